From an optimization exercise on the open Yosys and OpenROAD flow, aimed at small area, a short achievable clock period and few clock cycles; shortcuts taken in it are not production practice.
At most, simulation tests tie the RTL to the original design; equivalence was not proved.
Order is by start time. A run may have started before the one above it ended, and the first run may already hold edits.
The series may have gaps, and a smaller design here may also do less where the tests do not look.
For runs 2 to 4, only the layout was checked, not whether the RTL still works.
Power and IR drop assume default switching activity.

==> flow/run.sh <==
#!/bin/bash
# synth_recipe.tcl (not shown) runs the flow's synth.tcl, then flattens the netlist and writes it again
# the make line also repeats each setting of config.mk as NAME=value (left out here)
make -C /OpenROAD-flow-scripts/flow DESIGN_CONFIG=/design/flow/config.mk WORK_HOME=/design/flow/orfs CLKGATE_MAP_FILE= SYNTH_SCRIPT=/design/flow/synth_recipe.tcl finish
==> flow/config.mk <==
export PLATFORM = sky130hd
export DESIGN_NAME = CHIP
export DESIGN_NICKNAME = CHIP
export VERILOG_FILES = /design/flow/design.v
export SDC_FILE = /design/flow/constraint.sdc
export NUM_CORES = 4
export LEC_CHECK = 0
export CAP_MARGIN = 20
export CORE_MARGIN = 2
export CORE_UTILIZATION = 40
export SLEW_MARGIN = 20
==> flow/constraint.sdc <==
create_clock -name core_clock -period 10.5 [get_ports {clk}]
set_input_delay 2.1000 -clock core_clock [delete_from_list [all_inputs] [get_ports {clk}]]
set_output_delay 2.1000 -clock core_clock [all_outputs]
set_load 0.01 [all_outputs]
==> flow/design.v <==
module CHIP(
    input         clk, rst_n ,
    output       mem_wen_D  ,   
    output [31:0] mem_addr_D ,   
    output [31:0] mem_wdata_D,   
    input  [31:0] mem_rdata_D,   
    output [31:0] mem_addr_I ,   
    input  [31:0] mem_rdata_I   
);
    wire jalr, jal, branch, mem2reg, mem_write, alu_src, reg_write;
    wire [31:0] inst;
    wire [31:0] m2r_mux_out;  
    reg [31:0] registers [0:31];
    wire [31:0] read_data_2, write_data;
    wire signed [31:0] read_data_1;
    wire [3:0] alu_ctrl;
    wire signed [31:0] alu_input_2;
    reg [31:0] pc, alu_out;
    wire [31:0] pc_next, pc_a4;
    wire signed [31:0] imm_gen_out;
    assign inst = {mem_rdata_I[7:0], mem_rdata_I[15:8], mem_rdata_I[23:16], mem_rdata_I[31:24]};
    assign mem_wen_D = mem_write;
    assign mem_addr_D = alu_out;
    assign mem_wdata_D = {read_data_2[7:0], read_data_2[15:8], read_data_2[23:16], read_data_2[31:24]};
    assign mem_addr_I = pc;
    assign jal  = inst[2] & inst[3];
    assign jalr = inst[2] & (!inst[3]);
    assign branch = inst[6] & (!inst[2]);
    assign mem2reg = !inst[5];
    assign mem_write = (!inst[6]) & inst[5] & (!inst[4]);
    assign alu_src = inst[4] | (inst[6] & (!inst[2]));
    assign reg_write = inst[4] | inst[2] | (!inst[5]);
    assign m2r_mux_out = mem2reg? {mem_rdata_D[7:0], mem_rdata_D[15:8], mem_rdata_D[23:16], mem_rdata_D[31:24]} : alu_out;
    assign imm_gen_out[12:0] = inst[5]?
                                inst[3]?
                                    {inst[12], inst[20], inst[30:21], 1'b0}
                                : inst[6]?
                                    inst[2]?
                                        {inst[31], inst[31:20]}
                                    : {inst[31], inst[7], inst[30:25], inst[11:8], 1'b0}
                                : {inst[31], inst[31:25], inst[11:7]}
                            : {inst[31], inst[31:20]};
    assign imm_gen_out[20:13] = inst[3]? {inst[31], inst[19:13]} : {8{imm_gen_out[12]}};
    assign imm_gen_out[31:21] = {11{imm_gen_out[20]}};
    assign alu_ctrl[0] = inst[4] & inst[14] & inst[13] & (!inst[12]);
    assign alu_ctrl[1] = !(inst[4] & (!inst[3]) & inst[13]);
    assign alu_ctrl[2] = ( (!inst[4]) & (!inst[13]) ) | ( inst[30] & inst[4] );
    assign alu_ctrl[3] = inst[4] & (!inst[14]) & inst[13];
    assign write_data = (jal | jalr)? pc_a4 : m2r_mux_out;
    assign read_data_1 = registers[inst[19:15]];
    assign read_data_2 = registers[inst[24:20]];
    assign alu_input_2 = alu_src? read_data_2 : imm_gen_out;  
    always @(*) begin
        case (alu_ctrl)
            4'b0000: alu_out = read_data_1 & alu_input_2;
            4'b0001: alu_out = read_data_1 | alu_input_2;
            4'b0010: alu_out = read_data_1 + alu_input_2;
            4'b0110: alu_out = read_data_1 - alu_input_2;
            4'b1000: alu_out = (read_data_1 < alu_input_2)? 1 : 0;
            default: alu_out = 0;
        endcase
    end 
    assign pc_a4 = pc + 4;
    assign pc_next = jalr? (imm_gen_out + (read_data_1))
                        : ( (branch & (alu_out == 0)) | jal )? (imm_gen_out + pc) : pc_a4;
    integer i;
    always @(posedge clk) begin
        if (rst_n == 0) begin
            pc <= 0;
            for (i=1; i<32; i=i+1) begin
                registers[i] <= 0;
            end
        end else begin
            pc <= pc_next;
            if (reg_write) begin
                registers[inst[11:7]] <= write_data;
            end
        end
        registers[0] <= 0;
    end
endmodule
==> summary.txt, run 1 <==
Drt
  – Drc violations: 0
  – Vias/cell: between 6 and 7
  – Vias: 46,200
  – DR iter-0 viols: approximately 6,400
  – Final ANT Viol Nets: 0
  – Drt total wl: ~240,000 um
  – Routed len/inst: around 33 um
  – Drt pass-1 iters: 6

Timing
  – Fin. Hold Viols: 0
  – Fin crit share: slightly below 100%
  – Final Max Tran Viols: 0
  – Least-Margin Pin Slew: 0.994 ns
  – Fmax: about 0.098 GHz
  – TNS Setup: 0 ns
  – Slew HR: about a third
  – Setup violators final: 0
  – RSZ-0062 raised after global routing: false
  – Post-layout min period: roughly 10 ns
  – Layout Skew: just over 0.05 ns

Hold path
  – HP Class: reg2reg
  – Hold path start: pc[0]$_SDFFE_PN0P_

Clock network
  – Clock sink count: ~1,100
  – CTS Buf Count: between 100 and 150
  – Root buffer selected by CTS: clkbuf_16
  – Clock transition at path regs: 0.07 ns
  – Latest clock arrival within the worst-skew pair: between 0.7 and 0.8 ns
  – # Post-CTS Setup Buffers: 0
  – # hold bufs at CTS: 0
  – H-tree depth: 3
  – CTS tree: yes
  – CTS max path bufs: 3

Logic synthesis
  – Ys flop type: edfxtp_1
  – Synth Warn #: 1
  – Post-Syn Area per Cell: between 10 and 15 sq um
  – Mapped Area: just over 60,000 sq um
  – Seq cells post-synth: 1,056
  – Post-synth EDFFs: 992
  – Async SR Flop Fraction: 0%
  – Distinct cell type count after synthesis: approximately 90
  – Seq/Total Area, Yosys: roughly half
  – Cells after Synth: roughly 4,900

Place
  – DP Wirelength: between 150,000 and 200,000 um
  – Placed insts: roughly 7,000
  – Port Buf Inserts: 160
  – Gpl congestion: 1.00

Power
  – Max VDD drop: approximately 150 uV
  – PD cells: roughly 170 nW/um^2
  – P_leak: around 26 nW

Floorplanning
  – Core ar.: approximately 150,000 sq um
  – Starting Density: around 40%
  – Die height: around 400 um
  – Io pins: between 150 and 200
  – Die area: roughly 160,000 sq um
  – Die W: around 400 um
  – Std-Cell Rows: between 100 and 150

Setup path
  – Slowest stage delay, CP: a little over 0.5 ns
  – Slowest-stage cell, CP: mux4_2
  – CP Capture Type: output port
  – Critical Path AT: 8.14 ns
  – CP required: about 8.4 ns
  – Critical path's most frequent cell: o21ai_0
  – CP top delay family: compound AO/OA/AOI/OAI gates
  – Critical-path cell list: buf_8, buf_12, buf_4, mux4_2, mux4_2, mux2_2, o21ai_0, ha_1, nor2_1, o21ai_0, and3_1, o21ai_0, o21ai_1, a21oi_1, a41oi_1, or3_1, a32oi_1, buf_4, inv_1, clkdlybuf4s50_1
  – CP Max Fanout: 26
  – Reg2Reg Launch Point: registers[19][4]$_SDFFCE_PN0P_
  – Crit. Startpoint: mem_rdata_I[12]
  – Bufs and invs on worst path: 6
  – Worst setup SP type: primary input
  – CP Class: in2out

Final layout
  – Layout fillers: around 14,000
  – Post-Route Utilization: 46.7%
  – Layout Cells excl Fill: just over 7,000
  – P&R area growth vs syn: 15.6%
  – NumNets Final: 5,278
  – Proportion of layout cells with a drive suffix above 1: approximately a quarter

Global route
  – First-pass GRT wire length: around 340,000 um
  – Vias in the first global route: around 46,000
  – Overall global routing resource usage: between 20% and 30%
  – Largest net degree at the start of global routing: 67
  – Grt ovf: 0
  – Antenna violations before repair: 16

Flow run
  – Maxcap violations: 0

Run status
  – Outcome: no timing/DRC/antenna violations
## placed cells by master (no fill, tap or decap), types with 38 or more instances in the layout
cell / Yosys / routed
nand2_2: 0 / 41
edfxtp_1: 992 / 992
xnor2_1: 53 / 53
xor2_1: 38 / 38
buf_4: 1 / 285
a21o_1: 41 / 41
inv_1: 148 / 148
nand2_1: 199 / 137
clkdlybuf4s50_1: 0 / 146
o21ai_0: 108 / 107
mux2i_1: 61 / 61
nor2_1: 1166 / 1164
clkbuf_16: 0 / 114
nand3_1: 50 / 50
ha_1: 160 / 160
a21oi_1: 194 / 167
nor3_1: 50 / 50
mux4_2: 640 / 640
dfxtp_1: 64 / 64
## stage by stage
| stage | hold WS [ns] | worst slack, ns | power (mW) | instance area (sq um) |
|---|---|---|---|---|
| detailed placement | 0.608 | 0.296 | 8.20 | 68000 |
| global placement | 0.602 | 0.331 | 8.18 | 68000 |
| CTS | 0.619 | 0.256 | 12.4 | 72000 |
| global route | 0.650 | 0.0645 | 12.8 | 72000 |
| floorplan | 0.509 | 0.559 | 6.80 | 62400 |
| finish | 0.608 | 0.263 | 12.5 | 72100 |
## power breakdown
part           total [mW]  internal [mW]  switching, mW
registers            4.88           4.78          0.107
logic                3.30           1.27           2.03
clock network        4.29           2.48           1.81
## path summary, 6_finish.rpt
path,cells after the start,slack [ns],end
max,20,0.26,mem_addr_D[26]
min,2,0.61,pc[0]$_SDFFE_PN0P_
max reg2reg,22,3.22,pc[21]$_SDFF_PN0_
min reg2reg,2,0.61,pc[0]$_SDFFE_PN0P_
## worst register-to-register path: cells and delay by family, from the launching register on
family | cells | cell delay [ns]
muxes | 3 | 1.43
and+or+nand+nor | 6 | 1.54
AOI/OAI and AO/OA | 8 | 2.56
adders and majority gates | 1 | 0.40
DFF | 1 | 0.39
buffers and inverters | 4 | 0.87
## registers in the layout, indices dropped and copies added, names as in the netlist
name and count:
registers 1024, pc 32
## repair_timing
action,in CTS,in global routing
endpoints found under the setup margin,0,1
resized for setup,0,1
hold endpoints to repair,0,0
## layer usage
layer / wire length [um] / GRT usage [%] / vias up
met5: 85 / 0 / -
met4: 14300 / 15.7 / 14
met3: 28000 / 7.52 / 704
met2: 113000 / 48.5 / 3119
met1: 83600 / 37.0 / 23500
li1: - / - / 18900
## cell type report
class | instances | area (sq um) | area share [%]
Sequential cell | 1056 | 31100 | 43.1
Multi-Input combinational cell | 3253 | 29500 | 41.0
Timing Repair Buffer | 472 | 4310 | 5.98
Clock buffer | 145 | 3030 | 4.20
Tap cell | 2044 | 2560 | 3.55
Clock inverter | 67 | 953 | 1.32
Inverter | 151 | 567 | 0.787
Antenna cell | 9 | 22.5 | 0.0313
## synthesized netlist by cell type, types with 21 or more instances
cell | number | area [sq um]
a211oi_1 | 34 | 255
a21o_1 | 41 | 308
a21oi_1 | 194 | 971
a31oi_1 | 23 | 144
and3_1 | 25 | 156
buf_1 | 74 | 278
clkbuf_1 | 343 | 1290
dfxtp_1 | 64 | 1280
edfxtp_1 | 992 | 29800
ha_1 | 160 | 2000
inv_1 | 148 | 556
mux2_2 | 30 | 338
mux2i_1 | 61 | 611
mux4_2 | 640 | 14400
nand2_1 | 199 | 747
nand2b_1 | 21 | 131
nand3_1 | 50 | 250
nor2_1 | 1166 | 4380
nor2b_1 | 27 | 169
nor3_1 | 50 | 250
o21ai_0 | 108 | 541
xnor2_1 | 53 | 464
xor2_1 | 38 | 333
## cell families (layout without fill, tap and decap cells)
| logic type | count (synthesis) | count (layout) | share of synthesized area (%) |
|---|---|---|---|
| xor+xnor | 91 | 91 | 1.28 |
| fa+ha+maj | 164 | 164 | 3.34 |
| buf+inv | 578 | 835 | 3.52 |
| mux | 731 | 731 | 24.7 |
| compound gates | 620 | 620 | 6.65 |
| flops | 1056 | 1056 | 49.9 |
| other cells | 1 | 41 | 0.00602 |
| simple gates | 1615 | 1615 | 10.7 |
Testbench counts, summed over its fixed seeds: cycles 16,554.
==> run 2, diff against run 1 <==
==> flow/design.v (replaced) <==
module CHIP(
    input         clk, rst_n ,
    output        mem_wen_D  ,
    output [31:0] mem_addr_D ,
    output [31:0] mem_wdata_D,
    input  [31:0] mem_rdata_D,
    output [31:0] mem_addr_I ,
    input  [31:0] mem_rdata_I
);
    integer i;
    reg [31:1] pc;
    reg [31:0] rf [1:31];
    reg [31:1] valid;
    reg        v2, we2, ld2, st2, beq2, jalr2, link2, sub2, and2, or2, slt2, imm2_sel;
    reg [4:0]  rd2;
    reg [31:0] a2, b2, i2;
    reg        we3, ld3, wen3;
    reg [4:0]  rd3;
    reg [31:0] r3, sd3;
    wire [31:0] inst = {mem_rdata_I[7:0], mem_rdata_I[15:8], mem_rdata_I[23:16], mem_rdata_I[31:24]};
    wire [31:0] pc32 = {pc, 1'b0};
    assign mem_addr_I = pc32;
    wire is_r    = inst[4];
    wire is_lw   = !inst[5];
    wire is_sw   = !inst[6] & inst[5] & !inst[4];
    wire is_beq  = inst[6] & !inst[2];
    wire is_jal  = inst[3];
    wire is_jalr = inst[2] & !inst[3];
    wire is_link = inst[2];
    wire wr1     = inst[4] | !inst[5] | inst[2];
    wire [4:0] rs1 = inst[19:15];
    wire [4:0] rs2 = inst[24:20];
    wire [4:0] rd1 = inst[11:7];
    wire [31:0] imm_i = {{20{inst[31]}}, inst[31:20]};
    wire [31:0] imm_s = {{20{inst[31]}}, inst[31:25], inst[11:7]};
    wire [31:0] imm_b = {{20{inst[31]}}, inst[7], inst[30:25], inst[11:8], 1'b0};
    wire [31:0] imm_j = {{12{inst[31]}}, inst[19:12], inst[20], inst[30:21], 1'b0};
    wire [31:0] br_tgt = pc32 + (inst[3] ? imm_j : imm_b);
    wire [31:1] pc4    = pc + 31'd2;
    reg [31:0] rf1, rf2;
    always @(*) begin
        rf1 = 32'd0;
        rf2 = 32'd0;
        for (i = 1; i < 32; i = i + 1) begin
            rf1 = rf1 | ({32{rs1 == i && valid[i]}} & rf[i]);
            rf2 = rf2 | ({32{rs2 == i && valid[i]}} & rf[i]);
        end
    end
    wire [31:0] r2;
    wire [31:0] wb3 = ld3 ? {mem_rdata_D[7:0], mem_rdata_D[15:8], mem_rdata_D[23:16], mem_rdata_D[31:24]} : r3;
    wire f2_1 = v2 & we2 & (rd2 == rs1);
    wire f2_2 = v2 & we2 & (rd2 == rs2);
    wire f3_1 = we3 & (rd3 == rs1);
    wire f3_2 = we3 & (rd3 == rs2);
    wire [31:0] a1 = f2_1 ? r2 : f3_1 ? wb3 : rf1;
    wire [31:0] b1 = is_link ? {pc4, 1'b0} : f2_2 ? r2 : f3_2 ? wb3 : rf2;
    wire stall = v2 & ld2 & we2 & ((rd2 == rs1) | (rd2 == rs2));
    wire [31:0] yv  = imm2_sel ? i2 : b2;
    wire [31:0] sum = a2 + (yv ^ {32{sub2}}) + {31'd0, sub2};
    wire        lt  = (a2[31] ^ b2[31]) ? a2[31] : sum[31];
    assign r2 = and2  ? (a2 & b2) :
                or2   ? (a2 | b2) :
                slt2  ? {31'd0, lt} :
                link2 ? b2 : sum;
    wire        eq       = (a2 == b2);
    wire        redirect = v2 & ((beq2 & eq) | jalr2);
    wire [31:1] target   = jalr2 ? sum[31:1] : i2[31:1];
    assign mem_addr_D  = r3;
    assign mem_wdata_D = {sd3[7:0], sd3[15:8], sd3[23:16], sd3[31:24]};
    assign mem_wen_D   = wen3;
    always @(posedge clk) begin
        if (!rst_n) begin
            pc   <= 31'd0;
            v2   <= 1'b0;
            we3  <= 1'b0;
            wen3 <= 1'b0;
        end else begin
            if (redirect)     pc <= target;
            else if (stall)   pc <= pc;
            else if (is_jal)  pc <= br_tgt[31:1];
            else              pc <= pc4;
            v2   <= !redirect & !stall;
            we3  <= v2 & we2;
            wen3 <= v2 & st2;
        end
        we2      <= wr1 & (rd1 != 5'd0);
        ld2      <= is_lw;
        st2      <= is_sw;
        beq2     <= is_beq;
        jalr2    <= is_jalr;
        link2    <= is_link;
        sub2     <= (is_r & inst[30]) | (is_r & !inst[14] & inst[13]);
        and2     <= is_r & inst[14] & inst[13] & inst[12];
        or2      <= is_r & inst[14] & inst[13] & !inst[12];
        slt2     <= is_r & !inst[14] & inst[13];
        imm2_sel <= !is_r & !is_beq;
        rd2      <= rd1;
        a2       <= a1;
        b2       <= b1;
        i2       <= is_beq ? br_tgt : is_sw ? imm_s : imm_i;
        ld3 <= ld2;
        rd3 <= rd2;
        r3  <= r2;
        sd3 <= b2;
        if (we3) rf[rd3] <= wb3;
    end
    always @(posedge clk) begin
        if (!rst_n) valid <= 31'd0;
        else if (we3) valid[rd3] <= 1'b1;
    end
endmodule
==> run 2 against run 1 <==
Still clean on timing, DRC and antenna. Non-clock buffer count shrank 172. Register-to-register slack gained 1.9 ns. Clock power grew 11%. Cell count shrank 6.8%. Sequential power grew 16%. Via count grew 7.4%. Critical path type is now in2reg. Critical endpoint is now b2[13]$_DFF_P_. Largest power group unchanged. Highest routed layer unchanged.
==> summary.txt, run 2 <==
Timing
  – Fin. Hold Viols: 0 (unchanged)
  – Setup violators final: 0 (unchanged)
  – Fin crit share: 57.0% (-41 points)
  – Fmax: 0.167 GHz (+71%)
  – Least-Margin Pin Slew: 1.29 ns (+0.299 ns)
  – TNS Setup: 0 ns (unchanged)
  – RSZ-0062 raised after global routing: false
  – Final Max Tran Viols: 0 (unchanged)
  – Post-layout min period: 5.98 ns (-4.25 ns)
  – Slew HR: 13.8% (-18 points)
  – Layout Skew: 0.0370 ns (-0.0138 ns)

Final layout
  – Most frequent cells in the layout: edfxtp_1 (992), a22oi_1 (519), dfxtp_1 (244), nor2_1 (218), a221oi_1 (210)
  – Reg area: 34,700 sq um (+12%)
  – Layout Cells excl Fill: 6,705 (-6.8%)
  – Largest Register: rf
  – P&R area growth vs syn: 14.5%
  – Commonest non-fill, non-tap cell in the layout: edfxtp_1
  – Area occupied by multi-input gates: 21,200 sq um (-28%)
  – NumNets Final: 4,907 (-7.0%)
  – Layout fillers: 12,700 (-6.7%)
  – Proportion of layout cells with a drive suffix above 1: 10.6% (-15 points)
  – Max reg flops: 992 (-3.1%)

Logic synthesis
  – Async SR Flop Fraction: 0% (unchanged)
  – Distinct cell type count after synthesis: 81 (-9.0%)
  – Ys flop type: edfxtp_1
  – Post-synth EDFFs: 992 (unchanged)
  – Most common cell in the netlist: edfxtp_1
  – Synth Warn #: 1 (unchanged)
  – Main area contributors after synthesis: edfxtp_1 (52%), dfxtp_1 (8.6%), a22oi_1 (6.8%)
  – Synth cell count leaders: edfxtp_1 (992), a22oi_1 (519), clkbuf_1 (306)
  – Top cell type's share of synthesized area: 51.9% (+4.1 points)
  – Cells after Synth: 4,631 (-4.6%)
  – Post-synth top area cell: edfxtp_1
  – Post-Syn Area per Cell: 12.4 sq um (-3.4%)
  – Seq cells post-synth: 1,239 (+17%)
  – Seq/Total Area, Yosys: 60.5% (+11 points)
  – Mapped Area: 57,400 sq um (-7.9%)

Setup path
  – Bufs and invs on worst path: 2 (-4)
  – Slowest stage delay, CP: 0.82 ns (+0.31 ns)
  – CP required: 11.14 ns (+2.74 ns)
  – Critical-path cell list: clkdlybuf4s50_1, nor3b_1, and3_2, buf_4, a22o_1, a221oi_1, nand3_1, or4_1, mux2i_1, mux2_2, o21ai_0
  – Slowest-stage cell, CP: clkdlybuf4s50_1
  – CP Capture Type: register
  – CP top delay family: simple AND/OR/NAND/NOR gates
  – Critical Path AT: 6.62 ns (-1.52 ns)
  – CP Class: in2reg
  – CP Max Fanout: 20 (-23%)
  – Worst setup SP type: primary input

Power
  – P_leak: 22.3 nW (-15%)
  – Max VDD drop: 173 uV (+18%)
  – PD cells: 178 nW/um^2 (+2.6%)

Clock network
  – CTS tree: yes
  – Root buffer selected by CTS: clkbuf_16
  – Post-CTS sizing: 0 (unchanged)
  – CTS Buf Count: 133 (+17%)
  – CTS max path bufs: 3 (unchanged)
  – # hold bufs at CTS: 0 (unchanged)
  – Clock sink count: 1,239 (+17%)
  – H-tree depth: 4 (+1)
  – # Post-CTS Setup Buffers: 0 (unchanged)
  – Latest clock arrival within the worst-skew pair: 0.79 ns (about the same)
  – Clock transition at path regs: 0.06 ns (about the same)

Place
  – Placed insts: 6,455 (-7.5%)
  – Gpl congestion: 0.978 (-2.1%)
  – Port Buf Inserts: 159 (-0.63%)
  – DP Wirelength: 157,000 um (+3.1%)

Floorplanning
  – Die area: 146,000 sq um (-7.8%)
  – Die height: 383 um (-4.0%)
  – Core ar.: 142,000 sq um (-8.1%)
  – Io pins: 163 (unchanged)
  – Starting Density: 40.4% (+0.071 points)
  – Die W: 383 um (-4.0%)
  – Std-Cell Rows: 138 (-4.2%)

Drt
  – Vias/cell: 7.40 (+15%)
  – DR iter-0 viols: 12,100 (+90%)
  – Vias: 49,600 (+7.4%)
  – Final ANT Viol Nets: 0 (unchanged)
  – Routed len/inst: 40.7 um (+23%)
  – Drc violations: 0 (unchanged)
  – Drt total wl: 273,000 um (+14%)
  – Drt pass-1 iters: 14 (+8)

Global route
  – Vias in the first global route: 45,700 (-0.32%)
  – First-pass GRT wire length: 367,000 um (+9.0%)
  – Grt ovf: 0 (unchanged)
  – Overall global routing resource usage: 35.9% (+5.9 points)
  – Antenna violations before repair: 9 (-7)
  – Largest net degree at the start of global routing: 52 (-22%)

Flow run
  – Maxcap violations: 0 (unchanged)

Run status
  – Outcome: no timing/DRC/antenna violations

Hold path
  – HP Class: reg2reg
run 2: changes by cell type after synthesis, sizes merged, moves of 183 or more:
cell / delta
nor2: -926
mux4: -640
a22oi: +517
a22o: +198
a221oi: +197
dfxtp: +183
run 2: power by group:
| part | switching [mW] | total, mW | internal, mW |
|---|---|---|---|
| logic | 0.819 | 1.25 | 0.432 |
| registers | 0.130 | 5.66 | 5.53 |
| clock network | 2.05 | 4.75 | 2.71 |
| total | 3.00 | 11.7 | 8.67 |
run 2: logic make-up (layout without fill, tap and decap cells):
family,Yosys count,after routing,synth area share (%)
and+or+nand+nor,985,985,8.72
DFF,1239,1239,60.5
xor gates and xnor gates,136,136,2.09
adders and majority gates,141,141,3.10
buffers and inverters,479,653,3.18
other,1,11,0.00654
muxes,111,111,2.05
AOI/OAI and AO/OA,1539,1539,20.3
run 2: metal layers:
layer | GRT usage [%] | wire [um]
met1 | 44.2 | 92800
met2 | 51.9 | 112000
met3 | 14.8 | 45700
met4 | 22.4 | 21900
met5 | 0.992 | 471
run 2: final timing paths:
check	from	endpoint	slack [ns]	cells after the start
min reg2reg	ld2$_DFF_P_	ld3$_DFF_P_	0.38	0
max	mem_rdata_I[0]	b2[13]$_DFF_P_	4.52	11
min	ld2$_DFF_P_	ld3$_DFF_P_	0.38	0
max reg2reg	imm2_sel$_DFF_P_	b2[28]$_DFF_P_	5.16	13
run 2: per-stage QoR:
| step | utilization (%) | hold slack (ns) | cell area (sq um) | total power [mW] | setup slack [ns] |
|---|---|---|---|---|---|
| 5_1_grt | 46.3 | 0.371 | 65700 | 11.9 | 4.50 |
| 3_3_place_gp | 43.2 | 0.363 | 61300 | 6.96 | 3.88 |
| 2_1_floorplan | - | 0.325 | 57400 | 6.43 | 4.78 |
| 6_report | 46.3 | 0.379 | 65700 | 11.7 | 4.52 |
| 3_5_place_dp | 43.2 | 0.359 | 61300 | 6.97 | 3.90 |
| 4_1_cts | 46.3 | 0.367 | 65700 | 11.6 | 4.68 |
run 2: final cells by class:
type	instances	area share, %
antenna	10	0.0381
clock buffer	165	5.52
clock inverter	75	1.07
inverter	113	0.645
multi-input combinational	2913	32.2
sequential	1239	52.9
tap	1890	3.60
timing repair buffer	300	4.02
run 2: worst register-to-register path: stages (launching register included):
cell and delay [ns]:
dfxtp_2 0.31, buf_4 0.55, mux2i_2 0.47, a21oi_1 0.17, fa_1 0.46, nand2b_1 0.18, a21oi_1 0.32, o31ai_1 0.29
a2111oi_1 0.99, o21ai_0 0.35, nand3_1 0.14, o211ai_1 0.27, a211oi_1 0.62, a21oi_1 0.08
==> run 3, diff against run 2 <==
==> flow/design.v (replaced) <==
module CHIP(
    input         clk, rst_n ,
    output        mem_wen_D  ,
    output [31:0] mem_addr_D ,
    output [31:0] mem_wdata_D,
    input  [31:0] mem_rdata_D,
    output [31:0] mem_addr_I ,
    input  [31:0] mem_rdata_I
);
    integer i;
    function [32:0] padd(input [31:0] x, input [31:0] y, input cin);
        reg [31:0] g, p, gg, pp;
        integer l, k, j;
        begin
            g = x & y;
            p = x ^ y;
            gg = g;
            pp = p;
            gg[0] = g[0] | (p[0] & cin);
            for (l = 0; l < 5; l = l + 1)
                for (k = 0; k < 32; k = k + 1)
                    if (k[l]) begin
                        j = ((k >> (l + 1)) << (l + 1)) + (1 << l) - 1;
                        gg[k] = gg[k] | (pp[k] & gg[j]);
                        pp[k] = pp[k] & pp[j];
                    end
            padd = {gg[31], p ^ {gg[30:0], cin}};
        end
    endfunction
    function [31:0] incr(input [31:0] x);
        reg [31:0] t;
        integer k;
        begin
            t[0] = 1'b1;
            for (k = 1; k < 32; k = k + 1) t[k] = t[k-1] & x[k-1];
            incr = x ^ t;
        end
    endfunction
    function [31:0] decr(input [31:0] x);
        reg [31:0] t;
        integer k;
        begin
            t[0] = 1'b1;
            for (k = 1; k < 32; k = k + 1) t[k] = t[k-1] & !x[k-1];
            decr = x ^ t;
        end
    endfunction
    reg [31:1] pc;
    reg [31:0] rf [1:31];
    reg [31:1] valid;
    reg        v2, we2, ld2, st2, beq2, jalr2, link2, sub2, and2, or2, slt2;
    reg [4:0]  rd2;
    reg [31:0] a2, b2, y2;
    reg        we3, ld3, wen3;
    reg [4:0]  rd3;
    reg [31:0] r3, sd3;
    wire [31:0] inst = {mem_rdata_I[7:0], mem_rdata_I[15:8], mem_rdata_I[23:16], mem_rdata_I[31:24]};
    assign mem_addr_I = {pc, 1'b0};
    wire is_r    = inst[4];
    wire is_sw   = !inst[6] & inst[5] & !inst[4];
    wire is_beq  = inst[6] & !inst[2];
    wire is_jal  = inst[3];
    wire is_jalr = inst[2] & !inst[3];
    wire is_link = inst[2];
    wire wr1     = inst[4] | !inst[5] | inst[2];
    wire [4:0] rs1 = inst[19:15];
    wire [4:0] rs2 = inst[24:20];
    wire [4:0] rd1 = inst[11:7];
    wire [31:0] imm_i = {{20{inst[31]}}, inst[31:20]};
    wire [31:0] imm_s = {{20{inst[31]}}, inst[31:25], inst[11:7]};
    wire [32:0] jlo    = padd({12'd0, pc[20:1]}, {12'd0, inst[31], inst[19:12], inst[20], inst[30:21]}, 1'b0);
    wire [10:0] pchi_j = pc[31:21];
    wire [31:0] pchi_jp = incr({21'd0, pchi_j});
    wire [31:0] pchi_jm = decr({21'd0, pchi_j});
    wire [10:0] jhi    = (jlo[20] == inst[31]) ? pchi_j : jlo[20] ? pchi_jp[10:0] : pchi_jm[10:0];
    wire [31:1] jal_tgt = {jhi, jlo[19:0]};
    wire [32:0] blo    = padd({20'd0, pc[12:1]}, {20'd0, inst[31], inst[7], inst[30:25], inst[11:8]}, 1'b0);
    wire [18:0] pchi_b = pc[31:13];
    wire [31:0] pchi_bp = incr({13'd0, pchi_b});
    wire [31:0] pchi_bm = decr({13'd0, pchi_b});
    wire [18:0] bhi    = (blo[12] == inst[31]) ? pchi_b : blo[12] ? pchi_bp[18:0] : pchi_bm[18:0];
    wire [31:0] beq_tgt = {bhi, blo[11:0], 1'b0};
    wire [31:1] pc4 = pc + 31'd2;
    wire [31:0] r2;
    wire [31:0] wb3 = ld3 ? {mem_rdata_D[7:0], mem_rdata_D[15:8], mem_rdata_D[23:16], mem_rdata_D[31:24]} : r3;
    wire f2_1 = v2 & we2 & (rd2 == rs1);
    wire f2_2 = v2 & we2 & (rd2 == rs2);
    wire f3_1 = we3 & (rd3 == rs1);
    wire f3_2 = we3 & (rd3 == rs2);
    reg [31:0] rf1, rf2;
    always @(*) begin
        rf1 = 32'd0;
        rf2 = 32'd0;
        for (i = 1; i < 32; i = i + 1) begin
            rf1 = rf1 | ({32{rs1 == i && valid[i]}} & rf[i]);
            rf2 = rf2 | ({32{rs2 == i && valid[i]}} & rf[i]);
        end
    end
    wire s2_1 = f2_1;
    wire s3_1 = f3_1 & !f2_1;
    wire sr_1 = !f2_1 & !f3_1;
    wire [31:0] a1 = ({32{s2_1}} & r2) | ({32{s3_1}} & wb3) | ({32{sr_1}} & rf1);
    wire sl_2 = is_link;
    wire s2_2 = f2_2 & !is_link;
    wire s3_2 = f3_2 & !f2_2 & !is_link;
    wire sr_2 = !f2_2 & !f3_2 & !is_link;
    wire [31:0] b1 = ({32{sl_2}} & {pc4, 1'b0}) | ({32{s2_2}} & r2) | ({32{s3_2}} & wb3) | ({32{sr_2}} & rf2);
    wire yt   = is_beq;
    wire yi   = !is_r & !is_beq;
    wire y2s  = f2_2 & is_r;
    wire y3s  = f3_2 & !f2_2 & is_r;
    wire yrs  = !f2_2 & !f3_2 & is_r;
    wire [31:0] y1 = ({32{yt}} & beq_tgt) | ({32{yi}} & (is_sw ? imm_s : imm_i)) |
                     ({32{y2s}} & r2) | ({32{y3s}} & wb3) | ({32{yrs}} & rf2);
    wire stall = v2 & ld2 & we2 & ((rd2 == rs1) | (rd2 == rs2));
    wire [32:0] sum = padd(a2, y2 ^ {32{sub2}}, sub2);
    wire        lt  = (a2[31] ^ b2[31]) ? a2[31] : sum[31];
    assign r2 = and2  ? (a2 & b2) :
                or2   ? (a2 | b2) :
                slt2  ? {31'd0, lt} :
                link2 ? b2 : sum[31:0];
    wire        eq       = (a2 == b2);
    wire        redirect = v2 & ((beq2 & eq) | jalr2);
    wire [31:1] target   = jalr2 ? sum[31:1] : y2[31:1];
    assign mem_addr_D  = r3;
    assign mem_wdata_D = {sd3[7:0], sd3[15:8], sd3[23:16], sd3[31:24]};
    assign mem_wen_D   = wen3;
    always @(posedge clk) begin
        if (!rst_n) begin
            pc   <= 31'd0;
            v2   <= 1'b0;
            we3  <= 1'b0;
            wen3 <= 1'b0;
        end else begin
            if (redirect)     pc <= target;
            else if (stall)   pc <= pc;
            else if (is_jal)  pc <= jal_tgt;
            else              pc <= pc4;
            v2   <= !redirect & !stall;
            we3  <= v2 & we2;
            wen3 <= v2 & st2;
        end
        we2  <= wr1 & (rd1 != 5'd0);
        ld2  <= !inst[5];
        st2  <= is_sw;
        beq2 <= is_beq;
        jalr2 <= is_jalr;
        link2 <= is_link;
        sub2 <= (is_r & inst[30]) | (is_r & !inst[14] & inst[13]);
        and2 <= is_r & inst[14] & inst[13] & inst[12];
        or2  <= is_r & inst[14] & inst[13] & !inst[12];
        slt2 <= is_r & !inst[14] & inst[13];
        rd2  <= rd1;
        a2   <= a1;
        b2   <= b1;
        y2   <= y1;
        ld3 <= ld2;
        rd3 <= rd2;
        r3  <= r2;
        sd3 <= b2;
        if (we3) rf[rd3] <= wb3;
    end
    always @(posedge clk) begin
        if (!rst_n) valid <= 31'd0;
        else if (we3) valid[rd3] <= 1'b1;
    end
endmodule
==> flow/flow/run.sh (new file) <==
#!/bin/bash
# Standard ORFS layout, with timing repair aimed below the clock period.
set -euo pipefail
MARGIN=$(cat flow/margin.txt)
bash standard.sh SETUP_SLACK_MARGIN=$MARGIN finish > standard.log 2>&1
==> flow/flow/margin.txt (new file) <==
6.5
==> flow/standard.sh (new file) <==
#!/bin/bash
# synth_recipe.tcl (not shown) runs the flow's synth.tcl, then flattens the netlist and writes it again
# the make line also repeats each setting of config.mk as NAME=value (left out here)
make -C /OpenROAD-flow-scripts/flow DESIGN_CONFIG=/design/flow/config.mk WORK_HOME=/design/flow/orfs CLKGATE_MAP_FILE= SYNTH_SCRIPT=/design/flow/synth_recipe.tcl "${@:-finish}"
--- a/flow/config.mk
+++ b/flow/config.mk
@@ -8,4 +8,5 @@
 export CAP_MARGIN = 20
 export CORE_MARGIN = 2
 export CORE_UTILIZATION = 40
+export PLACE_DENSITY = 0.45
 export SLEW_MARGIN = 20
removed: flow/run.sh
==> run 3 against run 2 <==
Global-route usage up 8.0 points. Largest power group unchanged. Cell area up 14%. Via count up 5.8%. Largest cell class unchanged. Synthesized area up 1.1%.
==> summary.txt, run 3 <==
Timing
  – Fin. Hold Viols: 0 (unchanged)
  – Setup violators final: 0 (unchanged)
  – Post-layout min period: 4.22 ns (-1.76 ns)
  – TNS Setup: 0 ns (unchanged)
  – Final Max Tran Viols: 0 (unchanged)
  – Layout Skew: 0.0361 ns (-0.000923 ns)
  – Slew HR: 14.9% (+1.0 points)
  – Fin crit share: 40.2% (-17 points)
  – Fmax: 0.237 GHz (+42%)
  – Least-Margin Pin Slew: 1.28 ns (-0.0156 ns)
  – RSZ-0062 raised after global routing: true

Clock network
  – Clock sink count: 1,238 (-0.081%)
  – Latest clock arrival within the worst-skew pair: 0.81 ns (+0.02 ns)
  – CTS tree: yes
  – H-tree depth: 4 (unchanged)
  – Root buffer selected by CTS: clkbuf_16
  – CTS max path bufs: 3 (unchanged)
  – CTS Buf Count: 141 (+6.0%)
  – # hold bufs at CTS: 0 (unchanged)
  – Clock transition at path regs: 0.07 ns (about the same)

Floorplanning
  – Starting Density: 40.3% (-0.090 points)
  – Die W: 385 um (+0.55%)
  – Die area: 148,000 sq um (+1.1%)
  – Die height: 385 um (+0.55%)
  – Std-Cell Rows: 139 (+0.72%)
  – Core ar.: 144,000 sq um (+1.3%)
  – Io pins: 163 (unchanged)

Final layout
  – Post-Route Utilization: 51.9% (+5.6 points)
  – Layout fillers: 12,400 (-2.7%)
  – Max reg flops: 992 (unchanged)
  – Area occupied by multi-input gates: 24,200 sq um (+14%)
  – P&R area growth vs syn: 28.8%
  – Most frequent cells in the layout: edfxtp_1 (992), a22oi_1 (443), buf_4 (308), dfxtp_1 (212), nand3_1 (210)
  – Commonest non-fill, non-tap cell in the layout: edfxtp_1
  – NumNets Final: 5,357 (+9.2%)
  – Largest Register: rf
  – Reg area: 34,800 sq um (+0.15%)
  – Proportion of layout cells with a drive suffix above 1: 25.1% (+14 points)

Run status
  – Outcome: no timing/DRC/antenna violations

Logic synthesis
  – Seq cells post-synth: 1,238 (-0.081%)
  – Distinct cell type count after synthesis: 84 (+3.7%)
  – Synth cell count leaders: edfxtp_1 (992), a22oi_1 (487), clkbuf_1 (285)
  – Main area contributors after synthesis: edfxtp_1 (51%), dfxtp_1 (8.5%), a22oi_1 (6.3%)
  – Cells after Synth: 4,691 (+1.3%)
  – Post-Syn Area per Cell: 12.4 sq um (-0.18%)
  – Ys flop type: edfxtp_1
  – Most common cell in the netlist: edfxtp_1
  – Seq/Total Area, Yosys: 59.8% (-0.70 points)
  – Async SR Flop Fraction: 0% (unchanged)
  – Mapped Area: 58,000 sq um (+1.1%)
  – Synth Warn #: 1 (unchanged)
  – Top cell type's share of synthesized area: 51.3% (-0.57 points)
  – Post-synth EDFFs: 992 (unchanged)
  – Post-synth top area cell: edfxtp_1

Setup path
  – CP Max Fanout: 12 (-40%)
  – CP Class: in2reg
  – Worst setup SP type: primary input
  – R2R setup slack: 6.35 ns (+1.19 ns)
  – Reg2Reg Launch Point: b2[31]$_DFF_P_
  – CP required: 11.18 ns (+0.04 ns)
  – CP Capture Type: register
  – FF-to-FF End: pc[29]$_SDFFE_PN0P_
  – FF-to-FF path depth: 12 (-1)
  – Critical Path AT: 4.90 ns (-1.72 ns)

Drt
  – Vias: 52,500 (+5.8%)
  – Routed len/inst: 46.9 um (+15%)
  – Vias/cell: 7.30 (-1.3%)
  – DR iter-0 viols: 9,863 (-19%)
  – Drc violations: 0 (unchanged)
  – Drt total wl: 337,000 um (+23%)
  – Drt pass-1 iters: 13 (-1)
  – Final ANT Viol Nets: 0 (unchanged)

Power
  – P_int: 8.93 mW (+2.9%)
  – Comb power frac: 12.1% (+1.4 points)
  – PD cells: 163 nW/um^2 (-8.0%)
  – Total chip power: 12.2 mW (+4.6%)
  – Sw power: 3.27 mW (+9.3%)
  – Max VDD drop: 122 uV (-29%)
  – Seq pwr share: 46.6% (-1.9 points)
  – Clock power share: 41.4% (+0.7 points)
  – P_leak: 26.4 nW (+19%)
  – Sw Share: 26.8% (+1.2 points)

Global route
  – Grt ovf: 0 (unchanged)
  – Largest net degree at the start of global routing: 65 (+25%)
  – First-pass GRT wire length: 435,000 um (+19%)
  – Vias in the first global route: 48,000 (+5.0%)
  – Antenna violations before repair: 15 (+6)
  – Overall global routing resource usage: 43.9% (+8.0 points)

Hold path
  – Hold path depth: 0 (unchanged)
  – HP Class: reg2reg
  – Hold path start: b2[28]$_DFF_P_
  – Endpoint, Worst Hold: sd3[28]$_DFF_P_

Place
  – Gpl congestion: 0.903 (-7.7%)
  – Port Buf Inserts: 159 (unchanged)
  – DP Wirelength: 177,000 um (+13%)

Flow run
  – Maxcap violations: 0 (unchanged)
run 3: cell types whose count changed after synthesis, sizes merged, moves of 21 or more:
| cell | delta |
|---|---|
| nand3 | +60 |
| xnor2 | -30 |
| buf | +30 |
| or4 | +28 |
| nor2 | -41 |
| and3 | +39 |
| clkbuf | -21 |
| xor2 | +36 |
| nand4 | -70 |
| a22oi | -32 |
| o211ai | +41 |
run 3: final cells by class:
cell class,count,share of cell area [%]
Antenna cell,18,0.0603
Timing Repair inverter,1,0.00670
Multi-Input combinational cell,2954,32.4
Clock inverter,82,1.21
Inverter,131,0.663
Tap cell,1903,3.19
Sequential cell,1238,46.6
Timing Repair Buffer,680,10.9
Clock buffer,177,4.97
run 3: worst max-delay path by stage:
stage,from,to,slack (ns),depth (start not counted)
after floorplan,mem_rdata_I[2],pc[29]$_SDFFE_PN0P_,5.91,11
after global placement,mem_rdata_I[12],y2[26]$_DFF_P_,3.65,11
after detailed placement,mem_rdata_I[12],y2[18]$_DFF_P_,3.64,11
after CTS,mem_rdata_I[13],y2[20]$_DFF_P_,6.38,13
after global routing,mem_rdata_I[6],y2[29]$_DFF_P_,6.25,13
final,mem_rdata_I[13],y2[24]$_DFF_P_,6.28,13
run 3: critical path: stages:
cell,delay (ns)
buf_12,0.08
buf_12,0.11
buf_12,0.11
buf_12,0.10
and3b_2,0.26
and2_4,0.18
buf_4,0.17
bufbuf_16,0.35
a22oi_2,0.22
nand3_1,0.12
or4_4,0.55
a221oi_4,0.37
o221ai_2,0.14
run 3: cells by family (layout without fill, tap and decap cells):
family | Yosys count | after routing | synth area share [%]
AO/OA/AOI/OAI | 1543 | 1543 | 20.4
XOR/XNOR | 142 | 142 | 2.14
adder cells (fa/ha/maj) | 144 | 144 | 3.29
buffers and inverters | 506 | 1071 | 3.48
flip-flops | 1238 | 1238 | 59.8
multiplexers | 95 | 95 | 1.74
other | 1 | 19 | 0.00646
AND/OR/NAND/NOR | 1022 | 1029 | 9.14
run 3: per-layer routing:
| metal | vias to the layer above | GRT usage, % | wire length (um) |
|---|---|---|---|
| met5 | - | 0.910 | 109 |
| met4 | 12 | 26.1 | 25600 |
| met3 | 1288 | 16.3 | 48400 |
| met2 | 4846 | 65.3 | 143000 |
| met1 | 26300 | 54.4 | 120000 |
| li1 | 20000 | - | - |
run 3: per-stage QoR:
stage	hold WS [ns]	std cells	setup WS [ns]	instance area [sq um]
after detailed placement	0.365	6546	3.64	62900
final	0.373	7184	6.28	74700
after CTS	0.373	7066	6.38	72700
after global routing	0.381	7166	6.25	74700
after floorplan	0.345	4691	5.91	59500
after global placement	0.366	6546	3.65	62900
run 3: repair_timing:
item,in CTS,in global routing
pin swaps,175,171
gates resized for setup,622,223
endpoints found under the setup margin,195,146
buffers inserted,224,86
gates cloned,37,14
run 3: power by group through the flow:
stage	logic (mW)	registers, mW	clock network (mW)
after floorplan	0.749	5.71	0
after global placement	1.28	5.77	0
after detailed placement	1.28	5.77	0
after CTS	1.38	5.68	5.05
after global routing	1.56	5.69	5.23
final	1.47	5.68	5.05
==> run 4, diff against run 3 <==
==> flow/flow/run.sh (replaced) <==
#!/bin/bash
# Standard ORFS layout, with timing repair aimed below the clock period and
# plain buffers (not delay cells) on the ports.
set -euo pipefail
MARGIN=$(cat flow/margin.txt)
bash standard.sh SETUP_SLACK_MARGIN=$MARGIN "BUFFER_PORTS_ARGS=-buffer_cell sky130_fd_sc_hd__buf_2" finish > standard.log 2>&1
==> flow/flow/margin.txt (replaced) <==
6.6
--- a/flow/config.mk
+++ b/flow/config.mk
@@ -10,3 +10,4 @@
 export CORE_UTILIZATION = 40
 export PLACE_DENSITY = 0.45
 export SLEW_MARGIN = 20
+export TNS_END_PERCENT = 10
==> run 4 against run 3 <==
Still clean on timing, DRC and antenna. Combinational power fell by 14%. Sequential share of layout area is 3.6 points higher. Sequential power about the same. First-iteration DRC count grew 2.6%. Critical path depth shrank 2. Synthesized area is the same. Setup slack worse by 0.020 ns. Cell count shrank 3.3%. Clock skew increased by 0.0071 ns. Count of clock-buffer cells in the layout increased by 4. Cell area down 7.3%. Global-route usage down 2.0 points. Largest power group unchanged.
==> summary.txt, run 4 <==
Run status
  – Outcome: no timing/DRC/antenna violations

Drt
  – Vias: 50,500 (-3.8%)
  – Drt pass-1 iters: 10 (-3)
  – Final ANT Viol Nets: 0 (unchanged)
  – Drc violations: 0 (unchanged)
  – Vias/cell: 7.27 (-0.47%)
  – Drt total wl: 318,000 um (-5.6%)
  – DR iter-0 viols: 10,100 (+2.6%)
  – Routed len/inst: 45.8 um (-2.4%)

Logic synthesis
  – Most common cell in the netlist: edfxtp_1
  – Seq/Total Area, Yosys: 59.8% (unchanged)
  – Synth cell count leaders: edfxtp_1 (992), a22oi_1 (487), clkbuf_1 (285)
  – Post-synthesis compound-gate area fraction: 20.4% (unchanged)
  – Combinational family with the most area after synthesis: compound AO/OA/AOI/OAI gates
  – Seq cells post-synth: 1,238 (unchanged)
  – Post-synth EDFFs: 992 (unchanged)
  – Async SR Flop Fraction: 0% (unchanged)
  – Cells after Synth: 4,691 (unchanged)
  – Post-synth top area cell: edfxtp_1
  – Mapped Area: 58,000 sq um (unchanged)
  – Main area contributors after synthesis: edfxtp_1 (51%), dfxtp_1 (8.5%), a22oi_1 (6.3%)
  – Adder-cell share of the synthesized area: 3.29% (unchanged)
  – Synth Warn #: 1 (unchanged)
  – Top cell type's share of synthesized area: 51.3% (unchanged)
  – XOR/XNOR Fraction of Synth Area: 2.14% (unchanged)
  – Simple-Gate Fraction of Synth Area: 9.14% (unchanged)
  – Post-Syn Area per Cell: 12.4 sq um (unchanged)
  – Post-synthesis mux area share: 1.74% (unchanged)
  – Distinct cell type count after synthesis: 84 (unchanged)
  – Ys flop type: edfxtp_1

Global route
  – Overall global routing resource usage: 41.9% (-2.0 points)
  – Antenna violations before repair: 25 (+10)
  – Vias in the first global route: 47,000 (-2.1%)
  – Largest net degree at the start of global routing: 63 (-3.1%)
  – First-pass GRT wire length: 419,000 um (-3.8%)
  – Grt ovf: 0 (unchanged)

Final layout
  – Max reg flops: 992 (unchanged)
  – Commonest non-fill, non-tap cell in the layout: edfxtp_1
  – Layout fillers: 12,800 (+3.8%)
  – Most frequent cells in the layout: edfxtp_1 (992), a22oi_1 (484), dfxtp_1 (242), nand3_1 (209), buf_4 (202)
  – Area occupied by multi-input gates: 22,600 sq um (-6.8%)
  – P&R area growth vs syn: 19.4%
  – Reg area: 34,700 sq um (-0.19%)
  – Layout Cells excl Fill: 6,946 (-3.3%)
  – Proportion of layout cells with a drive suffix above 1: 19.3% (-5.8 points)
  – Largest Register: rf
  – NumNets Final: 5,131 (-4.2%)

Power
  – Sw power: 3.16 mW (-3.6%)
  – P_int: 8.74 mW (-2.2%)
  – P_leak: 24.6 nW (-7.0%)
  – Max VDD drop: 117 uV (-4.0%)
  – Comb power frac: 10.7% (-1.4 points)
  – Seq pwr share: 47.7% (+1.1 points)
  – Clock power share: 41.7% (+0.3 points)
  – Sw Share: 26.5% (-0.29 points)
  – PD cells: 172 nW/um^2 (+5.1%)

Timing
  – Setup ws final: 6.26 ns (-0.0203 ns)
  – Setup violators final: 0 (unchanged)
  – Post-layout min period: 4.24 ns (+0.0203 ns)
  – Slew HR: 17.2% (+2.3 points)
  – Fmax: 0.236 GHz (-0.48%)
  – Least-Margin Pin Slew: 1.24 ns (-0.0342 ns)
  – Fin crit share: 40.4% (+0.19 points)
  – TNS Setup: 0 ns (unchanged)
  – Fin. Hold Viols: 0 (unchanged)
  – Layout Skew: 0.0432 ns (+0.00708 ns)
  – Final Max Tran Viols: 0 (unchanged)
  – RSZ-0062 raised after global routing: true

Clock network
  – # hold bufs at CTS: 0 (unchanged)
  – H-tree depth: 4 (unchanged)
  – Latest clock arrival within the worst-skew pair: 0.81 ns (about the same)
  – Root buffer selected by CTS: clkbuf_16
  – Clock transition at path regs: 0.06 ns (about the same)
  – Clock sink count: 1,238 (unchanged)
  – CTS tree: yes
  – CTS max path bufs: 3 (unchanged)
  – CTS Buf Count: 140 (-0.71%)

Setup path
  – CP Capture Type: register
  – Worst setup SP type: primary input
  – CP Class: in2reg
  – Critical Path AT: 4.91 ns (about the same)
  – Bufs and invs on worst path: 2 (-4)
  – CP required: 11.17 ns (about the same)
  – CP Max Fanout: 22 (+10)
  – Critical-path cell list: buf_8, nor2b_1, and3_4, buf_12, a22o_1, a221oi_1, nand3_1, or4_4, a221o_1, a21oi_1, o21ai_0
  – Slowest stage delay, CP: 0.68 ns (+0.13 ns)
  – Slowest-stage cell, CP: or4_4
  – CP top delay family: simple AND/OR/NAND/NOR gates

Hold path
  – HP Class: reg2reg

Place
  – Gpl congestion: 0.914 (+1.2%)
  – Port Buf Inserts: 159 (unchanged)
  – Placed insts: 6,540 (-0.092%)
  – Dpl ws: 4.52 ns (+0.875 ns)
  – DP Wirelength: 176,000 um (-0.55%)

Floorplanning
  – Core ar.: 144,000 sq um (unchanged)
  – Die W: 385 um (unchanged)
  – Starting Density: 40.3% (unchanged)
  – Io pins: 163 (unchanged)
  – Die height: 385 um (unchanged)
  – Std-Cell Rows: 139 (unchanged)
  – Die area: 148,000 sq um (unchanged)

Flow run
  – Maxcap violations: 0 (unchanged)
-- run 4: timing repair --
action	in CTS	in global routing
buffers inserted	95	31
endpoints found under the setup margin	158	151
gates resized for setup	371	84
cloned	14	2
pin swaps	52	15
-- run 4: final timing paths --
| check | start | cells after the start | endpoint | slack (ns) |
|---|---|---|---|---|
| min reg2reg | b2[28]$_DFF_P_ | 0 | sd3[28]$_DFF_P_ | 0.37 |
| max | mem_rdata_I[12] | 11 | y2[21]$_DFF_P_ | 6.26 |
| min | b2[28]$_DFF_P_ | 0 | sd3[28]$_DFF_P_ | 0.37 |
| max reg2reg | a2[27]$_DFF_P_ | 11 | pc[27]$_SDFFE_PN0P_ | 6.45 |
-- run 4: kinds of logic after synthesis --
logic type / Yosys count
AOI/OAI and AO/OA: 1543
DFF: 1238
xor gates and xnor gates: 142
other: 1
muxes: 95
buffers and inverters: 506
adders and majority gates: 144
and+or+nand+nor: 1022
-- run 4: stage by stage --
stage	hold slack, ns	cell area, sq um	util, %	power (mW)
floorplan	0.345	58200	-	6.45
global placement	0.367	61300	42.6	6.96
detailed placement	0.365	61300	42.7	6.96
CTS	0.374	68600	47.7	11.9
global route	0.385	69200	48.1	12.2
finish	0.373	69300	48.2	11.9
-- run 4: final cells by class --
cell class	instances	share of cell area, %
Sequential cell	1238	50.1
Multi-Input combinational cell	2948	32.6
Timing Repair Buffer	462	6.57
Clock buffer	181	5.51
Tap cell	1903	3.44
Clock inverter	72	1.00
Inverter	131	0.712
Antenna cell	11	0.0397
-- run 4: power groups by stage --
stage	logic, mW	clock network [mW]	registers (mW)
floorplan	0.734	0	5.71
global placement	1.19	0	5.77
detailed placement	1.19	0	5.77
CTS	1.23	4.97	5.67
global route	1.36	5.17	5.68
finish	1.27	4.96	5.67
-- run 4: layer usage --
| layer | vias to the layer above | wire length, um | global-route usage [%] |
|---|---|---|---|
| met5 | - | 116 | 0 |
| met4 | 14 | 22800 | 25.2 |
| met3 | 1197 | 43300 | 14.7 |
| met2 | 4497 | 135000 | 61.5 |
| met1 | 25300 | 117000 | 53.2 |
| li1 | 19500 | - | - |
==> run 5, diff against run 4 <==
--- a/flow/design.v
+++ b/flow/design.v
@@ -112,6 +112,7 @@
     wire yrs  = !f2_2 & !f3_2 & is_r;
     wire [31:0] y1 = ({32{yt}} & beq_tgt) | ({32{yi}} & (is_sw ? imm_s : imm_i)) |
                      ({32{y2s}} & r2) | ({32{y3s}} & wb3) | ({32{yrs}} & rf2);
+    wire beq_same = is_beq & (rs1 == rs2);
     wire stall = v2 & ld2 & we2 & ((rd2 == rs1) | (rd2 == rs2));
     wire [32:0] sum = padd(a2, y2 ^ {32{sub2}}, sub2);
     wire        lt  = (a2[31] ^ b2[31]) ? a2[31] : sum[31];
@@ -122,6 +123,13 @@
     wire        eq       = (a2 == b2);
     wire        redirect = v2 & ((beq2 & eq) | jalr2);
     wire [31:1] target   = jalr2 ? sum[31:1] : y2[31:1];
+    wire [31:1] s1_tgt = is_jal ? jal_tgt : beq_tgt[31:1];
+    wire        s1_red = is_jal | beq_same;
+    wire        pn_t = redirect;
+    wire        pn_h = !redirect & stall;
+    wire        pn_s = !redirect & !stall & s1_red;
+    wire        pn_4 = !redirect & !stall & !s1_red;
+    wire [31:1] pc_next = ({31{pn_t}} & target) | ({31{pn_h}} & pc) | ({31{pn_s}} & s1_tgt) | ({31{pn_4}} & pc4);
     assign mem_addr_D  = r3;
     assign mem_wdata_D = {sd3[7:0], sd3[15:8], sd3[23:16], sd3[31:24]};
     assign mem_wen_D   = wen3;
@@ -132,10 +140,7 @@
             we3  <= 1'b0;
             wen3 <= 1'b0;
         end else begin
-            if (redirect)     pc <= target;
-            else if (stall)   pc <= pc;
-            else if (is_jal)  pc <= jal_tgt;
-            else              pc <= pc4;
+            pc <= pc_next;
             v2   <= !redirect & !stall;
             we3  <= v2 & we2;
             wen3 <= v2 & st2;
@@ -143,7 +148,7 @@
         we2  <= wr1 & (rd1 != 5'd0);
         ld2  <= !inst[5];
         st2  <= is_sw;
-        beq2 <= is_beq;
+        beq2 <= is_beq & (rs1 != rs2);
         jalr2 <= is_jalr;
         link2 <= is_link;
         sub2 <= (is_r & inst[30]) | (is_r & !inst[14] & inst[13]);
@@ -162,6 +167,8 @@
     end
     always @(posedge clk) begin
         if (!rst_n) valid <= 31'd0;
-        else if (we3) valid[rd3] <= 1'b1;
+        else
+            for (i = 1; i < 32; i = i + 1)
+                if (we3 && rd3 == i) valid[i] <= 1'b1;
     end
 endmodule
==> run 5 against run 4 <==
Flip-flop and latch count unchanged. Total power increased by 2.3%. Largest power group unchanged. Critical endpoint is now b2[8]$_DFF_P_. Register-to-register slack about the same. Critical path type unchanged. Die area decreased by 0.97%. Clock skew decreased by 0.0094 ns. Cell count decreased by 0.39%. Still clean on timing, DRC and antenna. Critical path depth decreased by 1.
==> summary.txt, run 5 <==
Timing
  – Fin. Hold Viols: 0 (unchanged)
  – Fmax: 0.238 GHz (+0.82%)
  – Least-Margin Pin Slew: 1.25 ns (+0.00556 ns)
  – Setup ws final: 6.29 ns (+0.0346 ns)
  – Hold_ws: 0.376 ns (+0.00265 ns)
  – RSZ-0062 raised after global routing: true
  – Setup violators final: 0 (unchanged)
  – Layout Skew: 0.0338 ns (-0.00938 ns)
  – Slew HR: 16.6% (-0.57 points)
  – TNS Setup: 0 ns (unchanged)
  – Post-layout min period: 4.21 ns (-0.0346 ns)
  – Final Max Tran Viols: 0 (unchanged)
  – Fin crit share: 40.1% (-0.33 points)

Final layout
  – Commonest non-fill, non-tap cell in the layout: edfxtp_1
  – Largest Register: rf
  – Post-Route Utilization: 49.2% (+1.1 points)
  – Layout Cells excl Fill: 6,919 (-0.39%)
  – NumNets Final: 5,076 (-1.1%)
  – Proportion of layout cells with a drive suffix above 1: 22.7% (+3.4 points)
  – Max reg flops: 992 (unchanged)
  – Most frequent cells in the layout: edfxtp_1 (992), a22oi_1 (453), dfxtp_1 (244), a22o_1 (238), a221oi_1 (218)
  – Layout fillers: 12,600 (-2.1%)
  – Design area: 70,400 sq um (+1.7%)
  – P&R area growth vs syn: 22.6%

Hold path
  – HP Class: reg2reg

Drt
  – Drc violations: 0 (unchanged)
  – DR iter-0 viols: 10,900 (+7.3%)
  – Routed len/inst: 49.8 um (+8.9%)
  – Drt pass-1 iters: 10 (unchanged)
  – Vias/cell: 7.44 (+2.3%)
  – Drt total wl: 345,000 um (+8.4%)
  – Final ANT Viol Nets: 0 (unchanged)
  – Vias: 51,500 (+1.9%)

Logic synthesis
  – Synth cell count leaders: edfxtp_1 (992), a22oi_1 (457), clkbuf_1 (289)
  – Synth Warn #: 1 (unchanged)
  – Post-synth top area cell: edfxtp_1
  – Mapped Area: 57,400 sq um (-0.98%)
  – Most common cell in the netlist: edfxtp_1
  – Async SR Flop Fraction: 0% (unchanged)
  – Main area contributors after synthesis: edfxtp_1 (52%), dfxtp_1 (8.6%), a22oi_1 (6.0%)
  – Cells after Synth: 4,602 (-1.9%)
  – Post-Syn Area per Cell: 12.5 sq um (+0.93%)
  – Top cell type's share of synthesized area: 51.9% (+0.51 points)
  – Seq/Total Area, Yosys: 60.4% (+0.59 points)
  – Ys flop type: edfxtp_1
  – Seq cells post-synth: 1,238 (unchanged)
  – Distinct cell type count after synthesis: 79 (-6.0%)
  – Post-synth EDFFs: 992 (unchanged)

Setup path
  – Worst setup SP type: primary input
  – CP Capture Type: register
  – CP required: 11.17 ns (about the same)
  – Critical Path AT: 4.88 ns (-0.03 ns)
  – CP Max Fanout: 31 (+41%)
  – Slowest stage delay, CP: 0.53 ns (-0.15 ns)
  – CP Class: in2reg
  – Slowest-stage cell, CP: buf_6
  – Critical-path cell list: buf_12, buf_4, nor3b_4, and3_2, buf_6, a222oi_1, nand4_1, nor3_2, o31a_1, mux2i_4

Clock network
  – Latest clock arrival within the worst-skew pair: 0.82 ns (about the same)
  – Clock transition at path regs: 0.06 ns (about the same)
  – Root buffer selected by CTS: clkbuf_16
  – Clock sink count: 1,238 (unchanged)
  – # hold bufs at CTS: 0 (unchanged)
  – CTS tree: yes
  – CTS Buf Count: 142 (+1.4%)
  – H-tree depth: 4 (unchanged)
  – CTS max path bufs: 3 (unchanged)

Place
  – Post-DP Area: 60,900 sq um (-0.74%)
  – Gpl congestion: 0.956 (+4.6%)
  – Dpl ws: 4.29 ns (-0.226 ns)
  – Placed insts: 6,438 (-1.6%)
  – DP Wirelength: 191,000 um (+8.4%)
  – Port Buf Inserts: 159 (unchanged)

Floorplanning
  – Io pins: 163 (unchanged)
  – Core ar.: 143,000 sq um (-0.48%)
  – Die height: 383 um (-0.49%)
  – Std-Cell Rows: 139 (unchanged)
  – Die W: 383 um (-0.49%)
  – Die area: 147,000 sq um (-0.97%)
  – Starting Density: 40.1% (-0.20 points)

Global route
  – Largest net degree at the start of global routing: 65 (+3.2%)
  – Grt ovf: 0 (unchanged)
  – Vias in the first global route: 47,800 (+1.7%)
  – Overall global routing resource usage: 45.7% (+3.8 points)
  – Antenna violations before repair: 25 (unchanged)
  – First-pass GRT wire length: 446,000 um (+6.5%)

Run status
  – Outcome: no timing/DRC/antenna violations

Power
  – PD cells: 173 nW/um^2 (+0.54%)
  – Max VDD drop: 132 uV (+12%)
  – Total chip power: 12.2 mW (+2.3%)
  – P_leak: 24.9 nW (+1.2%)

Flow run
  – Maxcap violations: 0 (unchanged)
-- run 5: cell count changes after synthesis, sizes merged, moves of 25 or more --
cell and delta:
o21a -25, nor2 +27, a22oi -30, a221oi +43
and3 -27, a22o +37
-- run 5: logic make-up after synthesis --
kind of cell / count (synthesis) / share of synthesized area (%)
xor gates and xnor gates: 155 / 2.36
DFF: 1238 / 60.4
and+or+nand+nor: 985 / 8.72
muxes: 91 / 1.72
AOI/OAI and AO/OA: 1490 / 20.2
other: 1 / 0.00653
adders and majority gates: 132 / 3.06
buffers and inverters: 510 / 3.50
-- run 5: critical path, delay by kind of cell --
| kind | cells | cell delay [ns] |
|---|---|---|
| buf+inv | 3 | 0.79 |
| simple gates | 4 | 0.99 |
| compound gates | 2 | 0.53 |
| mux | 1 | 0.35 |
-- run 5: layer usage --
metal  share of wire, %  global-route usage (%)  up-vias  wire (um)
li1                   -                       -    19200          -
met1                 34                    53.3    25700     117000
met2                 43                    67.5     5024     147000
met3                 14                    16.7     1489      46800
met4                9.9                    36.9       22      34300
met5              0.039                       0        -        135
-- run 5: what timing repair did --
| action | in CTS | in global routing |
|---|---|---|
| setup buffers | 111 | 56 |
| setup endpoints to repair | 151 | 136 |
| gates cloned | 24 | 8 |
| gates resized for setup | 443 | 150 |
| pin swaps | 95 | 69 |
-- run 5: path summary, 6_finish.rpt --
kind,start,endpoint,slack (ns),cells past startpoint
max,mem_rdata_I[15],b2[8]$_DFF_P_,6.29,10
max reg2reg,sub2$_DFF_P_,pc[26]$_SDFF_PN0_,6.44,12
min,ld2$_DFF_P_,ld3$_DFF_P_,0.38,0
min reg2reg,ld2$_DFF_P_,ld3$_DFF_P_,0.38,0
-- run 5: cell type report --
type | instances | area, sq um | share of cell area, %
antenna | 29 | 72.6 | 0.103
sequential | 1238 | 34700 | 49.3
inverter | 133 | 499 | 0.709
clock buffer | 179 | 3810 | 5.40
timing repair buffer | 507 | 5390 | 7.64
tap | 1903 | 2380 | 3.38
clock inverter | 74 | 627 | 0.890
multi-input combinational | 2856 | 23000 | 32.6
-- run 5: power breakdown --
group          internal (mW)  switching, mW
clock network           2.73           2.16
registers               5.52          0.152
logic                  0.504           1.10
total                   8.75           3.41
Testbench counts for the RTL of run 5, summed over its fixed seeds: cycles 17,482.
==> run 6, diff against run 5 <==
--- a/flow/config.mk
+++ b/flow/config.mk
@@ -8,6 +8,7 @@
 export CAP_MARGIN = 20
 export CORE_MARGIN = 2
 export CORE_UTILIZATION = 40
+export CTS_BUF_LIST = sky130_fd_sc_hd__clkbuf_4 sky130_fd_sc_hd__clkbuf_8
 export PLACE_DENSITY = 0.45
 export SLEW_MARGIN = 20
 export TNS_END_PERCENT = 10
==> run 6 against run 5 <==
Still clean on timing, DRC and antenna. Sequential share of layout area increased by 1.4 points. Clock skew increased by 0.010 ns. Combinational power decreased by 4%. First-iteration DRC count decreased by 11%. Synthesized cell count unchanged. Clock power about the same. Highest routed layer unchanged.
==> summary.txt, run 6 <==
Run status
  – Outcome: no timing/DRC/antenna violations

Setup path
  – Slowest stage delay, CP: 0.52 ns (about the same)
  – Critical Path AT: 5.08 ns (+0.20 ns)
  – FF-to-FF path depth: 16 (+4)
  – Worst setup SP type: primary input
  – CP Capture Type: register
  – Critical path's most frequent cell: buf_6
  – CP Max Fanout: 22 (-29%)
  – Bufs and invs on worst path: 3 (unchanged)
  – Reg2Reg Launch Point: sub2$_DFF_P_
  – Crit. Startpoint: mem_rdata_I[15]
  – CP required: 11.33 ns (+0.16 ns)
  – Slowest-stage cell, CP: and3_4
  – CP endpoint: b2[8]$_DFF_P_
  – CP Class: in2reg
  – FF-to-FF End: y2[16]$_DFF_P_
  – R2R setup slack: 6.46 ns (+0.02 ns)
  – Critical-path cell list: buf_6, nor3b_2, and3_4, buf_6, a221oi_1, nand4_1, nor3_1, o31a_1, buf_4, mux2i_4
  – Stages on the worst setup path: 10 (unchanged)
  – CP top delay family: simple AND/OR/NAND/NOR gates

Clock network
  – Root buffer selected by CTS: clkbuf_8
  – CTS Buf Count: 209 (+47%)
  – Clock transition at path regs: 0.06 ns (about the same)
  – Clock sink count: 1,238 (unchanged)
  – # hold bufs at CTS: 0 (unchanged)
  – CTS tree: yes
  – CTS max path bufs: 3 (unchanged)
  – Latest clock arrival within the worst-skew pair: 0.97 ns (+0.15 ns)
  – H-tree depth: 4 (unchanged)

Logic synthesis
  – Synth Warn #: 1 (unchanged)
  – Post-synth top area cell: edfxtp_1
  – Async SR Flop Fraction: 0% (unchanged)
  – Top cell type's share of synthesized area: 51.9% (unchanged)
  – Main area contributors after synthesis: edfxtp_1 (52%), dfxtp_1 (8.6%), a22oi_1 (6.0%)
  – Ys flop type: edfxtp_1
  – Post-Syn Area per Cell: 12.5 sq um (unchanged)
  – Mapped Area: 57,400 sq um (unchanged)
  – Seq cells post-synth: 1,238 (unchanged)
  – Distinct cell type count after synthesis: 79 (unchanged)
  – Most common cell in the netlist: edfxtp_1
  – Post-synth EDFFs: 992 (unchanged)
  – Seq/Total Area, Yosys: 60.4% (unchanged)
  – Synth cell count leaders: edfxtp_1 (992), a22oi_1 (457), clkbuf_1 (289)
  – Cells after Synth: 4,602 (unchanged)

Place
  – Placed insts: 6,438 (unchanged)
  – Port Buf Inserts: 159 (unchanged)
  – DP Wirelength: 191,000 um (unchanged)
  – Gpl congestion: 0.956 (unchanged)

Final layout
  – Most frequent cells in the layout: edfxtp_1 (992), a22oi_1 (456), dfxtp_1 (242), a22o_1 (238), clkbuf_8 (224)
  – Proportion of layout cells with a drive suffix above 1: 22.7% (+0.064 points)
  – Layout Cells excl Fill: 6,927 (+0.12%)
  – Layout fillers: 12,900 (+2.3%)
  – P&R area growth vs syn: 19.2%
  – NumNets Final: 5,041 (-0.69%)
  – Largest Register: rf
  – Commonest non-fill, non-tap cell in the layout: edfxtp_1
  – Max reg flops: 992 (unchanged)

Drt
  – Drc violations: 0 (unchanged)
  – Final ANT Viol Nets: 0 (unchanged)
  – DR iter-0 viols: 9,674 (-11%)
  – Drt total wl: 334,000 um (-3.1%)
  – Vias/cell: 7.29 (-2.0%)
  – Routed len/inst: 48.2 um (-3.2%)
  – Vias: 50,500 (-1.9%)
  – Drt pass-1 iters: 8 (-2)

Timing
  – Least-Margin Pin Slew: 1.20 ns (-0.0491 ns)
  – Fin crit share: 40.4% (+0.34 points)
  – Fin. Hold Viols: 0 (unchanged)
  – Post-layout min period: 4.24 ns (+0.0354 ns)
  – Fmax: 0.236 GHz (-0.83%)
  – TNS Setup: 0 ns (unchanged)
  – RSZ-0062 raised after global routing: true
  – Setup violators final: 0 (unchanged)
  – Final Max Tran Viols: 0 (unchanged)
  – Slew HR: 20.1% (+3.5 points)
  – Layout Skew: 0.0443 ns (+0.0105 ns)

Global route
  – First-pass GRT wire length: 435,000 um (-2.4%)
  – Overall global routing resource usage: 44.4% (-1.2 points)
  – Largest net degree at the start of global routing: 65 (unchanged)
  – Antenna violations before repair: 14 (-44%)
  – Vias in the first global route: 47,500 (-0.53%)
  – Grt ovf: 0 (unchanged)

Floorplanning
  – Die area: 147,000 sq um (unchanged)
  – Die height: 383 um (unchanged)
  – Starting Density: 40.1% (unchanged)
  – Std-Cell Rows: 139 (unchanged)
  – Die W: 383 um (unchanged)
  – Core ar.: 143,000 sq um (unchanged)
  – Io pins: 163 (unchanged)

Power
  – P_leak: 24.2 nW (-2.7%)
  – Max VDD drop: 141 uV (+7.4%)
  – PD cells: 176 nW/um^2 (+2.1%)

Hold path
  – HP Class: reg2reg
  – Hold path depth: 0 (unchanged)

Flow run
  – Maxcap violations: 0 (unchanged)
run 6: changes by cell type in the layout (fill, tap and decap cells not counted), sizes merged:
cell | previous run | this run
clkinv | 59 | 73
bufbuf | 16 | 6
clkbuf | 190 | 284
bufinv | 6 | 21
buf | 480 | 397
nand3 | 200 | 199
clkinvlp | 4 | 5
diode | 29 | 7
run 6: stage by stage:
step	total power [mW]	utilization [%]	setup WS, ns	area [sq um]	hold slack [ns]
floorplan	6.42	-	6.06	57900	0.337
global placement	7.11	42.5	4.09	60900	0.357
detailed placement	7.11	42.5	4.29	60900	0.365
CTS	11.9	47.1	6.39	67400	0.373
global route	12.3	47.8	6.35	68500	0.379
finish	12.1	47.8	6.26	68500	0.372
run 6: worst min-delay path by stage:
stage | from | to
2_1_floorplan | ld2$_DFF_P_ | ld3$_DFF_P_
3_3_place_gp | ld2$_DFF_P_ | ld3$_DFF_P_
3_5_place_dp | ld2$_DFF_P_ | ld3$_DFF_P_
4_1_cts | ld2$_DFF_P_ | ld3$_DFF_P_
5_1_grt | b2[26]$_DFF_P_ | sd3[26]$_DFF_P_
6_report | ld2$_DFF_P_ | ld3$_DFF_P_
run 6: cells by family after synthesis:
kind of cell	share of synthesized area, %
DFF	60.4
xor gates and xnor gates	2.36
other	0.00653
AOI/OAI and AO/OA	20.2
adders and majority gates	3.06
buffers and inverters	3.50
and+or+nand+nor	8.72
muxes	1.72
run 6: what timing repair did:
item,4_1_cts,5_1_grt
hold endpoints to repair,0,0
resized for setup,305,145
setup endpoints to repair,172,149
cloned,7,4
pin swaps,45,62
buffers inserted,57,29
run 6: where the power goes:
group / internal, mW / total [mW] / switching (mW)
Sequential: 5.52 / 5.67 / 0.149
Clock: 2.70 / 4.88 / 2.18
Combinational: 0.459 / 1.53 / 1.07
run 6: layout make-up:
class                      instances  area (sq um)  share of cell area (%)
multi-input combinational       2855         22600                    33.0
sequential                      1238         34700                    50.7
timing repair buffer             406          3660                    5.34
clock buffer                     281          3510                    5.13
clock inverter                   104          1080                    1.57
antenna                            7          17.5                  0.0256
inverter                         133           499                   0.729
tap                             1903          2380                    3.48
run 6: metal layers:
metal / part of all wire, % / track usage [%] / routed length, um / vias up
met5: 0.052 / 0.331 / 175 / -
met4: 9.5 / 34.2 / 31800 / 13
met3: 13 / 15.4 / 43600 / 1372
met2: 43 / 66.4 / 143000 / 4680
met1: 35 / 52.4 / 115000 / 25300
li1: - / - / - / 19200

[re-timing with driven ports]
In the flow no input, the clock included, has a driving cell. The finished layouts below were timed again as built, in two steps.
Step 1 (the two cells are an assumption about what drives the block):
set clk [get_ports {clk}]
set_driving_cell -lib_cell sky130_fd_sc_hd__clkbuf_16 $clk
set_driving_cell -lib_cell sky130_fd_sc_hd__buf_2 [delete_from_list [all_inputs] $clk]
Step 2 adds t to the input delays and takes it off the output delays; t is the mean of the earliest and latest rising clock arrival at the registers after step 1. Input paths then give back, and output paths get back, about the clock's delay inside the block.
Slacks: no drivers / after step 1 / after step 2; pairs: no drivers / after step 1.
run | shift t [ns] | slack for setup (ns) | hold WS [ns] | clock arrival spread, ns | worst data-port slew with drivers (ns)
run 1 | 0.832 | 0.263 / 0.211 / 0.211 | 0.608 / 0.608 / 0.608 | 0.051 / 0.050 | 0.23
run 2 | 0.855 | 4.516 / 4.572 / 3.718 | 0.379 / 0.379 / 0.379 | 0.038 / 0.037 | 0.06
run 3 | 0.871 | 6.277 / 6.293 / 5.421 | 0.373 / 0.373 / 0.373 | 0.037 / 0.037 | 0.08
run 4 | 0.869 | 6.257 / 6.284 / 5.416 | 0.373 / 0.373 / 0.373 | 0.045 / 0.045 | 0.09
run 5 | 0.878 | 6.292 / 6.212 / 5.334 | 0.376 / 0.376 / 0.376 | 0.034 / 0.034 | 0.20
run 6 | 1.031 | 6.256 / 6.288 / 5.257 | 0.372 / 0.372 / 0.372 | 0.055 / 0.055 | 0.05
After both steps setup and hold are still met in every run listed. For run 6, which loses most, drivers alone change the setup slack by +0.032 ns; drivers and shift together by -0.999 ns.
